Background: an optimization exercise with open tools, aiming at small area, a short achievable clock period and few clock cycles per item. Do not read the settings as production practice.
Only simulation tests tie the RTL to the original design; equivalence was not proved.
Runs are listed by start time; runs that overlapped did not see each other's results, and the first one shown may already differ from the original design.
Not every run is shown, and edits may drop behaviour that the tests do not exercise.

`design.v`:
```
module maxmin (
  input  [7:0] a,
  input  [7:0] b,
  output [7:0] hi,
  output [7:0] lo
);
  wire s = a[6:0] > b[6:0];
  wire sel = (a[7] ^ b[7]) ? a[7] : s;
  assign hi[7]   = a[7] | b[7];
  assign lo[7]   = a[7] & b[7];
  assign hi[6:0] = sel ? a[6:0] : b[6:0];
  assign lo[6:0] = sel ? b[6:0] : a[6:0];
endmodule
module sorter_top (
  input              clk,
  input              rst,
  input              in_valid,
  input      [79:0]  in_list,
  output reg         out_valid,
  output reg [79:0]  out_list
);
  wire [7:0] s0 [0:9];
  wire [7:0] s1 [0:9];
  wire [7:0] s2 [0:9];
  wire [7:0] s3 [0:9];
  wire [7:0] s4 [0:9];
  reg  [7:0] r4 [0:9];
  wire [7:0] s5 [0:9];
  wire [7:0] s6 [0:9];
  wire [7:0] s7 [0:9];
  wire [7:0] s8 [0:9];
  genvar g;
  generate
    for (g = 0; g < 10; g = g + 1) begin : io
      assign s0[g] = in_list[8*g +: 8];
      always @(posedge clk) r4[g] <= s4[g];
      always @(*) out_list[8*g +: 8] = s8[g];
    end
  endgenerate
  always @(posedge clk) begin
    if (rst) out_valid <= 1'b0;
    else     out_valid <= in_valid;
  end
  maxmin c1a (s0[0], s0[8], s1[0], s1[8]);
  maxmin c1b (s0[1], s0[9], s1[1], s1[9]);
  maxmin c1c (s0[2], s0[7], s1[2], s1[7]);
  maxmin c1d (s0[3], s0[5], s1[3], s1[5]);
  maxmin c1e (s0[4], s0[6], s1[4], s1[6]);
  maxmin c2a (s1[0], s1[2], s2[0], s2[2]);
  maxmin c2b (s1[1], s1[4], s2[1], s2[4]);
  maxmin c2c (s1[5], s1[8], s2[5], s2[8]);
  maxmin c2d (s1[7], s1[9], s2[7], s2[9]);
  assign s2[3] = s1[3];
  assign s2[6] = s1[6];
  maxmin c3a (s2[0], s2[3], s3[0], s3[3]);
  maxmin c3b (s2[2], s2[4], s3[2], s3[4]);
  maxmin c3c (s2[5], s2[7], s3[5], s3[7]);
  maxmin c3d (s2[6], s2[9], s3[6], s3[9]);
  assign s3[1] = s2[1];
  assign s3[8] = s2[8];
  maxmin c4a (s3[0], s3[1], s4[0], s4[1]);
  maxmin c4b (s3[3], s3[6], s4[3], s4[6]);
  maxmin c4c (s3[8], s3[9], s4[8], s4[9]);
  assign s4[2] = s3[2];
  assign s4[4] = s3[4];
  assign s4[5] = s3[5];
  assign s4[7] = s3[7];
  maxmin c5a (r4[1], r4[5], s5[1], s5[5]);
  maxmin c5b (r4[2], r4[3], s5[2], s5[3]);
  maxmin c5c (r4[4], r4[8], s5[4], s5[8]);
  maxmin c5d (r4[6], r4[7], s5[6], s5[7]);
  assign s5[0] = r4[0];
  assign s5[9] = r4[9];
  maxmin c6a (s5[1], s5[2], s6[1], s6[2]);
  maxmin c6b (s5[3], s5[5], s6[3], s6[5]);
  maxmin c6c (s5[4], s5[6], s6[4], s6[6]);
  maxmin c6d (s5[7], s5[8], s6[7], s6[8]);
  assign s6[0] = s5[0];
  assign s6[9] = s5[9];
  maxmin c7a (s6[2], s6[3], s7[2], s7[3]);
  maxmin c7b (s6[4], s6[5], s7[4], s7[5]);
  maxmin c7c (s6[6], s6[7], s7[6], s7[7]);
  assign s7[0] = s6[0];
  assign s7[1] = s6[1];
  assign s7[8] = s6[8];
  assign s7[9] = s6[9];
  maxmin c8a (s7[3], s7[4], s8[3], s8[4]);
  maxmin c8b (s7[5], s7[6], s8[5], s8[6]);
  assign s8[0] = s7[0];
  assign s8[1] = s7[1];
  assign s8[2] = s7[2];
  assign s8[7] = s7[7];
  assign s8[8] = s7[8];
  assign s8[9] = s7[9];
endmodule
```
`run.sh`:
```
#!/bin/bash
# synth_recipe.tcl (not shown) runs the flow's synth.tcl, then flattens the netlist and writes it again
# the make line also repeats each setting of config.mk as NAME=value (left out here)
make -C /OpenROAD-flow-scripts/flow DESIGN_CONFIG=/design/flow/config.mk WORK_HOME=/design/flow/orfs CLKGATE_MAP_FILE= SYNTH_SCRIPT=/design/flow/synth_recipe.tcl finish
```
`config.mk`:
```
export PLATFORM = sky130hd
export DESIGN_NAME = sorter_top
export DESIGN_NICKNAME = sorter_top
export VERILOG_FILES = /design/flow/design.v
export SDC_FILE = /design/flow/constraint.sdc
export NUM_CORES = 4
export LEC_CHECK = 0
export ABC_AREA = 1
export CAP_MARGIN = 20
export CORE_MARGIN = 2
export CORE_UTILIZATION = 40
export SLEW_MARGIN = 20
```
`constraint.sdc`:
```
create_clock -name core_clock -period 700.0 [get_ports {clk}]
set_input_delay 140.0000 -clock core_clock [delete_from_list [all_inputs] [get_ports {clk}]]
set_output_delay 140.0000 -clock core_clock [all_outputs]
set_load 0.01 [all_outputs]
```
==> results of run 1 <==
[flip-flops by register name, indices dropped and copies added (netlist names)]
| signal | count |
|---|---|
| r4 | 80 |
| out_valid | 1 |
[cell usage after synthesis (5+ instances only)]
library cell | n | area [um2]
nand2_4 | 11 | 124
buf_4 | 12 | 90.1
ha_1 | 220 | 2750
nand3b_1 | 9 | 67.6
a211oi_1 | 5 | 37.5
nand4_1 | 6 | 37.5
inv_1 | 318 | 1190
nor2_1 | 100 | 375
nand2_1 | 874 | 3280
clkbuf_1 | 37 | 139
nand2_2 | 48 | 300
dfxtp_1 | 81 | 1620
buf_2 | 5 | 25.0
nand3_1 | 204 | 1020
a31o_2 | 6 | 52.6
o21ai_0 | 295 | 1480
buf_6 | 6 | 67.6
a21oi_1 | 59 | 295
[stage by stage]
stage | hold slack, ps | area [um2] | std cells | utilization (%)
after floorplan | 140070 | 13400 | 2360 | -
after global placement | 140520 | 15300 | 2908 | 45.9
after detailed placement | 140530 | 15300 | 2908 | 45.9
after CTS | 140160 | 15500 | 2924 | 46.7
after global routing | 140190 | 15500 | 2924 | 46.7
final | 140170 | 15500 | 2924 | 46.7
[area by class of cell]
class / count / area share, %
flip-flops and latches: 81 / 10.4
clock inverters: 6 / 0.322
repair buffers: 167 / 10.7
clock buffers: 10 / 1.47
inverters: 325 / 7.85
well taps: 448 / 3.61
multi-input cells: 1887 / 65.6
[metal layers]
metal	GRT usage, %	routed length, um
met2	41.4	19300
met1	28.5	18900
met3	1.24	1180
met5	0	0
met4	9.00	1380
[cells by family after synthesis]
kind of cell	after synthesis	share of synthesized area (%)
flip-flops	81	12.1
AND/OR/NAND/NOR	1260	39.2
XOR/XNOR	1	0.0653
adder cells (fa/ha/maj)	220	20.5
buffers and inverters	392	11.9
AO/OA/AOI/OAI	406	16.2
[tightest hold or removal path, cell delays in order]
cell and delay (ps):
clkdlybuf4s50_1 400, inv_1 50, nor2_1 30
[cells in the final DEF, fill, tap and decap left out, types with 4 or more instances in the layout]
| cell type | instances |
|---|---|
| nand2_1 | 874 |
| inv_1 | 318 |
| o21ai_0 | 295 |
| ha_1 | 220 |
| nand3_1 | 204 |
| clkdlybuf4s50_1 | 163 |
| nor2_1 | 100 |
| dfxtp_1 | 81 |
| a21oi_1 | 59 |
| nand2_2 | 48 |
| nand2_4 | 11 |
| nand3b_1 | 9 |
| clkbuf_16 | 9 |
| a31o_2 | 6 |
| nand4_1 | 6 |
| a211oi_1 | 5 |
| a21boi_0 | 4 |
| a31oi_1 | 4 |
| nor2_2 | 4 |
| o21ai_1 | 4 |
| o21ai_2 | 4 |
| clkinv_1 | 4 |
| o21bai_1 | 4 |
| buf_4 | 4 |
[worst max-delay path by stage]
stage,from,endpoint,slack [ps],cells past startpoint
finish,r4[3][2]$_DFF_P_,out_list[36],552200,38
detailed placement,in_list[66],r4[1][3]$_DFF_P_,552370,37
global placement,in_list[66],r4[1][4]$_DFF_P_,552520,38
global route,r4[3][2]$_DFF_P_,out_list[36],551410,41
floorplan,in_list[58],r4[1][3]$_DFF_P_,554130,40
CTS,r4[3][2]$_DFF_P_,out_list[41],552290,37
==> run_results.csv, run 1 <==
group,metric,value,unit
floorplan,placement_rows,67,
layout,multi_input_area,10200,um2
critical_path,critical_path.startpoint_type,"flip-flop",
synth,yosys_warnings,3,
place,place.port_buffers,163,
detailed_routing,route.detailed.drc,0,
timing,setup_slack,552200,ps
clock_network,cts_setup_buffers,0,
global_route,grt_start_max_net_pins,31,
timing,setup_viol,0,
synth,netlist_area,13400,um2
global_route,number_of_global_route_vias_before_repair,13200,
clock_network,tritoncts.num_buffers,9,
detailed_routing,viasPerCell,4.99,
place,detailed_place_hpwl,35600,um
synth,number_of_enable_flip_flop_cells_after_synthesis,0,
layout,syn2layout_area_growth,15.8,%
synth,synth_seq_area_share,12.1,%
floorplan,core,33300,um2
min_path,worstHoldStart,"in_valid",
clock_network,clk_root_buffer_cell,"clkbuf_16",
floorplan,die_w,187,um
run_status,outcome,"finished clean",
layout,final.fill_count,3590,
layout,final_layout_size_suffix_gt1_share,3.92,%
floorplan,ios,164,
timing,minimum_clock_period_after_layout,147800,ps
timing,tightestPinTransition,964,ps
place,dpl_worst_slack,552370,ps
clock_network,postCtsResizedCells,0,
layout,design.final.nets,2774,
global_route,antenna_found_initial,0,
synth,main_flop_type_after_synthesis,"dfxtp_1",
critical_path,slowest_stage,"o21ai_0",
timing,max_slew_violations,0,
min_path,worstHoldEndpoint,"out_valid$_SDFF_PP0_",
global_route,track_usage,22.9,%
detailed_routing,drt-pass1-iter-count,5,
layout,final-seq-area,1620,um2
clock_network,tritoncts,"done",
clock_network,clockBufferDepth,2,
critical_path,setup.worst_path.end_class,"output pin",
timing,hold_viol,0,
synth,synth_nets,2663,
critical_path,crit_family,"simple AND/OR/NAND/NOR gates",
synth,synthesis.instances,2360,
critical_path,crit_arrival,7800,ps
critical_path,critPathMostFrequentCell,"nand2_1",
global_route,grt_first_pass_wirelength,65400,um
clock_network,number_of_sinks_driven_by_the_clock_tree,81,
floorplan,initial_core_util,40.3,%
place,place_congestion,0.919,
job,drv.max_cap_violation_count,0,
floorplan,height_of_the_chip,187,um
floorplan,dieArea,35000,um2
critical_path,crit_path_max_fanout,24,
synth,synth.lib_cells_used.distinct,46,
timing,setup_repair_after_global_routing_missed_its_margin,"false",
clock_network,postCtsHoldBufs,0,
critical_path,critical_path_class,"flip-flop to output pin",
timing,worst_slew_margin_rel,35.0,%
critical_path,timing.critical_path.slowest_cell_delay,510,ps
timing,accumulated_negative_setup_slack,0,ps
synth,synth-seq-cells,81,
timing,period_share,21.1,%
min_path,worst_hold_path.num_cells,3,
timing,timing.fmax,0.00677,GHz
clock_network,htree_levels,3,
layout,diodes,0,
synth,synth-async-reset-ratio,0,%
critical_path,required,560000,ps
clock_network,clkTransAtPathRegs,60,ps
critical_path,worst-path-buf-inv,5,
detailed_routing,vias,14600,
detailed_routing,drtAntennaViolNets,0,
detailed_routing,drt_iter0_drc,845,
global_route,globalRoute.totalOverflow,0,
detailed_routing,drt-total-wl,40800,um
detailed_routing,wire_per_inst,14.0,um
synth,syn_avg_cell_area,5.68,um2
min_path,timing.hold.worst.class,"primary input to flip-flop",
Testbench counts, summed over its fixed seeds: cycles 16,000, items 16,000.
Power of run 1 is not shown: default switching activity piles up to over one toggle a cycle in this logic, so the estimate is an artifact.
==> run 2, diff against run 1 <==
--- a/design.v
+++ b/design.v
@@ -4,8 +4,15 @@
   output [7:0] hi,
   output [7:0] lo
 );
-  wire s = a[6:0] > b[6:0];
-  wire sel = (a[7] ^ b[7]) ? a[7] : s;
+  wire [7:0] c;
+  assign c[0] = a[0] & ~b[0];
+  genvar i;
+  generate
+    for (i = 1; i < 7; i = i + 1) begin : g
+      assign c[i] = (a[i] & ~b[i]) | (a[i] & c[i-1]) | (~b[i] & c[i-1]);
+    end
+  endgenerate
+  wire sel = (a[7] ^ b[7]) ? a[7] : c[6];
   assign hi[7]   = a[7] | b[7];
   assign lo[7]   = a[7] & b[7];
   assign hi[6:0] = sel ? a[6:0] : b[6:0];
==> flow/run.sh (new file) <==
#!/bin/bash
# Own flow: the standard layout, with two changes.
#  * synthesis: the standard flow's script with a different ABC script (flow/pre_synth.tcl)
#  * port buffers: buffer_ports uses buf_1 instead of the cell it picks itself
# Everything else (floorplan, power grid, placement, CTS, routing) is standard.sh.
set -euo pipefail
W=$(pwd)
cat "$W/flow/pre_synth.tcl" "$W/synth_recipe.tcl" > "$W/own_synth.tcl"
sed "s#synth_recipe\.tcl#own_synth.tcl#g" "$W/standard.sh" > "$W/own_standard.sh"
grep -q own_synth.tcl "$W/own_standard.sh"
export OWN_ABC_SCRIPT="$W/flow/abc.script"
export BUFFER_PORTS_ARGS="-buffer_cell sky130_fd_sc_hd__buf_1"
bash "$W/own_standard.sh" > "$W/make.log" 2>&1
==> flow/abc.script (new file) <==
strash
dc2
dch -f
amap
==> flow/pre_synth.tcl (new file) <==
# Prepended to the standard flow's synthesis script: the same synthesis, except that ABC maps
# with flow/abc.script instead of ORFS's area script, and the adder-extraction
# step (extract_fa) is skipped, so ABC sees the comparators as plain logic.
proc abc {args} {
  set i [lsearch -exact $args -script]
  if { $i >= 0 } {
    lset args [expr {$i + 1}] $::env(OWN_ABC_SCRIPT)
  }
  yosys abc {*}$args
}
unset -nocomplain ::env(ADDER_MAP_FILE)
==> standard.sh (new file) <==
#!/bin/bash
# synth_recipe.tcl (not shown) runs the flow's synth.tcl, then flattens the netlist and writes it again
# the make line also repeats each setting of config.mk as NAME=value (left out here)
make -C /OpenROAD-flow-scripts/flow DESIGN_CONFIG=/design/flow/config.mk WORK_HOME=/design/flow/orfs CLKGATE_MAP_FILE= SYNTH_SCRIPT=/design/flow/synth_recipe.tcl "${@:-finish}"
removed: run.sh
==> run 2 against run 1 <==
Against the previous run:
- cell count shrank 41%
- wire length fell by 34%
- first-iteration DRC count is 20% lower
- critical path type unchanged
==> run_results.csv, run 2 <==
group,metric,value,unit
floorplan,initial_core_util,40.4,%
timing,max_slew_violations,0,
floorplan,core,19300,um2
floorplan,height_of_the_chip,144,um
critical_path,crit_start,"r4[5][2]$_DFF_P_",
floorplan,ios,164,
synth,synth_seq_area_share,20.8,%
timing,minimum_clock_period_after_layout,149590,ps
layout,reg.largest.list,"r4: 80 flops, out_valid: 1 flops",
detailed_routing,route.detailed.drc,0,
global_route,number_of_global_route_vias_before_repair,8255,
synth,number_of_enable_flip_flop_cells_after_synthesis,0,
synth,netlist_area,7800,um2
global_route,track_usage,25.3,%
clock_network,htree_levels,3,
synth,yosys.area_share.simple,11.8,%
clock_network,tritoncts,"done",
detailed_routing,drt-total-wl,26900,um
synth,yosys_warnings,3,
layout,regMostFlops,"r4",
timing,tightestPinTransition,1050,ps
synth,post_synth_mux_area_share,0,%
place,placed_cells_incl_taps,1707,
critical_path,critPathMostFrequentCell,"o21ai_0",
synth,synth_nets,1343,
critical_path,slowest_stage,"o22ai_1",
critical_path,required,560000,ps
min_path,timing.hold.worst.class,"primary input to flip-flop",
layout,post_layout_nonfiller_instances,1723,
layout,layout.cells.most_common,"o22ai_1",
synth,main_flop_type_after_synthesis,"dfxtp_1",
run_status,outcome,"finished clean",
synth,post_synth_xor_area_fraction,0,%
clock_network,clk_root_buffer_cell,"clkbuf_16",
timing,timing.fmax,0.00668,GHz
min_path,worstHoldStart,"rst",
clock_network,postCtsHoldBufs,0,
timing,setup_viol,0,
timing,period_share,21.4,%
layout,syn2layout_area_growth,18.1,%
synth,synth_fa_ha_area_share,0,%
synth,ys_top_cells_by_area,"o22ai_1 32%, dfxtp_1 21%, clkinv_1 15%",
layout,design.final.nets,1537,
layout,finalCoreUtilization,47.7,%
detailed_routing,wire_per_inst,15.6,um
place,place.port_buffers,163,
critical_path,critical_path.startpoint_type,"flip-flop",
synth,synth_compound_area_share,52.4,%
place,place_congestion,1.00,
floorplan,dieArea,20600,um2
synth,synth-seq-cells,81,
synth,synth-async-reset-ratio,0,%
global_route,antenna_found_initial,0,
detailed_routing,drt_iter0_drc,676,
timing,worst_slew_margin_rel,30.2,%
floorplan,placement_rows,51,
layout,largest_register_ff_count,80,
clock_network,tritoncts.num_buffers,9,
layout,diodes,0,
detailed_routing,drtAntennaViolNets,0,
clock_network,clkTransAtPathRegs,60,ps
synth,synthesis.instances,1260,
clock_network,postCtsResizedCells,0,
timing,hold_viol,0,
clock_network,cts_setup_buffers,0,
layout,final_layout_size_suffix_gt1_share,2.40,%
synth,yosys.cell_count.top_type,"o22ai_1",
synth,synthTopCellsByCount,"399 x o22ai_1, 312 x clkinv_1, 145 x nor2_1",
layout,mostFrequentLayoutCells,"399 x o22ai_1, 312 x clkinv_1, 163 x buf_1",
place,detailed_place_hpwl,22400,um
synth,syn_avg_cell_area,6.19,um2
critical_path,timing.critical_path.slowest_cell_delay,820,ps
critical_path,critical_path_class,"flip-flop to output pin",
synth,synth_top_family_by_area,"compound AO/OA/AOI/OAI gates",
detailed_routing,drt-pass1-iter-count,6,
clock_network,number_of_sinks_driven_by_the_clock_tree,81,
critical_path,crit_arrival,9590,ps
detailed_routing,viasPerCell,5.85,
global_route,grt_start_max_net_pins,17,
detailed_routing,vias,10100,
critical_path,crit_path_max_fanout,16,
global_route,grt_first_pass_wirelength,41400,um
critical_path,setup.worst_path.end_class,"output pin",
job,drv.max_cap_violation_count,0,
synth,synth.lib_cells_used.distinct,26,
timing,accumulated_negative_setup_slack,0,ps
global_route,globalRoute.totalOverflow,0,
synth,netlist.area_leader.share,32.0,%
timing,setup_repair_after_global_routing_missed_its_margin,"false",
synth,synth.largest_area_cell,"o22ai_1",
floorplan,die_w,144,um
clock_network,clockBufferDepth,2,
## run 2: cell count changes after synthesis, moves of 12 or more
cell | before | now
a222oi_1 | 0 | 18
buf_4 | 12 | 0
clkbuf_1 | 37 | 0
clkinv_1 | 4 | 312
ha_1 | 220 | 0
inv_1 | 318 | 0
nand2_1 | 874 | 73
nand2_2 | 48 | 0
nand3_1 | 204 | 6
nor2_1 | 100 | 145
o211ai_1 | 2 | 21
o21ai_0 | 295 | 47
o221ai_1 | 2 | 33
o22ai_1 | 0 | 399
## run 2: cells by family after synthesis
group                  count (synthesis)
AOI/OAI and AO/OA                    630
DFF                                   81
buffers and inverters                312
and+or+nand+nor                      237
## run 2: final timing paths
| check | endpoint | slack, ps | cells after the start |
|---|---|---|---|
| max | out_list[32] | 550410 | 46 |
| min | out_valid$_SDFF_PP0_ | 139800 | 2 |
## run 2: cell type report
| class | instances | area [um2] |
|---|---|---|
| repair buffers | 183 | 762 |
| well taps | 265 | 332 |
| flip-flops and latches | 81 | 1620 |
| fillers | 2099 | 10100 |
| multi-input cells | 867 | 5010 |
| clock inverters | 6 | 92.6 |
| clock buffers | 9 | 225 |
| inverters | 312 | 1170 |
## run 2: critical path, delay by kind of cell (launching register included)
family / cells / cell delay [ps]
AND/OR/NAND/NOR: 8 / 1090
buffers and inverters: 9 / 2450
flip-flops: 1 / 360
AO/OA/AOI/OAI: 29 / 5350
## run 2: routing by layer
layer  share of wire [%]  vias up  track usage (%)
li1                    -     5215                -
met1                  46     4499             34.5
met2                  46      326             41.3
met3                 6.4       31             4.23
met4                 1.9        0             6.66
met5                   0        -                0
## run 2: through the flow
step                cell area (um2)  setup slack, ps  hold slack [ps]
global placement               8890           550600           140150
detailed placement             8890           550440           140160
CTS                            9210           550610           139800
global route                   9220           548990           139800
finish                         9220           550410           139800
floorplan                      7800           550780           140070
Testbench counts for the RTL of run 2, summed over its fixed seeds: cycles 16,000, items 16,000.
Power of run 2 is left out for the same reason.
==> run 3, diff against run 2 <==
--- a/flow/run.sh
+++ b/flow/run.sh
@@ -2,6 +2,7 @@
 # Own flow: the standard layout, with two changes.
 #  * synthesis: the standard flow's script with a different ABC script (flow/pre_synth.tcl)
 #  * port buffers: buffer_ports uses buf_1 instead of the cell it picks itself
+#  * CTS: small clock buffers and no dummy loads
 # Everything else (floorplan, power grid, placement, CTS, routing) is standard.sh.
 set -euo pipefail
 W=$(pwd)
@@ -9,5 +10,6 @@
 sed "s#synth_recipe\.tcl#own_synth.tcl#g" "$W/standard.sh" > "$W/own_standard.sh"
 grep -q own_synth.tcl "$W/own_standard.sh"
 export OWN_ABC_SCRIPT="$W/flow/abc.script"
+export CTS_ARGS="-sink_clustering_enable -repair_clock_nets -dont_use_dummy_load -buf_list {sky130_fd_sc_hd__clkbuf_4 sky130_fd_sc_hd__clkbuf_8}"
 export BUFFER_PORTS_ARGS="-buffer_cell sky130_fd_sc_hd__buf_1"
 bash "$W/own_standard.sh" > "$W/make.log" 2>&1
==> flow/abc.script (replaced) <==
strash
dc2
dch -f
amap -F 10 -A 20 -C 5000
--- a/config.mk
+++ b/config.mk
@@ -8,5 +8,6 @@
 export ABC_AREA = 1
 export CAP_MARGIN = 20
 export CORE_MARGIN = 2
-export CORE_UTILIZATION = 40
+export CORE_UTILIZATION = 60
+export GPL_TIMING_DRIVEN = 1
 export SLEW_MARGIN = 20
==> run 3 against run 2 <==
Against the previous run:
- still clean on timing, DRC and antenna
- utilization is 22 points higher
- sequential cell count stayed put
- setup slack worse by 1500 ps
- die area is 33% lower
- sequential share of layout area is 0.99 points higher
- count of clock-buffer cells in the layout stayed put
- worst hold slack worse by 23 ps
- cell count is 8.2% lower
- maximum frequency is 0.98% lower
- cell area is 5.3% lower
==> run_results.csv, run 3 <==
group,metric,value,unit
critical_path,setup.worst_path.end_class,"output pin",
global_route,number_of_global_route_vias_before_repair,7983,
layout,regMostFlops,"r4",
synth,syn_avg_cell_area,6.26,um2
job,drv.max_cap_violation_count,0,
clock_network,postCtsResizedCells,0,
global_route,grt_first_pass_wirelength,38600,um
timing,hold_viol,0,
detailed_routing,route.detailed.drc,0,
synth,yosys.cell_count.top_type,"o22ai_1",
synth,synth-async-reset-ratio,0,%
global_route,globalRoute.totalOverflow,0,
layout,reg.largest.list,"r4: 80 flops, out_valid: 1 flops",
global_route,antenna_found_initial,0,
timing,max_slew_violations,0,
detailed_routing,wire_per_inst,16.1,um
timing,worst_slew_margin_rel,29.2,%
critical_path,critical_path_class,"flip-flop to output pin",
floorplan,die_w,117,um
global_route,grt_start_max_net_pins,19,
critical_path,timing.critical_path.slowest_cell_delay,820,ps
place,dpl_worst_slack,549770,ps
synth,synth-seq-cells,81,
critical_path,crit_path_max_fanout,16,
synth,yosys_warnings,3,
synth,synth_seq_area_share,21.1,%
timing,setup_slack,548930,ps
critical_path,critical_path.startpoint_type,"flip-flop",
timing,accumulated_negative_setup_slack,0,ps
detailed_routing,drt-total-wl,25400,um
detailed_routing,drt-pass1-iter-count,6,
synth,main_flop_type_after_synthesis,"dfxtp_1",
timing,setup_repair_after_global_routing_missed_its_margin,"false",
place,place_congestion,1.04,
detailed_routing,drt_iter0_drc,982,
timing,tightestPinTransition,1060,ps
detailed_routing,viasPerCell,6.52,
layout,layout.cells.most_common,"o22ai_1",
synth,synthTopCellsByCount,"426 x o22ai_1, 305 x clkinv_1, 134 x nor2_1",
clock_network,number_of_sinks_driven_by_the_clock_tree,81,
clock_network,postCtsHoldBufs,0,
floorplan,initial_core_util,61.3,%
clock_network,tritoncts.num_buffers,9,
layout,design.final.nets,1495,
critical_path,critPathMostFrequentCell,"o22ai_1",
synth,synth_nets,1313,
critical_path,required,560000,ps
timing,setup_viol,0,
clock_network,cts_setup_buffers,0,
detailed_routing,drtAntennaViolNets,0,
floorplan,placement_rows,41,
layout,final_layout_size_suffix_gt1_share,1.42,%
timing,minimum_clock_period_after_layout,151070,ps
run_status,outcome,"finished clean",
synth,netlist.area_leader.share,34.6,%
synth,number_of_enable_flip_flop_cells_after_synthesis,0,
layout,mostFrequentLayoutCells,"424 x o22ai_1, 305 x clkinv_1, 163 x buf_1",
timing,timing.fmax,0.00662,GHz
floorplan,height_of_the_chip,117,um
timing,period_share,21.6,%
layout,largest_register_ff_count,80,
floorplan,dieArea,13800,um2
synth,synthesis.instances,1230,
clock_network,clockBufferDepth,2,
synth,netlist_area,7700,um2
synth,synth.largest_area_cell,"o22ai_1",
synth,synth.lib_cells_used.distinct,22,
critical_path,crit_arrival,11070,ps
clock_network,clk_root_buffer_cell,"clkbuf_8",
min_path,timing.hold.worst.class,"primary input to flip-flop",
clock_network,htree_levels,3,
place,place.port_buffers,163,
global_route,track_usage,35.6,%
place,detailed_place_hpwl,20800,um
detailed_routing,vias,10300,
synth,ys_top_cells_by_area,"o22ai_1 35%, dfxtp_1 21%, clkinv_1 15%",
clock_network,tritoncts,"done",
clock_network,clkTransAtPathRegs,90,ps
critical_path,slowest_stage,"o22ai_1",
floorplan,core,12600,um2
layout,diodes,0,
layout,syn2layout_area_growth,13.3,%
floorplan,ios,164,
-- run 3: cell count changes in the layout (fill, tap and decap cells not counted), sizes merged, moves of 6 or more --
cell | before | now
o22a | 5 | 11
nor2 | 145 | 134
o221ai | 33 | 15
o22ai | 399 | 426
a22oi | 9 | 27
nand2 | 73 | 39
o211ai | 21 | 10
a21oi | 62 | 83
clkinv | 313 | 305
a221oi | 10 | 1
buf | 183 | 171
a222oi | 18 | 26
-- run 3: routing by layer --
metal	GRT usage (%)	part of all wire (%)	vias up
li1	-	-	5161
met1	45.6	43	4522
met2	57.8	44	533
met3	4.43	7.2	95
met4	20.4	5.7	0
met5	0	0	-
-- run 3: final timing paths --
check | start | to | slack (ps) | cells past startpoint
worst max-delay path | r4[3][2]$_DFF_P_ | out_list[27] | 548930 | 35
worst min-delay path | rst | out_valid$_SDFF_PP0_ | 139780 | 2
-- run 3: area by class of cell --
class,instances,area [um2]
tap,172,215
timing repair buffer,171,672
inverter,305,1140
fill,1186,3840
clock buffer,9,124
sequential,81,1620
multi-input combinational,844,4950
-- run 3: logic make-up (layout without fill, tap and decap cells) --
family / after synthesis / after routing / synth area share [%]
DFF: 81 / 81 / 21.1
and+or+nand+nor: 179 / 179 / 8.87
buffers and inverters: 305 / 485 / 14.9
AOI/OAI and AO/OA: 665 / 665 / 55.2
-- run 3: through the flow --
stage,hold WS (ps),utilization (%),instance area [um2],instances
after floorplan,140070,-,7700,1230
after global placement,140150,68.3,8590,1573
after detailed placement,140160,68.3,8590,1573
after CTS,139760,69.3,8710,1582
after global routing,139810,69.4,8730,1582
final,139780,69.4,8730,1582
-- run 3: critical path: cells and delay by family (launching register included) --
kind | cells | cell delay, ps
compound gates | 24 | 7200
buf+inv | 8 | 2910
flops | 1 | 360
simple gates | 3 | 240
Power of run 3 is left out for the same reason.
==> run 4, diff against run 3 <==
--- a/config.mk
+++ b/config.mk
@@ -9,5 +9,5 @@
 export CAP_MARGIN = 20
 export CORE_MARGIN = 2
 export CORE_UTILIZATION = 60
-export GPL_TIMING_DRIVEN = 1
+export GPL_TIMING_DRIVEN = 0
 export SLEW_MARGIN = 20
==> run 4 against run 3 <==
Against the previous run:
- first-iteration DRC count grew 7.8%
- via count decreased by 1.1%
- die area is the same
- wire length fell by 0.88%
- cell count is 0.32% lower
- critical path depth fell by 2
- count of clock-buffer cells in the layout unchanged
- global-route usage is 0.66 points lower
- utilization is 0.34 points lower
- maximum frequency hardly changed
- sequential share of layout area is 0.091 points higher
- synthesized area unchanged
==> run_results.csv, run 4 <==
group,metric,value,unit
min_path,timing.hold.worst.class,"primary input to flip-flop",
global_route,grt_first_pass_wirelength,37800,um
timing,tightestPinTransition,1070,ps
synth,synth_seq_area_share,21.1,%
critical_path,crit_arrival,11130,ps
synth,main_flop_type_after_synthesis,"dfxtp_1",
floorplan,ios,164,
clock_network,tritoncts.num_buffers,9,
detailed_routing,wire_per_inst,16.0,um
place,place_congestion,1.01,
detailed_routing,drt-total-wl,25200,um
floorplan,core,12600,um2
clock_network,cts_setup_buffers,0,
clock_network,clk_root_buffer_cell,"clkbuf_8",
synth,synth.lib_cells_used.distinct,22,
synth,netlist_area,7700,um2
synth,synth-async-reset-ratio,0,%
clock_network,clockBufferDepth,2,
clock_network,number_of_sinks_driven_by_the_clock_tree,81,
synth,number_of_enable_flip_flop_cells_after_synthesis,0,
clock_network,htree_levels,3,
synth,syn_avg_cell_area,6.26,um2
layout,final_layout_size_suffix_gt1_share,0.996,%
critical_path,required,560000,ps
layout,mostFrequentLayoutCells,"426 x o22ai_1, 305 x clkinv_1, 163 x buf_1",
floorplan,die_w,117,um
detailed_routing,drt_iter0_drc,1059,
clock_network,postCtsHoldBufs,0,
synth,ys_top_cells_by_area,"o22ai_1 35%, dfxtp_1 21%, clkinv_1 15%",
global_route,globalRoute.totalOverflow,0,
global_route,track_usage,34.9,%
synth,synth_nets,1313,
clock_network,postCtsResizedCells,0,
detailed_routing,drt-pass1-iter-count,8,
synth,synthTopCellsByCount,"426 x o22ai_1, 305 x clkinv_1, 134 x nor2_1",
layout,final-seq-area,1620,um2
floorplan,placement_rows,41,
floorplan,dieArea,13800,um2
timing,accumulated_negative_setup_slack,0,ps
clock_network,clkTransAtPathRegs,90,ps
critical_path,slowest_stage,"o22ai_1",
place,place.port_buffers,163,
timing,worst_slew_margin_rel,28.6,%
timing,setup_viol,0,
synth,synth.largest_area_cell,"o22ai_1",
timing,period_share,21.6,%
run_status,outcome,"finished clean",
floorplan,height_of_the_chip,117,um
detailed_routing,viasPerCell,6.47,
timing,hold_viol,0,
layout,reg.largest.list,"r4: 80 flops, out_valid: 1 flops",
synth,synthesis.instances,1230,
global_route,number_of_global_route_vias_before_repair,7785,
synth,synth-seq-cells,81,
critical_path,critical_path_class,"flip-flop to output pin",
layout,largest_register_ff_count,80,
layout,design.final.nets,1490,
synth,yosys_warnings,3,
job,drv.max_cap_violation_count,0,
layout,syn2layout_area_growth,12.8,%
layout,regMostFlops,"r4",
place,detailed_place_hpwl,20600,um
timing,timing.fmax,0.00662,GHz
layout,diodes,0,
timing,minimum_clock_period_after_layout,151130,ps
layout,multi_input_area,4940,um2
global_route,grt_start_max_net_pins,19,
timing,setup_repair_after_global_routing_missed_its_margin,"false",
critical_path,timing.critical_path.slowest_cell_delay,810,ps
synth,yosys.cell_count.top_type,"o22ai_1",
global_route,antenna_found_initial,0,
critical_path,setup.worst_path.end_class,"output pin",
critical_path,crit_path_max_fanout,16,
timing,max_slew_violations,0,
detailed_routing,vias,10200,
critical_path,critical_path.startpoint_type,"flip-flop",
detailed_routing,drtAntennaViolNets,0,
floorplan,initial_core_util,61.3,%
layout,layout.cells.most_common,"o22ai_1",
clock_network,tritoncts,"done",
synth,netlist.area_leader.share,34.6,%
detailed_routing,route.detailed.drc,0,
layout,final.fill_count,1199,
==> run 4: kinds of logic after synthesis <==
logic type / count (synthesis) / share of synthesized area, %
AND/OR/NAND/NOR: 179 / 8.87
buffers and inverters: 305 / 14.9
flip-flops: 81 / 21.1
AO/OA/AOI/OAI: 665 / 55.2
==> run 4: critical path, delay by kind of cell, from the launching register on <==
family,cells,cell delay (ps)
and+or+nand+nor,3,230
buffers and inverters,8,3000
AOI/OAI and AO/OA,22,7180
DFF,1,390
==> run 4: final timing paths <==
check	depth (start not counted)	to	slack [ps]	start
min	2	out_valid$_SDFF_PP0_	139790	rst
max	33	out_list[25]	548880	r4[3][2]$_DFF_P_
==> run 4: cell type report <==
| type | count | area share (%) |
|---|---|---|
| multi-input cells | 844 | 56.9 |
| clock buffers | 9 | 1.43 |
| flip-flops and latches | 81 | 18.7 |
| repair buffers | 166 | 7.30 |
| well taps | 172 | 2.48 |
| inverters | 305 | 13.2 |
==> run 4: routing by layer <==
metal  part of all wire, %  global-route usage, %
met3                   6.5                   3.55
met4                   4.3                   16.0
met2                    45                   58.0
met1                    44                   45.8
met5                     0                      0
==> run 4: per-stage QoR <==
step	util [%]	std cells	setup WS, ps	hold WS, ps	area [um2]
after floorplan	-	1230	551350	140070	7700
after global placement	67.8	1565	549650	140150	8530
after detailed placement	67.9	1565	549590	140160	8530
after CTS	68.9	1574	549250	139780	8660
after global routing	69.1	1577	547730	139790	8680
final	69.1	1577	548880	139790	8680
Power of run 4 is left out for the same reason.
==> run 5, diff against run 4 <==
==> flow/run.sh (replaced) <==
#!/bin/bash
# Own flow: the standard layout, with these changes.
#  * synthesis: the standard flow's script with a different ABC script (flow/pre_synth.tcl), after
#    which flow/handmap.py replaces the mapped logic with a hand-mapped netlist of the
#    same sorting network (flow/post_synth.tcl); the flip-flops stay as synthesised
#  * port buffers: buffer_ports uses buf_1 instead of the cell it picks itself
#  * CTS: small clock buffers and no dummy loads
# Everything else (floorplan, power grid, placement, CTS, routing) is standard.sh.
set -euo pipefail
W=$(pwd)
cat "$W/flow/pre_synth.tcl" "$W/synth_recipe.tcl" "$W/flow/post_synth.tcl" > "$W/own_synth.tcl"
sed "s#synth_recipe\.tcl#own_synth.tcl#g" "$W/standard.sh" > "$W/own_standard.sh"
grep -q own_synth.tcl "$W/own_standard.sh"
export OWN_FLOW_DIR="$W/flow" OWN_WORK_DIR="$W"
export OWN_ABC_SCRIPT="$W/flow/abc.script"
export CTS_ARGS="-sink_clustering_enable -repair_clock_nets -dont_use_dummy_load -buf_list {sky130_fd_sc_hd__clkbuf_4 sky130_fd_sc_hd__clkbuf_8}"
export BUFFER_PORTS_ARGS="-buffer_cell sky130_fd_sc_hd__buf_1"
bash "$W/own_standard.sh" > "$W/make.log" 2>&1
==> flow/handmap.py (new file) <==
#!/usr/bin/env python3
"""Hand-mapped gate netlist for sorter_top (the 29-comparator network in rtl/).

Usage: handmap.py NETLIST
NETLIST is the standard synthesis's netlist of sorter_top. It is rewritten with the same
ports and the same flip-flops (instance names and cell type), and with the sorting logic
mapped by hand to sky130_fd_sc_hd cells:
  * comparator: a ripple of maj3 cells, from the least significant bit up
  * exchange: two o22ai per bit (bits 0..6); bit 7 is max = a|b, min = a&b
  * signals are kept in whichever polarity is cheaper; inverters where needed.
"""
import sys, re

NET = [[(0, 8), (1, 9), (2, 7), (3, 5), (4, 6)],
       [(0, 2), (1, 4), (5, 8), (7, 9)],
       [(0, 3), (2, 4), (5, 7), (6, 9)],
       [(0, 1), (3, 6), (8, 9)],
       [(1, 5), (2, 3), (4, 8), (6, 7)],
       [(1, 2), (3, 5), (4, 6), (7, 8)],
       [(2, 3), (4, 5), (6, 7)],
       [(3, 4), (5, 6)]]
CUT = 4          # the register sits after this many layers
M, N = 10, 8
P = "sky130_fd_sc_hd__"
AREA = {"inv_2": 3.7536, "nand2_1": 3.7536, "nor2_1": 3.7536, "nand2b_1": 6.256,
        "nor2b_1": 6.256, "and2_0": 6.256, "or2_0": 6.256, "and2b_1": 7.5072,
        "or2b_1": 7.5072, "maj3_1": 10.0096, "o22ai_1": 6.256, "o22a_1": 7.5072 + 1.2512,
        "dfxtp_1": 20.0192}


class Gen:
    def __init__(self):
        self.cells = []
        self.wires = []
        self.n = 0
        self.inv_cache = {}

    def net(self):
        self.n += 1
        w = "hm_%d" % self.n
        self.wires.append(w)
        return w

    def cell(self, typ, pins, name=None):
        if name is None:
            name = "hm_c%d" % len(self.cells)
        self.cells.append((typ, name, pins))

    def g(self, typ, ins, outpin="Y"):
        o = self.net()
        pins = dict(ins)
        pins[outpin] = o
        self.cell(typ, pins)
        return o

    def inv(self, net):
        if net not in self.inv_cache:
            o = self.g("inv_2", {"A": net})
            self.inv_cache[net] = o
            self.inv_cache[o] = net
        return self.inv_cache[net]

    def as_pol(self, sig, pol):
        net, p = sig
        return net if p == pol else self.inv(net)

    def has(self, sig, pol):
        net, p = sig
        return p == pol or net in self.inv_cache

    # ---------------------------------------------------------------- one exchange
    def ce(self, x, y, want_hi, want_lo):
        """x, y: 8 (net, pol) pairs, LSB first. want_*: None or required polarity per bit.
        Returns hi, lo as (net, pol) lists."""
        # Plan: DP over bits on the carry polarity, choosing chain form and mux polarity.
        def inv_cost(needs, avail):
            c = 0
            seen = set()
            for k in needs:
                if k not in avail and k not in seen:
                    seen.add(k)
                    c += AREA["inv_2"]
            return c, seen

        def out_cost(q, want):
            # o22ai gives polarity (not q); o22a gives q
            if want is None or want != q:
                return AREA["o22ai_1"]
            return AREA["o22a_1"]

        INF = 1e9
        best = {}
        # bit 0 options
        px, py = x[0][1], y[0][1]
        for cpol in (True, False):
            for q in (True, False):
                start = {(True, True, True): 6.256, (True, False, True): 6.256,
                         (False, True, True): 3.7536, (False, False, True): 6.256,
                         (True, True, False): 6.256, (True, False, False): 3.7536,
                         (False, True, False): 6.256, (False, False, False): 6.256}[(px, py, cpol)]
                avail = {("x", px), ("y", py)}
                ic, _ = inv_cost([("x", q), ("y", q)], avail)
                c = start + ic + out_cost(q, want_hi[0]) + out_cost(q, want_lo[0])
                if cpol not in best or c < best[cpol][0]:
                    best[cpol] = (c, [(cpol, q)])
        for i in range(1, N):
            px, py = x[i][1], y[i][1]
            nb = {}
            for cin, (c0, plan) in best.items():
                for f in (True, False):
                    cc = c0 + (AREA["inv_2"] if cin != f else 0) + AREA["maj3_1"]
                    avail = {("x", px), ("y", py)}
                    needs = [("x", f), ("y", not f)]
                    if i < N - 1:
                        for q in (True, False):
                            ic, _ = inv_cost(needs + [("x", q), ("y", q)], avail)
                            c = cc + ic + out_cost(q, want_hi[i]) + out_cost(q, want_lo[i])
                            if f not in nb or c < nb[f][0]:
                                nb[f] = (c, plan + [(f, q)])
                    else:
                        ic, made = inv_cost(needs, avail)
                        av = avail | made
                        c = cc + ic + self.msb_cost(av, want_hi[i], want_lo[i])[0]
                        if f not in nb or c < nb[f][0]:
                            nb[f] = (c, plan + [(f, None)])
            best = nb
        spol = min(best, key=lambda k: best[k][0])
        plan = best[spol][1]
        # ---- build it
        # bit 0 carry
        cpol, q = plan[0]
        x0, y0 = x[0], y[0]
        X, Y = x0[0], y0[0]
        k = (x0[1], y0[1], cpol)
        if k == (True, True, True):
            c = self.g(P + "nor2b_1", {"A": Y, "B_N": X})
        elif k == (True, False, True):
            c = self.g(P + "and2_0", {"A": X, "B": Y}, "X")
        elif k == (False, True, True):
            c = self.g(P + "nor2_1", {"A": X, "B": Y})
        elif k == (False, False, True):
            c = self.g(P + "nor2b_1", {"A": X, "B_N": Y})
        elif k == (True, True, False):
            c = self.g(P + "nand2b_1", {"A_N": Y, "B": X})
        elif k == (True, False, False):
            c = self.g(P + "nand2_1", {"A": X, "B": Y})
        elif k == (False, True, False):
            c = self.g(P + "or2_0", {"A": X, "B": Y}, "X")
        else:
            c = self.g(P + "nand2b_1", {"A_N": X, "B": Y})
        carry = (c, cpol)
        for i in range(1, N):
            f, _ = plan[i]
            cn = self.as_pol(carry, f)
            a = self.as_pol(x[i], f)
            b = self.as_pol(y[i], not f)
            o = self.g(P + "maj3_1", {"A": a, "B": b, "C": cn}, "X")
            carry = (o, f)
        # carry: (x > y) in polarity carry[1]
        s = self.as_pol(carry, True)
        ns = self.as_pol(carry, False)
        hi, lo = [], []
        for i in range(N - 1):
            q = plan[i][1]
            a = self.as_pol(x[i], q)
            b = self.as_pol(y[i], q)
            for (u, v, want, out) in ((a, b, want_hi[i], hi), (b, a, want_lo[i], lo)):
                pins = {"A1": ns, "A2": u, "B1": s, "B2": v}
                if want is None or want != q:
                    out.append((self.g(P + "o22ai_1", pins), not q))
                else:
                    out.append((self.g(P + "o22a_1", pins, "X"), q))
        avail = set()
        for nm, sig in (("x", x[N - 1]), ("y", y[N - 1])):
            avail.add((nm, sig[1]))
            if sig[0] in self.inv_cache:
                avail.add((nm, not sig[1]))
        _, hsel, lsel = self.msb_cost(avail, want_hi[N - 1], want_lo[N - 1])
        hi.append(self.msb_build(x[N - 1], y[N - 1], *hsel, True))
        lo.append(self.msb_build(x[N - 1], y[N - 1], *lsel, False))
        return hi, lo

    # bit 7: hi = x|y, lo = x&y. Options: (xpol, ypol, outpol) -> (cell, area)
    MSB = {
        # for hi = x | y
        (True, True, True, True): 6.256, (True, True, False, True): 3.7536,
        (False, False, True, True): 3.7536, (False, False, False, True): 6.256,
        (True, False, False, True): 6.256, (True, False, True, True): 7.5072,
        (False, True, False, True): 6.256, (False, True, True, True): 7.5072,
        # for lo = x & y
        (True, True, True, False): 6.256, (True, True, False, False): 3.7536,
        (False, False, True, False): 3.7536, (False, False, False, False): 6.256,
        (True, False, False, False): 6.256, (True, False, True, False): 7.5072,
        (False, True, False, False): 6.256, (False, True, True, False): 7.5072,
    }

    def msb_cost(self, avail, want_hi, want_lo):
        tot = 0
        sels = []
        for is_hi, want in ((True, want_hi), (False, want_lo)):
            bestc, bsel = 1e9, None
            for xp in (True, False):
                if ("x", xp) not in avail:
                    continue
                for yp in (True, False):
                    if ("y", yp) not in avail:
                        continue
                    for op in (True, False):
                        c = self.MSB[(xp, yp, op, is_hi)]
                        if want is not None and want != op:
                            c += AREA["inv_2"]
                        if c < bestc:
                            bestc, bsel = c, (xp, yp, op)
            tot += bestc
            sels.append(bsel)
        return tot, sels[0], sels[1]

    def msb_build(self, xs, ys, xp, yp, op, is_hi):
        a = self.as_pol(xs, xp)
        b = self.as_pol(ys, yp)
        if not xp and yp:          # make (x, y) = (true, false) or same polarity
            a, b, xp, yp = b, a, yp, xp
        # now (xp, yp) in {(T,T), (F,F), (T,F)}
        if is_hi:
            # x|y
            if xp and yp:
                return (self.g(P + "or2_0", {"A": a, "B": b}, "X"), True) if op else \
                    (self.g(P + "nor2_1", {"A": a, "B": b}), False)
            if not xp and not yp:   # a=~x, b=~y: x|y = nand(a,b)
                return (self.g(P + "nand2_1", {"A": a, "B": b}), True) if op else \
                    (self.g(P + "and2_0", {"A": a, "B": b}, "X"), False)
            # a = x, b = ~y: x|y = a | ~b
            return (self.g(P + "or2b_1", {"A": a, "B_N": b}, "X"), True) if op else \
                (self.g(P + "nor2b_1", {"A": a, "B_N": b}), False)
        else:
            if xp and yp:
                return (self.g(P + "and2_0", {"A": a, "B": b}, "X"), True) if op else \
                    (self.g(P + "nand2_1", {"A": a, "B": b}), False)
            if not xp and not yp:   # x&y = nor(a,b)
                return (self.g(P + "nor2_1", {"A": a, "B": b}), True) if op else \
                    (self.g(P + "or2_0", {"A": a, "B": b}, "X"), False)
            # a = x, b = ~y: x&y = a & ~b
            return (self.g(P + "and2b_1", {"A_N": b, "B": a}, "X"), True) if op else \
                (self.g(P + "nand2b_1", {"A_N": b, "B": a}), False)


def build(flop_names):
    G = Gen()
    vals = [[("in_list[%d]" % (N * k + b), True) for b in range(N)] for k in range(M)]
    # which elements each layer's comparators touch, to know the sinks
    def layers_run(vals, layers, sink_true):
        for li, layer in enumerate(layers):
            last = [True] * M
            # an element's output must be true if no later comparator in these layers uses it
            for e in range(M):
                for later in layers[li + 1:]:
                    if any(e in p for p in later):
                        last[e] = False
                        break
            for (i, j) in layer:
                wh = [True] * N if last[i] else [None] * N
                wl = [True] * N if last[j] else [None] * N
                hi, lo = G.ce(vals[i], vals[j], wh, wl)
                vals[i], vals[j] = hi, lo
        return [[(G.as_pol(s, True), True) for s in v] for v in vals]
    vals = layers_run(vals, NET[:CUT], True)
    q = []
    for k in range(M):
        qq = []
        for b in range(N):
            o = G.net()
            G.cell(P + "dfxtp_1", {"CLK": "clk", "D": vals[k][b][0], "Q": o},
                   name="\\r4[%d][%d]$_DFF_P_ " % (k, b))
            qq.append((o, True))
        q.append(qq)
    vals = layers_run(q, NET[CUT:], True)
    assigns = []
    for k in range(M):
        for b in range(N):
            assigns.append(("out_list[%d]" % (N * k + b), vals[k][b][0]))
    d = G.g(P + "nor2b_1", {"A": "rst", "B_N": "in_valid"})
    G.cell(P + "dfxtp_1", {"CLK": "clk", "D": d, "Q": "out_valid"},
           name="\\out_valid$_SDFF_PP0_ ")
    names = set(c[1].strip() for c in G.cells if c[0].endswith("dfxtp_1"))
    want = set(n.strip() for n in flop_names)
    if names != want:
        raise SystemExit("handmap: flip-flop names differ from the synthesis's: %s" %
                         sorted(names ^ want)[:5])
    return G, assigns


def main():
    path = sys.argv[1]
    text = open(path).read()
    flops = re.findall(r"sky130_fd_sc_hd__(\w+)\s+(\\\S+|\w+)\s*\(", text)
    ff = [n for t, n in flops if t.startswith("df")]
    if any(not t.startswith("dfxtp_1") for t, n in flops if t.startswith("df")):
        raise SystemExit("handmap: unexpected flip-flop cell")
    G, assigns = build(ff)
    out = ["/* sorter_top, hand-mapped by flow/handmap.py */",
           "module sorter_top(clk, rst, in_valid, in_list, out_valid, out_list);",
           "  input clk;", "  input rst;", "  input in_valid;", "  input [79:0] in_list;",
           "  output out_valid;", "  output [79:0] out_list;"]
    for w in G.wires:
        out.append("  wire %s;" % w)
    for typ, name, pins in G.cells:
        if not typ.startswith(P):
            typ = P + typ
        conns = ", ".join(".%s(%s)" % (p, n) for p, n in pins.items())
        out.append("  %s %s (%s);" % (typ, name, conns))
    for o, n in assigns:
        out.append("  assign %s = %s;" % (o, n))
    out.append("endmodule")
    open(path, "w").write("\n".join(out) + "\n")
    area = 0.0
    for typ, name, pins in G.cells:
        t = typ[len(P):] if typ.startswith(P) else typ
        area += AREA[t]
    sys.stderr.write("handmap: %d cells, area %.1f\n" % (len(G.cells), area))


if __name__ == "__main__":
    main()
==> flow/post_synth.tcl (new file) <==
# Appended to the standard flow's synthesis script: replace the mapped logic with the hand-mapped
# netlist from flow/handmap.py (same ports, same flip-flops by name and cell type).
exec python3 $::env(OWN_FLOW_DIR)/handmap.py $::env(RESULTS_DIR)/1_2_yosys.v 2> $::env(OWN_WORK_DIR)/handmap.log
==> run 5 against run 4 <==
Against the previous run:
- via count shrank 17%
- synthesized area fell by 1.3%
- critical endpoint is now out_list[49]
- sequential share of layout area up 0.29 points
- still clean
- count of clock-buffer cells in the layout unchanged
- non-clock buffer count decreased by 3
- synthesized cell count is 17% lower
- largest cell class unchanged
- global-route usage fell by 1.7 points
- highest routed layer unchanged
==> run_results.csv, run 5 <==
group,metric,value,unit
run_status,outcome,"finished clean",
layout,mostFrequentLayoutCells,"388 x o22ai_1, 244 x inv_2, 203 x maj3_1",
critical_path,critical_path.startpoint_type,"flip-flop",
synth,yosys_warnings,3,
synth,netlist_area,7600,um2
global_route,antenna_found_initial,0,
place,place_congestion,0.982,
global_route,grt_first_pass_wirelength,34900,um
floorplan,ios,164,
timing,timing.fmax,0.00649,GHz
global_route,use_met3,4.88,%
global_route,track_usage,33.2,%
clock_network,tritoncts,"done",
timing,setup_viol,0,
layout,layout.cells.most_common,"o22ai_1",
critical_path,critPathMostFrequentCell,"maj3_1",
critical_path,slowest_stage,"maj3_1",
floorplan,placement_rows,41,
layout,regMostFlops,"r4",
critical_path,crit_path_max_fanout,15,
timing,minimum_clock_period_after_layout,154190,ps
clock_network,tritoncts.num_buffers,9,
job,drv.max_cap_violation_count,0,
clock_network,number_of_sinks_driven_by_the_clock_tree,81,
detailed_routing,route.detailed.drc,0,
critical_path,critical_path_class,"flip-flop to output pin",
place,place.port_buffers,163,
clock_network,clockBufferDepth,2,
min_path,timing.hold.worst.class,"primary input to flip-flop",
timing,tightestPinTransition,565,ps
place,placed_cell_area,8430,um2
detailed_routing,drtAntennaViolNets,0,
layout,diodes,0,
critical_path,crit_arrival,14190,ps
global_route,grt_start_max_net_pins,16,
timing,setup_repair_after_global_routing_missed_its_margin,"false",
timing,hold_viol,0,
critical_path,setup.worst_path.end_class,"output pin",
floorplan,core,12500,um2
clock_network,clkTransAtPathRegs,70,ps
floorplan,height_of_the_chip,117,um
clock_network,postCtsHoldBufs,0,
floorplan,die_w,117,um
clock_network,htree_levels,3,
layout,largest_register_ff_count,80,
min_path,worstHoldEndpoint,"out_valid$_SDFF_PP0_",
detailed_routing,viasPerCell,6.23,
critical_path,required,560000,ps
layout,final_layout_size_suffix_gt1_share,21.2,%
global_route,number_of_global_route_vias_before_repair,7011,
detailed_routing,drt_iter0_drc,687,
floorplan,dieArea,13600,um2
clock_network,cts_setup_buffers,0,
min_path,worstHoldStart,"rst",
synth,synth_nets,1105,
global_route,grt-busiest-layer,"met2",
timing,accumulated_negative_setup_slack,0,ps
layout,postLayoutCellArea,8550,um2
place,detailed_place_hpwl,19100,um
global_route,use_met2,53.8,%
clock_network,postCtsResizedCells,0,
timing,worst_slew_margin_rel,62.4,%
layout,reg.largest.list,"r4: 80 flops, out_valid: 1 flops",
global_route,globalRouteMet1Util,42.6,%
layout,finalCoreUtilization,68.3,%
detailed_routing,drt-total-wl,23000,um
timing,period_share,22.0,%
critical_path,timing.critical_path.slowest_cell_delay,570,ps
detailed_routing,drt-pass1-iter-count,5,
synth,synthesis.instances,1022,
clock_network,clk_root_buffer_cell,"clkbuf_8",
synth,syn_avg_cell_area,7.44,um2
min_path,worst_hold_path.num_cells,2,
timing,max_slew_violations,0,
detailed_routing,vias,8504,
floorplan,initial_core_util,60.7,%
layout,final.fill_count,1175,
global_route,globalRoute.totalOverflow,0,
layout,design.final.nets,1279,
layout,syn2layout_area_growth,12.5,%
detailed_routing,wire_per_inst,16.9,um
run 5: per-stage QoR:
stage / hold WS (ps) / instances / setup slack [ps]
2_1_floorplan: 140070 / 1022 / 547150
3_3_place_gp: 140150 / 1357 / 546360
3_5_place_dp: 140160 / 1357 / 546250
4_1_cts: 139780 / 1366 / 545870
5_1_grt: 139820 / 1366 / 545170
6_report: 139800 / 1366 / 545810
run 5: worst max path at each step:
stage | from | endpoint | slack (ps) | depth (start not counted)
after global routing | r4[6][0]$_DFF_P_ | out_list[45] | 545170 | 41
after detailed placement | r4[6][0]$_DFF_P_ | out_list[45] | 546250 | 41
final | r4[6][0]$_DFF_P_ | out_list[49] | 545810 | 41
after floorplan | r4[6][0]$_DFF_P_ | out_list[24] | 547150 | 40
after global placement | r4[6][0]$_DFF_P_ | out_list[45] | 546360 | 41
after CTS | r4[6][0]$_DFF_P_ | out_list[45] | 545870 | 41
run 5: cell type report:
type / instances / area, um2 / area share [%]
timing repair buffer: 163 / 612 / 7.16
sequential: 81 / 1620 / 19.0
inverter: 244 / 916 / 10.7
tap: 172 / 215 / 2.52
clock buffer: 9 / 124 / 1.45
multi-input combinational: 697 / 5060 / 59.2
run 5: layer usage:
metal  routed length (um)  vias to the layer above
li1                     -                     4247
met1                 9940                     3769
met3                 1630                       69
met4                 1270                        0
met2                10200                      419
met5                    0                        -
run 5: worst max-delay path: cells and delay by family, from the launching register on:
kind	cells	cell delay, ps
adder cells (fa/ha/maj)	28	10890
AND/OR/NAND/NOR	4	700
flip-flops	1	310
AO/OA/AOI/OAI	4	660
buffers and inverters	5	1240
Power of run 5 is left out for the same reason.
==> run 6, diff against run 5 <==
--- a/design.v
+++ b/design.v
@@ -5,14 +5,14 @@
   output [7:0] lo
 );
   wire [7:0] c;
-  assign c[0] = a[0] & ~b[0];
+  assign c[0] = a[0];
   genvar i;
   generate
-    for (i = 1; i < 7; i = i + 1) begin : g
+    for (i = 1; i < 8; i = i + 1) begin : g
       assign c[i] = (a[i] & ~b[i]) | (a[i] & c[i-1]) | (~b[i] & c[i-1]);
     end
   endgenerate
-  wire sel = (a[7] ^ b[7]) ? a[7] : c[6];
+  wire sel = c[7];
   assign hi[7]   = a[7] | b[7];
   assign lo[7]   = a[7] & b[7];
   assign hi[6:0] = sel ? a[6:0] : b[6:0];
==> flow/run.sh (replaced) <==
#!/bin/bash
# Own flow: the standard layout, with two changes.
#  * synthesis: the standard flow's script with a different ABC script (flow/pre_synth.tcl)
#  * port buffers: buffer_ports uses buf_1 instead of the cell it picks itself
#  * CTS: small clock buffers and no dummy loads
# Everything else (floorplan, power grid, placement, CTS, routing) is standard.sh.
set -euo pipefail
W=$(pwd)
cat "$W/flow/pre_synth.tcl" "$W/synth_recipe.tcl" > "$W/own_synth.tcl"
sed "s#synth_recipe\.tcl#own_synth.tcl#g" "$W/standard.sh" > "$W/own_standard.sh"
grep -q own_synth.tcl "$W/own_standard.sh"
export OWN_ABC_SCRIPT="$W/flow/abc.script"
export CTS_ARGS="-sink_clustering_enable -repair_clock_nets -dont_use_dummy_load -buf_list {sky130_fd_sc_hd__clkbuf_4 sky130_fd_sc_hd__clkbuf_8}"
export BUFFER_PORTS_ARGS="-buffer_cell sky130_fd_sc_hd__buf_1"
bash "$W/own_standard.sh" > "$W/make.log" 2>&1
removed: flow/handmap.py
removed: flow/post_synth.tcl
==> run 6 against run 5 <==
Against the previous run:
- wire length rose by 12%
- utilization rose by 2.0 points
- synthesized cell count rose by 16%
- cell count rose by 12%
- worst hold slack got worse by 2.0 ps
- sequential cell count unchanged
- setup slack improved by 2900 ps
- critical path depth is 4 lower
- count of clock-buffer cells in the layout did not move
- critical endpoint is now out_list[44]
==> run_results.csv, run 6 <==
group,metric,value,unit
floorplan,height_of_the_chip,116,um
clock_network,clk_root_buffer_cell,"clkbuf_8",
critical_path,critical_path_class,"flip-flop to output pin",
clock_network,clockBufferDepth,2,
min_path,worst_hold_path.num_cells,2,
clock_network,number_of_sinks_driven_by_the_clock_tree,81,
layout,finalCoreUtilization,70.3,%
clock_network,clkTransAtPathRegs,70,ps
synth,number_of_enable_flip_flop_cells_after_synthesis,0,
synth,synthesis.instances,1186,
clock_network,htree_levels,3,
synth,main_flop_type_after_synthesis,"dfxtp_1",
synth,netlist_area,7550,um2
layout,syn2layout_area_growth,13.4,%
global_route,antenna_found_initial,0,
timing,period_share,21.6,%
synth,synth.largest_area_cell,"o22ai_1",
global_route,track_usage,36.4,%
timing,minimum_clock_period_after_layout,151280,ps
floorplan,core,12200,um2
global_route,grt_first_pass_wirelength,39100,um
synth,synth_nets,1269,
global_route,grt_start_max_net_pins,19,
clock_network,postCtsHoldBufs,0,
detailed_routing,drt-total-wl,25700,um
timing,max_slew_violations,0,
floorplan,dieArea,13500,um2
clock_network,tritoncts.num_buffers,9,
layout,final_layout_size_suffix_gt1_share,1.32,%
detailed_routing,wire_per_inst,16.8,um
min_path,timing.hold.worst.class,"primary input to flip-flop",
synth,yosys_warnings,3,
detailed_routing,viasPerCell,6.65,
clock_network,tritoncts,"done",
critical_path,crit_path_max_fanout,17,
timing,timing.fmax,0.00661,GHz
detailed_routing,drt-pass1-iter-count,8,
layout,largest_register_ff_count,80,
detailed_routing,drt_iter0_drc,1321,
critical_path,crit_arrival,11280,ps
layout,reg.largest.list,"r4: 80 flops, out_valid: 1 flops",
clock_network,cts_setup_buffers,0,
floorplan,initial_core_util,62.0,%
place,place_congestion,0.983,
critical_path,critical_path.startpoint_type,"flip-flop",
timing,worst_slew_margin_rel,28.7,%
detailed_routing,route.detailed.drc,0,
critical_path,timing.critical_path.slowest_cell_delay,770,ps
run_status,outcome,"finished clean",
synth,yosys.cell_count.top_type,"o22ai_1",
timing,setup_viol,0,
layout,diodes,0,
timing,hold_viol,0,
critical_path,setup.worst_path.end_class,"output pin",
synth,netlist.area_leader.share,31.3,%
critical_path,slowest_stage,"o22ai_1",
timing,tightestPinTransition,1070,ps
layout,regMostFlops,"r4",
layout,final.fill_count,1148,
critical_path,required,560000,ps
timing,setup_repair_after_global_routing_missed_its_margin,"false",
synth,synth.lib_cells_used.distinct,25,
floorplan,placement_rows,40,
synth,synth-seq-cells,81,
floorplan,ios,164,
synth,synthTopCellsByCount,"378 x o22ai_1, 248 x clkinv_1, 162 x nor2_1",
synth,synth-async-reset-ratio,0,%
synth,ys_top_cells_by_area,"o22ai_1 31%, dfxtp_1 21%, clkinv_1 12%",
detailed_routing,drtAntennaViolNets,0,
synth,syn_avg_cell_area,6.36,um2
timing,accumulated_negative_setup_slack,0,ps
floorplan,die_w,116,um
layout,design.final.nets,1447,
global_route,globalRoute.totalOverflow,0,
detailed_routing,vias,10200,
clock_network,postCtsResizedCells,0,
place,place.port_buffers,163,
layout,layout.cells.most_common,"o22ai_1",
place,detailed_place_hpwl,20600,um
job,drv.max_cap_violation_count,0,
layout,mostFrequentLayoutCells,"376 x o22ai_1, 248 x clkinv_1, 163 x buf_1",
global_route,number_of_global_route_vias_before_repair,8173,
synth,synth_seq_area_share,21.5,%
==> run 6: worst paths after layout <==
kind                        startpoint              endpoint  slack (ps)
worst max-delay path  r4[1][1]$_DFF_P_          out_list[44]      548720
worst min-delay path               rst  out_valid$_SDFF_PP0_      139790
==> run 6: layout make-up <==
class | count | area [um2] | area share (%)
clock buffers | 9 | 124 | 1.45
inverters | 248 | 931 | 10.9
multi-input cells | 857 | 5030 | 58.8
flip-flops and latches | 81 | 1620 | 19.0
well taps | 168 | 210 | 2.46
repair buffers | 167 | 639 | 7.47
==> run 6: metrics by stage <==
stage	hold slack (ps)	area, um2	cells	setup WS, ps
3_3_place_gp	140150	8370	1517	549540
2_1_floorplan	140070	7550	1186	551110
5_1_grt	139810	8550	1530	547810
3_5_place_dp	140160	8410	1519	549230
4_1_cts	139790	8530	1528	548860
6_report	139790	8550	1530	548720
==> run 6: kinds of logic (layout without fill, tap and decap cells) <==
| family | after synthesis | count (layout) | synth area share (%) |
|---|---|---|---|
| AOI/OAI and AO/OA | 643 | 643 | 55.3 |
| buffers and inverters | 248 | 424 | 12.3 |
| and+or+nand+nor | 214 | 214 | 10.9 |
| DFF | 81 | 81 | 21.5 |
==> run 6: per-layer routing <==
layer	up-vias	part of all wire, %	track usage, %
li1	5010	-	-
met5	-	0	0
met2	547	45	61.5
met1	4524	42	46.1
met4	0	5.1	18.2
met3	94	7.8	4.36
==> run 6: worst max-delay path: cells and delay by family (launching register included) <==
family / cells / cell delay [ps]
and+or+nand+nor: 3 / 410
AOI/OAI and AO/OA: 28 / 7550
buffers and inverters: 6 / 2600
DFF: 1 / 340
Testbench counts for the RTL of run 6, summed over its fixed seeds: cycles 16,000, items 16,000.
Power of run 6 is left out for the same reason.
==> run 7, diff against run 6 <==
==> flow/run.sh (replaced) <==
#!/bin/bash
# Own flow: the standard layout, with these changes.
#  * synthesis: the standard flow's script with a different ABC script (flow/pre_synth.tcl), after
#    which flow/handmap.py replaces the mapped logic with a hand-mapped netlist of the
#    same sorting network (flow/post_synth.tcl); the flip-flops stay as synthesised
#  * port buffers: buffer_ports uses buf_1 instead of the cell it picks itself
#  * CTS: small clock buffers and no dummy loads
# Everything else (floorplan, power grid, placement, CTS, routing) is standard.sh.
set -euo pipefail
W=$(pwd)
cat "$W/flow/pre_synth.tcl" "$W/synth_recipe.tcl" "$W/flow/post_synth.tcl" > "$W/own_synth.tcl"
sed "s#synth_recipe\.tcl#own_synth.tcl#g" "$W/standard.sh" > "$W/own_standard.sh"
grep -q own_synth.tcl "$W/own_standard.sh"
export OWN_FLOW_DIR="$W/flow" OWN_WORK_DIR="$W"
export OWN_ABC_SCRIPT="$W/flow/abc.script"
export CTS_ARGS="-sink_clustering_enable -repair_clock_nets -dont_use_dummy_load -buf_list {sky130_fd_sc_hd__clkbuf_4 sky130_fd_sc_hd__clkbuf_8}"
export BUFFER_PORTS_ARGS="-buffer_cell sky130_fd_sc_hd__buf_1"
bash "$W/own_standard.sh" > "$W/make.log" 2>&1
==> flow/handmap.py (new file) <==
#!/usr/bin/env python3
"""Hand-mapped gate netlist for sorter_top (the 29-comparator network in rtl/).

Usage: handmap.py NETLIST
NETLIST is the standard synthesis's netlist of sorter_top. It is rewritten with the same
ports and the same flip-flops (instance names and cell type), and with the sorting logic
mapped by hand to sky130_fd_sc_hd cells:
  * comparator: a ripple of maj3 cells, from the least significant bit up; it starts from
    bit 0 of one operand, which decides only ties of the upper bits
  * exchange: two o22ai per bit (bits 0..6); bit 7 is max = a|b, min = a&b
  * signals are kept in whichever polarity is cheaper; inverters where needed.
"""
import sys, re

NET = [[(0, 8), (1, 9), (2, 7), (3, 5), (4, 6)],
       [(0, 2), (1, 4), (5, 8), (7, 9)],
       [(0, 3), (2, 4), (5, 7), (6, 9)],
       [(0, 1), (3, 6), (8, 9)],
       [(1, 5), (2, 3), (4, 8), (6, 7)],
       [(1, 2), (3, 5), (4, 6), (7, 8)],
       [(2, 3), (4, 5), (6, 7)],
       [(3, 4), (5, 6)]]
CUT = 4          # the register sits after this many layers
M, N = 10, 8
P = "sky130_fd_sc_hd__"
AREA = {"inv_2": 3.7536, "nand2_1": 3.7536, "nor2_1": 3.7536, "nand2b_1": 6.256,
        "nor2b_1": 6.256, "and2_0": 6.256, "or2_0": 6.256, "and2b_1": 7.5072,
        "or2b_1": 7.5072, "maj3_1": 10.0096, "o22ai_1": 6.256, "o22a_1": 7.5072 + 1.2512,
        "dfxtp_1": 20.0192}


class Gen:
    def __init__(self):
        self.cells = []
        self.wires = []
        self.n = 0
        self.inv_cache = {}

    def net(self):
        self.n += 1
        w = "hm_%d" % self.n
        self.wires.append(w)
        return w

    def cell(self, typ, pins, name=None):
        if name is None:
            name = "hm_c%d" % len(self.cells)
        self.cells.append((typ, name, pins))

    def g(self, typ, ins, outpin="Y"):
        o = self.net()
        pins = dict(ins)
        pins[outpin] = o
        self.cell(typ, pins)
        return o

    def inv(self, net):
        if net not in self.inv_cache:
            o = self.g("inv_2", {"A": net})
            self.inv_cache[net] = o
            self.inv_cache[o] = net
        return self.inv_cache[net]

    def as_pol(self, sig, pol):
        net, p = sig
        return net if p == pol else self.inv(net)

    def has(self, sig, pol):
        net, p = sig
        return p == pol or net in self.inv_cache

    # ---------------------------------------------------------------- one exchange
    def ce(self, x, y, want_hi, want_lo):
        """x, y: 8 (net, pol) pairs, LSB first. want_*: None or required polarity per bit.
        Returns hi, lo as (net, pol) lists."""
        # Plan: DP over bits on the carry polarity, choosing chain form and mux polarity.
        def inv_cost(needs, avail):
            c = 0
            seen = set()
            for k in needs:
                if k not in avail and k not in seen:
                    seen.add(k)
                    c += AREA["inv_2"]
            return c, seen

        def out_cost(q, want):
            # o22ai gives polarity (not q); o22a gives q
            if want is None or want != q:
                return AREA["o22ai_1"]
            return AREA["o22a_1"]

        INF = 1e9
        best = {}
        # bit 0: the chain starts from x0 (or ~y0) itself: when the upper bits are equal and
        # x0 != y0, x0 says which is larger; when x == y, either choice gives the same outputs.
        px, py = x[0][1], y[0][1]
        for cpol in (True, False):
            # carry true = x0 or ~y0; carry inverted = ~x0 or y0
            free = (px == cpol) or (py != cpol)
            start = 0.0 if free else AREA["inv_2"]
            for q in (True, False):
                avail = {("x", px), ("y", py)}
                ic, _ = inv_cost([("x", q), ("y", q)], avail)
                c = start + ic + out_cost(q, want_hi[0]) + out_cost(q, want_lo[0])
                if cpol not in best or c < best[cpol][0]:
                    best[cpol] = (c, [(cpol, q)])
        for i in range(1, N):
            px, py = x[i][1], y[i][1]
            nb = {}
            for cin, (c0, plan) in best.items():
                for f in (True, False):
                    cc = c0 + (AREA["inv_2"] if cin != f else 0) + AREA["maj3_1"]
                    avail = {("x", px), ("y", py)}
                    needs = [("x", f), ("y", not f)]
                    if i < N - 1:
                        for q in (True, False):
                            ic, _ = inv_cost(needs + [("x", q), ("y", q)], avail)
                            c = cc + ic + out_cost(q, want_hi[i]) + out_cost(q, want_lo[i])
                            if f not in nb or c < nb[f][0]:
                                nb[f] = (c, plan + [(f, q)])
                    else:
                        ic, made = inv_cost(needs, avail)
                        av = avail | made
                        c = cc + ic + self.msb_cost(av, want_hi[i], want_lo[i])[0]
                        if f not in nb or c < nb[f][0]:
                            nb[f] = (c, plan + [(f, None)])
            best = nb
        spol = min(best, key=lambda k: best[k][0])
        plan = best[spol][1]
        # ---- build it
        # bit 0 carry
        cpol, q = plan[0]
        x0, y0 = x[0], y[0]
        if x0[1] == cpol:
            c = x0[0]
        elif y0[1] != cpol:
            c = y0[0]
        else:
            c = self.inv(x0[0])
        carry = (c, cpol)
        for i in range(1, N):
            f, _ = plan[i]
            cn = self.as_pol(carry, f)
            a = self.as_pol(x[i], f)
            b = self.as_pol(y[i], not f)
            o = self.g(P + "maj3_1", {"A": a, "B": b, "C": cn}, "X")
            carry = (o, f)
        # carry: (x > y) in polarity carry[1]
        s = self.as_pol(carry, True)
        ns = self.as_pol(carry, False)
        hi, lo = [], []
        for i in range(N - 1):
            q = plan[i][1]
            a = self.as_pol(x[i], q)
            b = self.as_pol(y[i], q)
            for (u, v, want, out) in ((a, b, want_hi[i], hi), (b, a, want_lo[i], lo)):
                pins = {"A1": ns, "A2": u, "B1": s, "B2": v}
                if want is None or want != q:
                    out.append((self.g(P + "o22ai_1", pins), not q))
                else:
                    out.append((self.g(P + "o22a_1", pins, "X"), q))
        avail = set()
        for nm, sig in (("x", x[N - 1]), ("y", y[N - 1])):
            avail.add((nm, sig[1]))
            if sig[0] in self.inv_cache:
                avail.add((nm, not sig[1]))
        _, hsel, lsel = self.msb_cost(avail, want_hi[N - 1], want_lo[N - 1])
        hi.append(self.msb_build(x[N - 1], y[N - 1], *hsel, True))
        lo.append(self.msb_build(x[N - 1], y[N - 1], *lsel, False))
        return hi, lo

    # bit 7: hi = x|y, lo = x&y. Options: (xpol, ypol, outpol) -> (cell, area)
    MSB = {
        # for hi = x | y
        (True, True, True, True): 6.256, (True, True, False, True): 3.7536,
        (False, False, True, True): 3.7536, (False, False, False, True): 6.256,
        (True, False, False, True): 6.256, (True, False, True, True): 7.5072,
        (False, True, False, True): 6.256, (False, True, True, True): 7.5072,
        # for lo = x & y
        (True, True, True, False): 6.256, (True, True, False, False): 3.7536,
        (False, False, True, False): 3.7536, (False, False, False, False): 6.256,
        (True, False, False, False): 6.256, (True, False, True, False): 7.5072,
        (False, True, False, False): 6.256, (False, True, True, False): 7.5072,
    }

    def msb_cost(self, avail, want_hi, want_lo):
        tot = 0
        sels = []
        for is_hi, want in ((True, want_hi), (False, want_lo)):
            bestc, bsel = 1e9, None
            for xp in (True, False):
                if ("x", xp) not in avail:
                    continue
                for yp in (True, False):
                    if ("y", yp) not in avail:
                        continue
                    for op in (True, False):
                        c = self.MSB[(xp, yp, op, is_hi)]
                        if want is not None and want != op:
                            c += AREA["inv_2"]
                        if c < bestc:
                            bestc, bsel = c, (xp, yp, op)
            tot += bestc
            sels.append(bsel)
        return tot, sels[0], sels[1]

    def msb_build(self, xs, ys, xp, yp, op, is_hi):
        a = self.as_pol(xs, xp)
        b = self.as_pol(ys, yp)
        if not xp and yp:          # make (x, y) = (true, false) or same polarity
            a, b, xp, yp = b, a, yp, xp
        # now (xp, yp) in {(T,T), (F,F), (T,F)}
        if is_hi:
            # x|y
            if xp and yp:
                return (self.g(P + "or2_0", {"A": a, "B": b}, "X"), True) if op else \
                    (self.g(P + "nor2_1", {"A": a, "B": b}), False)
            if not xp and not yp:   # a=~x, b=~y: x|y = nand(a,b)
                return (self.g(P + "nand2_1", {"A": a, "B": b}), True) if op else \
                    (self.g(P + "and2_0", {"A": a, "B": b}, "X"), False)
            # a = x, b = ~y: x|y = a | ~b
            return (self.g(P + "or2b_1", {"A": a, "B_N": b}, "X"), True) if op else \
                (self.g(P + "nor2b_1", {"A": a, "B_N": b}), False)
        else:
            if xp and yp:
                return (self.g(P + "and2_0", {"A": a, "B": b}, "X"), True) if op else \
                    (self.g(P + "nand2_1", {"A": a, "B": b}), False)
            if not xp and not yp:   # x&y = nor(a,b)
                return (self.g(P + "nor2_1", {"A": a, "B": b}), True) if op else \
                    (self.g(P + "or2_0", {"A": a, "B": b}, "X"), False)
            # a = x, b = ~y: x&y = a & ~b
            return (self.g(P + "and2b_1", {"A_N": b, "B": a}, "X"), True) if op else \
                (self.g(P + "nand2b_1", {"A_N": b, "B": a}), False)


def build(flop_names):
    G = Gen()
    vals = [[("in_list[%d]" % (N * k + b), True) for b in range(N)] for k in range(M)]
    # which elements each layer's comparators touch, to know the sinks
    def layers_run(vals, layers, sink_true):
        for li, layer in enumerate(layers):
            last = [True] * M
            # an element's output must be true if no later comparator in these layers uses it
            for e in range(M):
                for later in layers[li + 1:]:
                    if any(e in p for p in later):
                        last[e] = False
                        break
            for (i, j) in layer:
                wh = [True] * N if last[i] else [None] * N
                wl = [True] * N if last[j] else [None] * N
                hi, lo = G.ce(vals[i], vals[j], wh, wl)
                vals[i], vals[j] = hi, lo
        return [[(G.as_pol(s, True), True) for s in v] for v in vals]
    vals = layers_run(vals, NET[:CUT], True)
    q = []
    for k in range(M):
        qq = []
        for b in range(N):
            o = G.net()
            G.cell(P + "dfxtp_1", {"CLK": "clk", "D": vals[k][b][0], "Q": o},
                   name="\\r4[%d][%d]$_DFF_P_ " % (k, b))
            qq.append((o, True))
        q.append(qq)
    vals = layers_run(q, NET[CUT:], True)
    assigns = []
    for k in range(M):
        for b in range(N):
            assigns.append(("out_list[%d]" % (N * k + b), vals[k][b][0]))
    d = G.g(P + "nor2b_1", {"A": "rst", "B_N": "in_valid"})
    G.cell(P + "dfxtp_1", {"CLK": "clk", "D": d, "Q": "out_valid"},
           name="\\out_valid$_SDFF_PP0_ ")
    names = set(c[1].strip() for c in G.cells if c[0].endswith("dfxtp_1"))
    want = set(n.strip() for n in flop_names)
    if names != want:
        raise SystemExit("handmap: flip-flop names differ from the synthesis's: %s" %
                         sorted(names ^ want)[:5])
    return G, assigns


def main():
    path = sys.argv[1]
    text = open(path).read()
    flops = re.findall(r"sky130_fd_sc_hd__(\w+)\s+(\\\S+|\w+)\s*\(", text)
    ff = [n for t, n in flops if t.startswith("df")]
    if any(not t.startswith("dfxtp_1") for t, n in flops if t.startswith("df")):
        raise SystemExit("handmap: unexpected flip-flop cell")
    G, assigns = build(ff)
    out = ["/* sorter_top, hand-mapped by flow/handmap.py */",
           "module sorter_top(clk, rst, in_valid, in_list, out_valid, out_list);",
           "  input clk;", "  input rst;", "  input in_valid;", "  input [79:0] in_list;",
           "  output out_valid;", "  output [79:0] out_list;"]
    for w in G.wires:
        out.append("  wire %s;" % w)
    for typ, name, pins in G.cells:
        if not typ.startswith(P):
            typ = P + typ
        conns = ", ".join(".%s(%s)" % (p, n) for p, n in pins.items())
        out.append("  %s %s (%s);" % (typ, name, conns))
    for o, n in assigns:
        out.append("  assign %s = %s;" % (o, n))
    out.append("endmodule")
    open(path, "w").write("\n".join(out) + "\n")
    area = 0.0
    for typ, name, pins in G.cells:
        t = typ[len(P):] if typ.startswith(P) else typ
        area += AREA[t]
    sys.stderr.write("handmap: %d cells, area %.1f\n" % (len(G.cells), area))


if __name__ == "__main__":
    main()
==> flow/post_synth.tcl (new file) <==
# Appended to the standard flow's synthesis script: replace the mapped logic with the hand-mapped
# netlist from flow/handmap.py (same ports, same flip-flops by name and cell type).
exec python3 $::env(OWN_FLOW_DIR)/handmap.py $::env(RESULTS_DIR)/1_2_yosys.v 2> $::env(OWN_WORK_DIR)/handmap.log
==> run 7 against run 6 <==
Against the previous run:
- global-route usage decreased by 3.6 points
- cell count decreased by 13%
- first-iteration DRC count decreased by 43%
- synthesized cell count decreased by 16%
- utilization decreased by 0.99 points
- critical path depth increased by 1
- maximum frequency decreased by 1.6%
- worst hold slack got worse by 3.0 ps
- via count decreased by 17%
==> run_results.csv, run 7 <==
group,metric,value,unit
critical_path,critical_path.startpoint_type,"flip-flop",
floorplan,core,12100,um2
clock_network,postCtsResizedCells,0,
critical_path,critPathMostFrequentCell,"maj3_1",
floorplan,die_w,115,um
timing,period_share,22.0,%
layout,syn2layout_area_growth,12.8,%
layout,final-seq-area,1620,um2
clock_network,clkTransAtPathRegs,70,ps
floorplan,dieArea,13300,um2
layout,mostFrequentLayoutCells,"388 x o22ai_1, 244 x inv_2, 203 x maj3_1",
detailed_routing,vias,8493,
min_path,timing.hold.worst.class,"primary input to flip-flop",
layout,reg.largest.list,"r4: 80 flops, out_valid: 1 flops",
critical_path,crit_arrival,13800,ps
synth,yosys_warnings,3,
global_route,track_usage,32.8,%
timing,accumulated_negative_setup_slack,0,ps
timing,max_slew_violations,0,
critical_path,required,560000,ps
place,place.port_buffers,163,
layout,design.final.nets,1250,
global_route,globalRoute.totalOverflow,0,
global_route,number_of_global_route_vias_before_repair,7013,
detailed_routing,drt-total-wl,22800,um
synth,synth_nets,1076,
detailed_routing,route.detailed.drc,0,
detailed_routing,viasPerCell,6.37,
critical_path,crit_path_max_fanout,15,
clock_network,tritoncts,"done",
global_route,grt_first_pass_wirelength,34200,um
clock_network,tritoncts.num_buffers,9,
synth,synthesis.instances,993,
layout,regMostFlops,"r4",
critical_path,slowest_stage,"maj3_1",
critical_path,timing.critical_path.slowest_cell_delay,570,ps
timing,timing.fmax,0.00650,GHz
synth,netlist_area,7420,um2
detailed_routing,drt_iter0_drc,750,
job,drv.max_cap_violation_count,0,
layout,multi_input_area,4880,um2
synth,syn_avg_cell_area,7.47,um2
critical_path,setup.worst_path.end_class,"output pin",
timing,hold_slack,139790,ps
floorplan,placement_rows,40,
detailed_routing,wire_per_inst,17.1,um
place,detailed_place_hpwl,18900,um
global_route,grt_start_max_net_pins,16,
layout,largest_register_ff_count,80,
floorplan,height_of_the_chip,115,um
clock_network,postCtsHoldBufs,0,
clock_network,clk_root_buffer_cell,"clkbuf_8",
clock_network,cts_setup_buffers,0,
critical_path,critical_path_class,"flip-flop to output pin",
layout,diodes,0,
timing,minimum_clock_period_after_layout,153800,ps
timing,hold_viol,0,
timing,worst_slew_margin_rel,64.5,%
timing,setup_repair_after_global_routing_missed_its_margin,"false",
run_status,outcome,"finished clean",
clock_network,clockBufferDepth,2,
timing,setup_viol,0,
detailed_routing,drtAntennaViolNets,0,
floorplan,initial_core_util,61.5,%
layout,final.fill_count,1129,
global_route,antenna_found_initial,0,
layout,final_layout_size_suffix_gt1_share,21.7,%
detailed_routing,drt-pass1-iter-count,6,
place,place_congestion,1.01,
timing,tightestPinTransition,533,ps
clock_network,htree_levels,3,
floorplan,ios,164,
layout,layout.cells.most_common,"o22ai_1",
clock_network,number_of_sinks_driven_by_the_clock_tree,81,
==> run 7: layout make-up <==
class,instances,area share (%)
multi-input combinational,668,58.4
sequential,81,19.4
inverter,244,10.9
timing repair buffer,163,7.31
tap,168,2.51
clock buffer,9,1.48
==> run 7: worst max-delay path: cells and delay by family, from the launching register on <==
kind / cells / cell delay [ps]
fa+ha+maj: 28 / 11080
compound gates: 4 / 740
buf+inv: 6 / 1250
flops: 1 / 390
==> run 7: metrics by stage <==
| step | util (%) | std cells | setup slack, ps | instance area (um2) |
|---|---|---|---|---|
| after floorplan | - | 993 | 547610 | 7420 |
| after global placement | 68.3 | 1324 | 546860 | 8240 |
| after detailed placement | 68.3 | 1324 | 546710 | 8240 |
| after CTS | 69.3 | 1333 | 546310 | 8360 |
| after global routing | 69.3 | 1333 | 545690 | 8360 |
| final | 69.3 | 1333 | 546200 | 8360 |
==> run 7: worst paths after layout <==
kind / from / endpoint / slack, ps / cells past startpoint
setup / recovery: r4[7][1]$_DFF_P_ / out_list[26] / 546200 / 38
hold / removal: rst / out_valid$_SDFF_PP0_ / 139790 / 2
==> run 7: metal layers <==
metal | GRT usage [%] | routed length (um) | vias up
li1 | - | - | 4155
met1 | 41.7 | 9840 | 3819
met2 | 53.8 | 10100 | 444
met3 | 4.48 | 1740 | 75
met4 | 18.2 | 1170 | 0
met5 | 0 | 0 | -
Power of run 7 is left out for the same reason.
==> run 8, diff against run 7 <==
==> flow/run.sh (replaced) <==
#!/bin/bash
# Own flow: the standard layout, with these changes.
#  * synthesis: the standard synthesis, after which flow/handmap.py replaces the
#    mapped logic with a hand-mapped netlist of the same sorting network
#    (flow/post_synth.tcl); the flip-flops stay as synthesised
#  * port buffers: buffer_ports uses buf_1 instead of the cell it picks itself
#  * CTS: small clock buffers and no dummy loads
# Everything else (floorplan, power grid, placement, routing) is standard.sh.
set -euo pipefail
W=$(pwd)
cat "$W/synth_recipe.tcl" "$W/flow/post_synth.tcl" > "$W/own_synth.tcl"
sed "s#synth_recipe\.tcl#own_synth.tcl#g" "$W/standard.sh" > "$W/own_standard.sh"
grep -q own_synth.tcl "$W/own_standard.sh"
export OWN_FLOW_DIR="$W/flow" OWN_WORK_DIR="$W"
export CTS_ARGS="-sink_clustering_enable -repair_clock_nets -dont_use_dummy_load -buf_list {sky130_fd_sc_hd__clkbuf_4 sky130_fd_sc_hd__clkbuf_8}"
export BUFFER_PORTS_ARGS="-buffer_cell sky130_fd_sc_hd__buf_1"
bash "$W/own_standard.sh" > "$W/make.log" 2>&1
--- a/flow/handmap.py
+++ b/flow/handmap.py
@@ -5,7 +5,7 @@
 NETLIST is the standard synthesis's netlist of sorter_top. It is rewritten with the same
 ports and the same flip-flops (instance names and cell type), and with the sorting logic
 mapped by hand to sky130_fd_sc_hd cells:
-  * comparator: a ripple of maj3 cells, from the least significant bit up; it starts from
+  * comparator: a ripple of majority cells (a222oi, inverting, and maj3 for the last bit), from the least significant bit up; it starts from
     bit 0 of one operand, which decides only ties of the upper bits
   * exchange: two o22ai per bit (bits 0..6); bit 7 is max = a|b, min = a&b
   * signals are kept in whichever polarity is cheaper; inverters where needed.
@@ -25,7 +25,7 @@
 P = "sky130_fd_sc_hd__"
 AREA = {"inv_2": 3.7536, "nand2_1": 3.7536, "nor2_1": 3.7536, "nand2b_1": 6.256,
         "nor2b_1": 6.256, "and2_0": 6.256, "or2_0": 6.256, "and2b_1": 7.5072,
-        "or2b_1": 7.5072, "maj3_1": 10.0096, "o22ai_1": 6.256, "o22a_1": 7.5072 + 1.2512,
+        "or2b_1": 7.5072, "maj3_1": 10.0096, "a222oi_1": 10.0096, "o22ai_1": 6.256, "o22a_1": 7.5072 + 1.2512,
         "dfxtp_1": 20.0192}
 
 
@@ -108,22 +108,29 @@
             px, py = x[i][1], y[i][1]
             nb = {}
             for cin, (c0, plan) in best.items():
-                for f in (True, False):
-                    cc = c0 + (AREA["inv_2"] if cin != f else 0) + AREA["maj3_1"]
+                # chain cell options: (kind, x pol, y pol, carry out pol, area)
+                # maj3: c' = maj(x, ~y, c), or its dual on inverted signals
+                # a222oi: inverting majority, faster; the carry changes polarity
+                opts = []
+                if i < N - 1:
+                    opts.append(("a222oi", cin, not cin, not cin, AREA["a222oi_1"]))
+                opts.append(("maj3", cin, not cin, cin, AREA["maj3_1"] + (1e-3 if i < N - 1 else 0)))
+                for kind, fx, fy, cout, ca in opts:
+                    cc = c0 + ca
                     avail = {("x", px), ("y", py)}
-                    needs = [("x", f), ("y", not f)]
+                    needs = [("x", fx), ("y", fy)]
                     if i < N - 1:
                         for q in (True, False):
                             ic, _ = inv_cost(needs + [("x", q), ("y", q)], avail)
                             c = cc + ic + out_cost(q, want_hi[i]) + out_cost(q, want_lo[i])
-                            if f not in nb or c < nb[f][0]:
-                                nb[f] = (c, plan + [(f, q)])
+                            if cout not in nb or c < nb[cout][0]:
+                                nb[cout] = (c, plan + [(kind, q)])
                     else:
                         ic, made = inv_cost(needs, avail)
                         av = avail | made
                         c = cc + ic + self.msb_cost(av, want_hi[i], want_lo[i])[0]
-                        if f not in nb or c < nb[f][0]:
-                            nb[f] = (c, plan + [(f, None)])
+                        if cout not in nb or c < nb[cout][0]:
+                            nb[cout] = (c, plan + [(kind, None)])
             best = nb
         spol = min(best, key=lambda k: best[k][0])
         plan = best[spol][1]
@@ -139,12 +146,17 @@
             c = self.inv(x0[0])
         carry = (c, cpol)
         for i in range(1, N):
-            f, _ = plan[i]
-            cn = self.as_pol(carry, f)
-            a = self.as_pol(x[i], f)
-            b = self.as_pol(y[i], not f)
-            o = self.g(P + "maj3_1", {"A": a, "B": b, "C": cn}, "X")
-            carry = (o, f)
+            kind, _ = plan[i]
+            cp = carry[1]
+            a = self.as_pol(x[i], cp)
+            b = self.as_pol(y[i], not cp)
+            if kind == "maj3":
+                o = self.g(P + "maj3_1", {"A": a, "B": b, "C": carry[0]}, "X")
+                carry = (o, cp)
+            else:
+                o = self.g(P + "a222oi_1", {"A1": a, "A2": b, "B1": a, "B2": carry[0],
+                                              "C1": b, "C2": carry[0]})
+                carry = (o, not cp)
         # carry: (x > y) in polarity carry[1]
         s = self.as_pol(carry, True)
         ns = self.as_pol(carry, False)
--- a/config.mk
+++ b/config.mk
@@ -8,6 +8,6 @@
 export ABC_AREA = 1
 export CAP_MARGIN = 20
 export CORE_MARGIN = 2
-export CORE_UTILIZATION = 60
+export CORE_UTILIZATION = 75
 export GPL_TIMING_DRIVEN = 0
 export SLEW_MARGIN = 20
removed: flow/abc.script
removed: flow/pre_synth.tcl
==> run 8 against run 7 <==
Against the previous run:
- largest cell class unchanged
- highest routed layer unchanged
- synthesized cell count increased by 0.40%
- utilization grew 17 points
- non-clock buffer count is the same
- maximum frequency is 0.96% higher
==> run_results.csv, run 8 <==
group,metric,value,unit
min_path,timing.hold.worst.class,"primary input to flip-flop",
critical_path,crit_arrival,12340,ps
layout,layout.cells.most_common,"o22ai_1",
place,dpl_worst_slack,547830,ps
critical_path,critPathMostFrequentCell,"a222oi_1",
critical_path,crit_path_max_fanout,15,
timing,minimum_clock_period_after_layout,152340,ps
floorplan,height_of_the_chip,103,um
clock_network,postCtsResizedCells,0,
timing,tightestPinTransition,543,ps
detailed_routing,drt_iter0_drc,1094,
place,placed_cell_area,8200,um2
clock_network,clkTransAtPathRegs,80,ps
clock_network,htree_levels,3,
timing,worst_slew_margin_rel,63.8,%
clock_network,tritoncts.num_buffers,9,
detailed_routing,route.detailed.drc,0,
global_route,track_usage,42.0,%
layout,final.fill_count,622,
critical_path,critical_path.startpoint_type,"flip-flop",
layout,reg.largest.list,"r4: 80 flops, out_valid: 1 flops",
layout,final_layout_size_suffix_gt1_share,22.0,%
detailed_routing,viasPerCell,7.17,
floorplan,initial_core_util,76.6,%
global_route,antenna_found_initial,0,
critical_path,slowest_stage,"maj3_1",
layout,diodes,0,
job,drv.max_cap_violation_count,0,
timing,setup_repair_after_global_routing_missed_its_margin,"false",
detailed_routing,vias,9339,
clock_network,number_of_sinks_driven_by_the_clock_tree,81,
place,detailed_place_hpwl,18500,um
floorplan,die_w,103,um
detailed_routing,drt-total-wl,23700,um
place,place_congestion,1.08,
timing,setup_slack,547660,ps
layout,design.final.nets,1254,
floorplan,placement_rows,36,
clock_network,clockBufferDepth,2,
timing,accumulated_negative_setup_slack,0,ps
timing,max_slew_violations,0,
critical_path,crit_family,"compound AO/OA/AOI/OAI gates",
clock_network,clk_root_buffer_cell,"clkbuf_8",
synth,netlist_area,7420,um2
detailed_routing,wire_per_inst,18.2,um
clock_network,tritoncts,"done",
critical_path,setup.worst_path.end_class,"output pin",
critical_path,timing.critical_path.slowest_cell_delay,570,ps
synth,yosys_warnings,3,
place,place.port_buffers,163,
global_route,grt_first_pass_wirelength,35000,um
timing,setup_viol,0,
layout,syn2layout_area_growth,12.2,%
run_status,outcome,"finished clean",
layout,postLayoutCellArea,8320,um2
global_route,grt_start_max_net_pins,17,
synth,syn_avg_cell_area,7.44,um2
synth,synthesis.instances,997,
floorplan,core,9680,um2
clock_network,cts_setup_buffers,0,
critical_path,worst-path-buf-inv,8,
global_route,number_of_global_route_vias_before_repair,7161,
floorplan,ios,164,
layout,mostFrequentLayoutCells,"388 x o22ai_1, 248 x inv_2, 163 x buf_1",
global_route,globalRoute.totalOverflow,0,
floorplan,dieArea,10700,um2
layout,regMostFlops,"r4",
critical_path,required,560000,ps
layout,largest_register_ff_count,80,
synth,synth_nets,1080,
timing,timing.fmax,0.00656,GHz
detailed_routing,drtAntennaViolNets,0,
timing,period_share,21.8,%
detailed_routing,drt-pass1-iter-count,11,
clock_network,postCtsHoldBufs,0,
critical_path,critical_path_class,"flip-flop to output pin",
timing,hold_viol,0,
run 8: layout make-up:
class	instances	area [um2]	area share [%]
inverters	248	931	11.2
repair buffers	163	612	7.35
multi-input cells	668	4870	58.5
clock buffers	9	124	1.49
well taps	133	166	2.00
flip-flops and latches	81	1620	19.5
run 8: stage by stage:
step           utilization [%]  std cells  hold slack [ps]
2_1_floorplan                -        997           140070
3_3_place_gp              84.6       1293           140160
3_5_place_dp              84.6       1293           140160
4_1_cts                   85.9       1302           139790
5_1_grt                   85.9       1302           139810
6_report                  85.9       1302           139800
run 8: per-layer routing:
layer | wire length, um | up-vias | track usage (%)
met3 | 2680 | 102 | 7.66
met4 | 1240 | 0 | 21.1
met5 | 0 | - | 0
met1 | 9160 | 3904 | 51.7
met2 | 10600 | 714 | 70.3
li1 | - | 4619 | -
run 8: path summary, 6_finish.rpt:
kind	cells after the start	end	slack, ps	from
worst min-delay path	2	out_valid$_SDFF_PP0_	139800	rst
worst max-delay path	40	out_list[43]	547660	r4[8][1]$_DFF_P_
Power of run 8 is left out for the same reason.
==> run 9, diff against run 8 <==
==> flow/run.sh (replaced) <==
#!/bin/bash
# Own flow: the standard layout, with these changes.
#  * synthesis: the standard flow's script with a different ABC script (flow/pre_synth.tcl), after
#    which flow/handmap.py replaces the mapped logic with a hand-mapped netlist of the
#    same sorting network (flow/post_synth.tcl); the flip-flops stay as synthesised
#  * port buffers: buffer_ports uses buf_1 instead of the cell it picks itself
#  * CTS: small clock buffers and no dummy loads
# Everything else (floorplan, power grid, placement, CTS, routing) is standard.sh.
set -euo pipefail
W=$(pwd)
cat "$W/flow/pre_synth.tcl" "$W/synth_recipe.tcl" "$W/flow/post_synth.tcl" > "$W/own_synth.tcl"
sed "s#synth_recipe\.tcl#own_synth.tcl#g" "$W/standard.sh" > "$W/own_standard.sh"
grep -q own_synth.tcl "$W/own_standard.sh"
export OWN_FLOW_DIR="$W/flow" OWN_WORK_DIR="$W"
export OWN_ABC_SCRIPT="$W/flow/abc.script"
export CTS_ARGS="-sink_clustering_enable -repair_clock_nets -dont_use_dummy_load -buf_list {sky130_fd_sc_hd__clkbuf_4 sky130_fd_sc_hd__clkbuf_8}"
export BUFFER_PORTS_ARGS="-buffer_cell sky130_fd_sc_hd__buf_1"
bash "$W/own_standard.sh" > "$W/make.log" 2>&1
==> flow/abc.script (new file) <==
strash
dc2
dch -f
amap -F 10 -A 20 -C 5000
==> flow/pre_synth.tcl (new file) <==
# Prepended to the standard flow's synthesis script: the same synthesis, except that ABC maps
# with flow/abc.script instead of ORFS's area script, and the adder-extraction
# step (extract_fa) is skipped, so ABC sees the comparators as plain logic.
proc abc {args} {
  set i [lsearch -exact $args -script]
  if { $i >= 0 } {
    lset args [expr {$i + 1}] $::env(OWN_ABC_SCRIPT)
  }
  yosys abc {*}$args
}
unset -nocomplain ::env(ADDER_MAP_FILE)
--- a/config.mk
+++ b/config.mk
@@ -8,6 +8,6 @@
 export ABC_AREA = 1
 export CAP_MARGIN = 20
 export CORE_MARGIN = 2
-export CORE_UTILIZATION = 75
+export CORE_UTILIZATION = 60
 export GPL_TIMING_DRIVEN = 0
 export SLEW_MARGIN = 20
==> run 9 against run 8 <==
Against the previous run:
- critical endpoint unchanged
- global-route usage fell by 8.3 points
- sequential share of layout area down 0.10 points
- synthesized area unchanged
==> run_results.csv, run 9 <==
group,metric,value,unit
floorplan,initial_core_util,61.5,%
synth,netlist_area,7420,um2
min_path,timing.hold.worst.class,"primary input to flip-flop",
global_route,globalRoute.totalOverflow,0,
place,place.port_buffers,163,
layout,mostFrequentLayoutCells,"388 x o22ai_1, 248 x inv_2, 163 x buf_1",
timing,minimum_clock_period_after_layout,152000,ps
clock_network,htree_levels,3,
layout,layout.cells.most_common,"o22ai_1",
layout,design.final.nets,1254,
synth,synth_nets,1080,
detailed_routing,drt_iter0_drc,1032,
layout,reg.largest.list,"r4: 80 flops, out_valid: 1 flops",
timing,tightestPinTransition,535,ps
layout,largest_register_ff_count,80,
timing,period_share,21.7,%
clock_network,tritoncts,"done",
timing,setup_repair_after_global_routing_missed_its_margin,"false",
job,drv.max_cap_violation_count,0,
critical_path,crit_path_max_fanout,15,
layout,final_layout_size_suffix_gt1_share,22.0,%
clock_network,cts_setup_buffers,0,
detailed_routing,drt-total-wl,23300,um
layout,diodes,0,
layout,post_layout_nonfiller_instances,1337,
critical_path,critPathMostFrequentCell,"a222oi_1",
timing,timing.fmax,0.00658,GHz
detailed_routing,vias,8910,
floorplan,ios,164,
global_route,antenna_found_initial,0,
clock_network,postCtsResizedCells,0,
global_route,grt_start_max_net_pins,18,
timing,accumulated_negative_setup_slack,0,ps
synth,synthesis.instances,997,
floorplan,placement_rows,40,
floorplan,core,12100,um2
critical_path,crit_arrival,12000,ps
clock_network,clockBufferDepth,2,
place,placed_cells_incl_taps,1328,
global_route,grt_first_pass_wirelength,35200,um
critical_path,critical_path_class,"flip-flop to output pin",
timing,hold_slack,139810,ps
layout,postLayoutCellArea,8360,um2
run_status,outcome,"finished clean",
layout,syn2layout_area_growth,12.8,%
detailed_routing,routed-wl-met3,1650,um
floorplan,dieArea,13300,um2
clock_network,postCtsHoldBufs,0,
timing,setup_viol,0,
place,place_congestion,1.04,
critical_path,timing.critical_path.slowest_cell_delay,590,ps
timing,worst_slew_margin_rel,64.3,%
detailed_routing,route.detailed.drc,0,
detailed_routing,drt-pass1-iter-count,9,
detailed_routing,dr_top_layer,"met4",
timing,hold_viol,0,
critical_path,setup.worst_path.end_class,"output pin",
clock_network,number_of_sinks_driven_by_the_clock_tree,81,
clock_network,tritoncts.num_buffers,9,
detailed_routing,m1WireLength,10400,um
detailed_routing,wl_met2,10800,um
detailed_routing,viasPerCell,6.66,
layout,regMostFlops,"r4",
floorplan,die_w,115,um
detailed_routing,wire_per_inst,17.4,um
critical_path,slowest_stage,"maj3_1",
clock_network,clk_root_buffer_cell,"clkbuf_8",
critical_path,required,560000,ps
place,placed_cell_area,8240,um2
floorplan,height_of_the_chip,115,um
synth,yosys_warnings,3,
detailed_routing,drtAntennaViolNets,0,
synth,syn_avg_cell_area,7.44,um2
clock_network,clkTransAtPathRegs,60,ps
timing,max_slew_violations,0,
global_route,number_of_global_route_vias_before_repair,6984,
critical_path,critical_path.startpoint_type,"flip-flop",
global_route,track_usage,33.7,%
place,detailed_place_hpwl,19100,um
-- run 9: cell counts in the layout (fill, tap and decap cells not counted) --
No cell type changed its count.
-- run 9: layout make-up --
class	instances	area, um2
Inverter	248	931
Clock buffer	9	124
Timing Repair Buffer	163	612
Multi-Input combinational cell	668	4870
Tap cell	168	210
Fill cell	1113	3700
Sequential cell	81	1620
-- run 9: per-stage QoR --
stage                     worst slack [ps]  utilization (%)
after floorplan                     549080                -
after global placement              548020             68.3
after detailed placement            547860             68.3
after CTS                           548080             69.3
after global routing                546850             69.3
final                               548000             69.3
-- run 9: worst max-delay path, delay by kind of cell (launching register included) --
family          cells  cell delay [ps]
compound gates     28             7780
fa+ha+maj           4             2240
buf+inv             7             1240
flops               1              390
-- run 9: final timing paths --
path	endpoint	cells after the start	slack (ps)	start
setup / recovery	out_list[43]	39	548000	r4[1][1]$_DFF_P_
hold / removal	out_valid$_SDFF_PP0_	2	139810	rst
-- run 9: layer usage --
metal	GRT usage (%)	vias up
met5	0	-
met4	8.03	0
met3	3.16	33
met2	57.8	387
met1	45.8	3850
li1	-	4640
Power of run 9 is left out for the same reason.
==> run 10, diff against run 9 <==
==> flow/run.sh (replaced) <==
#!/bin/bash
# Own flow: the standard layout, with these changes.
#  * synthesis: the standard synthesis, after which flow/handmap.py replaces the
#    mapped logic with a hand-mapped netlist of the same sorting network
#    (flow/post_synth.tcl); the flip-flops stay as synthesised
#  * port buffers: buffer_ports uses buf_1 instead of the cell it picks itself
#  * CTS: small clock buffers and no dummy loads
# Everything else (floorplan, power grid, placement, routing) is standard.sh.
set -euo pipefail
W=$(pwd)
cat "$W/synth_recipe.tcl" "$W/flow/post_synth.tcl" > "$W/own_synth.tcl"
sed "s#synth_recipe\.tcl#own_synth.tcl#g" "$W/standard.sh" > "$W/own_standard.sh"
grep -q own_synth.tcl "$W/own_standard.sh"
export OWN_FLOW_DIR="$W/flow" OWN_WORK_DIR="$W"
export CTS_ARGS="-sink_clustering_enable -repair_clock_nets -dont_use_dummy_load -buf_list {sky130_fd_sc_hd__clkbuf_4 sky130_fd_sc_hd__clkbuf_8}"
export BUFFER_PORTS_ARGS="-buffer_cell sky130_fd_sc_hd__buf_1"
bash "$W/own_standard.sh" > "$W/make.log" 2>&1
--- a/config.mk
+++ b/config.mk
@@ -9,5 +9,5 @@
 export CAP_MARGIN = 20
 export CORE_MARGIN = 2
 export CORE_UTILIZATION = 60
-export GPL_TIMING_DRIVEN = 0
+export GPL_TIMING_DRIVEN = 1
 export SLEW_MARGIN = 20
removed: flow/abc.script
removed: flow/pre_synth.tcl
==> run 10 against run 9 <==
Against the previous run:
- still clean
- count of clock-buffer cells in the layout unchanged
- worst hold slack worse by 20 ps
- cell count is the same
- synthesized cell count stayed put
==> run_results.csv, run 10 <==
group,metric,value,unit
run_status,outcome,"finished clean",
min_path,timing.hold.worst.class,"primary input to flip-flop",
layout,finalCoreUtilization,69.3,%
clock_network,number_of_sinks_driven_by_the_clock_tree,81,
timing,timing.fmax,0.00658,GHz
layout,mostFrequentLayoutCells,"388 x o22ai_1, 248 x inv_2, 163 x buf_1",
floorplan,ios,164,
global_route,grt_first_pass_wirelength,35600,um
clock_network,cts_setup_buffers,0,
layout,layout.cells.most_common,"o22ai_1",
job,drv.max_cap_violation_count,0,
detailed_routing,drtAntennaViolNets,0,
timing,tightestPinTransition,527,ps
clock_network,postCtsResizedCells,0,
detailed_routing,wire_per_inst,17.6,um
clock_network,tritoncts,"done",
synth,syn_avg_cell_area,7.44,um2
layout,diodes,0,
clock_network,clk_root_buffer_cell,"clkbuf_8",
synth,yosys_warnings,3,
timing,setup_slack,547980,ps
critical_path,critical_path_class,"flip-flop to output pin",
layout,largest_register_ff_count,80,
detailed_routing,drt_iter0_drc,1115,
synth,synth_nets,1080,
layout,final_layout_size_suffix_gt1_share,22.0,%
detailed_routing,drt-pass1-iter-count,9,
synth,synthesis.instances,997,
floorplan,initial_core_util,61.5,%
timing,minimum_clock_period_after_layout,152020,ps
floorplan,height_of_the_chip,115,um
timing,setup_viol,0,
critical_path,crit_arrival,12020,ps
global_route,track_usage,34.0,%
synth,netlist_area,7420,um2
detailed_routing,drt-total-wl,23500,um
floorplan,placement_rows,40,
critical_path,setup.worst_path.end_class,"output pin",
timing,hold_slack,139790,ps
layout,syn2layout_area_growth,12.8,%
place,place_congestion,1.03,
detailed_routing,viasPerCell,6.67,
critical_path,crit_family,"compound AO/OA/AOI/OAI gates",
clock_network,tritoncts.num_buffers,9,
timing,hold_viol,0,
detailed_routing,route.detailed.drc,0,
clock_network,clockBufferDepth,2,
critical_path,required,560000,ps
timing,worst_slew_margin_rel,64.8,%
global_route,grt_start_max_net_pins,16,
critical_path,critPathMostFrequentCell,"a222oi_1",
global_route,globalRoute.totalOverflow,0,
clock_network,clkTransAtPathRegs,80,ps
critical_path,crit_path_max_fanout,15,
floorplan,core,12100,um2
timing,setup_repair_after_global_routing_missed_its_margin,"false",
timing,max_slew_violations,0,
place,detailed_place_hpwl,19200,um
clock_network,postCtsHoldBufs,0,
clock_network,htree_levels,3,
floorplan,die_w,115,um
layout,design.final.nets,1254,
critical_path,timing.critical_path.slowest_cell_delay,580,ps
place,place.port_buffers,163,
detailed_routing,vias,8920,
critical_path,critical_path.startpoint_type,"flip-flop",
global_route,number_of_global_route_vias_before_repair,7045,
floorplan,dieArea,13300,um2
timing,accumulated_negative_setup_slack,0,ps
layout,regMostFlops,"r4",
critical_path,slowest_stage,"maj3_1",
place,dpl_worst_slack,547900,ps
global_route,antenna_found_initial,0,
critical_path,worst-path-buf-inv,7,
timing,period_share,21.7,%
layout,reg.largest.list,"r4: 80 flops, out_valid: 1 flops",
run 10: worst paths after layout:
check	end	slack, ps	cells after the start	start
setup / recovery	out_list[37]	547980	39	r4[8][1]$_DFF_P_
hold / removal	out_valid$_SDFF_PP0_	139790	2	rst
run 10: through the flow:
| step | std cells | instance area [um2] |
|---|---|---|
| final | 1337 | 8360 |
| after floorplan | 997 | 7420 |
| after detailed placement | 1328 | 8240 |
| after global placement | 1328 | 8240 |
| after CTS | 1337 | 8360 |
| after global routing | 1337 | 8360 |
run 10: final cells by class:
type                    instances  area [um2]
multi-input cells             668        4870
fillers                      1112        3700
repair buffers                163         612
clock buffers                   9         124
flip-flops and latches         81        1620
well taps                     168         210
inverters                     248         931
run 10: metal layers:
layer | vias up | wire length [um] | global-route usage (%)
li1 | 4628 | - | -
met1 | 3794 | 10300 | 44.3
met2 | 439 | 10500 | 57.0
met3 | 59 | 1900 | 5.11
met4 | 0 | 821 | 12.6
met5 | - | 0 | 0
Power of run 10 is left out for the same reason.
==> run 11, diff against run 10 <==
--- a/config.mk
+++ b/config.mk
@@ -9,5 +9,5 @@
 export CAP_MARGIN = 20
 export CORE_MARGIN = 2
 export CORE_UTILIZATION = 60
-export GPL_TIMING_DRIVEN = 1
+export GPL_TIMING_DRIVEN = 0
 export SLEW_MARGIN = 20
==> run 11 against run 10 <==
Against the previous run:
- synthesized area is the same
- highest routed layer unchanged
- setup slack gained 13 ps
- synthesized cell count is the same
- cell count is the same
- sequential share of layout area is the same
- utilization is the same
- cell area is the same
- critical path depth is the same
==> run_results.csv, run 11 <==
group,metric,value,unit
global_route,antenna_found_initial,0,
detailed_routing,viasPerCell,6.66,
min_path,timing.hold.worst.class,"primary input to flip-flop",
clock_network,tritoncts,"done",
clock_network,number_of_sinks_driven_by_the_clock_tree,81,
timing,worst_slew_margin_rel,64.3,%
synth,synthesis.instances,997,
synth,netlist_area,7420,um2
run_status,outcome,"finished clean",
global_route,track_usage,33.7,%
critical_path,critical_path.startpoint_type,"flip-flop",
synth,syn_avg_cell_area,7.44,um2
floorplan,ios,164,
critical_path,timing.critical_path.slowest_cell_delay,590,ps
layout,final.fill_count,1113,
detailed_routing,vias,8910,
place,dpl_worst_slack,547860,ps
clock_network,postCtsResizedCells,0,
critical_path,worst-path-buf-inv,7,
timing,tightestPinTransition,535,ps
detailed_routing,route.detailed.drc,0,
min_path,worstHoldStart,"rst",
timing,minimum_clock_period_after_layout,152000,ps
timing,setup_viol,0,
detailed_routing,drt-total-wl,23300,um
synth,synth_nets,1080,
critical_path,slowest_stage,"maj3_1",
synth,yosys_warnings,3,
timing,accumulated_negative_setup_slack,0,ps
clock_network,htree_levels,3,
timing,hold_viol,0,
critical_path,crit_arrival,12000,ps
floorplan,placement_rows,40,
place,place_congestion,1.04,
layout,diodes,0,
layout,mostFrequentLayoutCells,"388 x o22ai_1, 248 x inv_2, 163 x buf_1",
critical_path,setup.worst_path.end_class,"output pin",
layout,finalCoreUtilization,69.3,%
layout,final-seq-area,1620,um2
floorplan,dieArea,13300,um2
floorplan,initial_core_util,61.5,%
clock_network,postCtsHoldBufs,0,
detailed_routing,drtAntennaViolNets,0,
clock_network,tritoncts.num_buffers,9,
layout,reg.largest.list,"r4: 80 flops, out_valid: 1 flops",
clock_network,clockBufferDepth,2,
global_route,grt_first_pass_wirelength,35200,um
min_path,worst_hold_path.num_cells,2,
global_route,globalRoute.totalOverflow,0,
clock_network,cts_setup_buffers,0,
layout,syn2layout_area_growth,12.8,%
floorplan,height_of_the_chip,115,um
place,placed_cell_area,8240,um2
critical_path,critPathMostFrequentCell,"a222oi_1",
critical_path,crit_path_max_fanout,15,
layout,design.final.nets,1254,
detailed_routing,drt_iter0_drc,1032,
layout,multi_input_area,4870,um2
floorplan,core,12100,um2
timing,max_slew_violations,0,
critical_path,required,560000,ps
detailed_routing,wire_per_inst,17.4,um
layout,regMostFlops,"r4",
floorplan,die_w,115,um
clock_network,clk_root_buffer_cell,"clkbuf_8",
place,place.port_buffers,163,
critical_path,crit_family,"compound AO/OA/AOI/OAI gates",
place,detailed_place_hpwl,19100,um
detailed_routing,drt-pass1-iter-count,9,
global_route,grt_start_max_net_pins,18,
layout,layout.cells.most_common,"o22ai_1",
critical_path,critical_path_class,"flip-flop to output pin",
layout,final_layout_size_suffix_gt1_share,22.0,%
min_path,worstHoldEndpoint,"out_valid$_SDFF_PP0_",
timing,timing.fmax,0.00658,GHz
clock_network,clkTransAtPathRegs,60,ps
timing,setup_slack,548000,ps
global_route,number_of_global_route_vias_before_repair,6984,
timing,setup_repair_after_global_routing_missed_its_margin,"false",
layout,postLayoutCellArea,8360,um2
layout,largest_register_ff_count,80,
job,drv.max_cap_violation_count,0,
timing,period_share,21.7,%
run 11: cell counts in the layout (fill, tap and decap cells not counted):
No cell type changed its count.
run 11: area by class of cell:
class	instances	area share (%)
flip-flops and latches	81	19.4
well taps	168	2.51
multi-input cells	668	58.2
clock buffers	9	1.48
inverters	248	11.1
repair buffers	163	7.31
run 11: how the worst max path moves through the flow:
stage                     startpoint  cells after the start               end  slack (ps)
CTS                 r4[1][1]$_DFF_P_                     38      out_list[29]      548080
global route        r4[3][1]$_DFF_P_                     41      out_list[43]      546850
global placement          in_list[1]                     38  r4[1][6]$_DFF_P_      548020
finish              r4[1][1]$_DFF_P_                     39      out_list[43]      548000
detailed placement       in_list[65]                     39  r4[1][6]$_DFF_P_      547860
floorplan                in_list[57]                     37  r4[0][0]$_DFF_P_      549080
run 11: stage by stage:
step	std cells	hold slack, ps
after floorplan	997	140070
after detailed placement	1328	140160
after global routing	1337	139800
final	1337	139810
after CTS	1337	139790
after global placement	1328	140150
run 11: layer usage:
metal | up-vias | global-route usage (%) | routed length (um)
li1 | 4640 | - | -
met1 | 3850 | 45.8 | 10400
met2 | 387 | 57.8 | 10800
met3 | 33 | 3.16 | 1650
met4 | 0 | 8.03 | 490
met5 | - | 0 | 0
Power of run 11 is left out for the same reason.
==> run 12, diff against run 11 <==
--- a/flow/handmap.py
+++ b/flow/handmap.py
@@ -9,6 +9,7 @@
     bit 0 of one operand, which decides only ties of the upper bits
   * exchange: two o22ai per bit (bits 0..6); bit 7 is max = a|b, min = a&b
   * signals are kept in whichever polarity is cheaper; inverters where needed.
+  * the late signals (carry, select) go to each cell's faster input pins.
 """
 import sys, re
 
@@ -151,11 +152,11 @@
             a = self.as_pol(x[i], cp)
             b = self.as_pol(y[i], not cp)
             if kind == "maj3":
-                o = self.g(P + "maj3_1", {"A": a, "B": b, "C": carry[0]}, "X")
+                o = self.g(P + "maj3_1", {"A": a, "B": carry[0], "C": b}, "X")
                 carry = (o, cp)
             else:
-                o = self.g(P + "a222oi_1", {"A1": a, "A2": b, "B1": a, "B2": carry[0],
-                                              "C1": b, "C2": carry[0]})
+                o = self.g(P + "a222oi_1", {"A1": a, "A2": b, "B1": carry[0], "B2": a,
+                                              "C1": carry[0], "C2": b})
                 carry = (o, not cp)
         # carry: (x > y) in polarity carry[1]
         s = self.as_pol(carry, True)
@@ -166,7 +167,7 @@
             a = self.as_pol(x[i], q)
             b = self.as_pol(y[i], q)
             for (u, v, want, out) in ((a, b, want_hi[i], hi), (b, a, want_lo[i], lo)):
-                pins = {"A1": ns, "A2": u, "B1": s, "B2": v}
+                pins = {"A1": u, "A2": ns, "B1": v, "B2": s}
                 if want is None or want != q:
                     out.append((self.g(P + "o22ai_1", pins), not q))
                 else:
==> run 12 against run 11 <==
Against the previous run:
- still clean on timing, DRC and antenna
- non-clock buffer count is the same
- via count rose by 2.1%
- worst hold slack worse by 12 ps
- synthesized cell count unchanged
- sequential share of layout area unchanged
- utilization is the same
- count of clock-buffer cells in the layout unchanged
- cell count unchanged
- wire length grew 0.94%
- global-route usage is 0.24 points lower
- highest routed layer unchanged
==> run_results.csv, run 12 <==
group,metric,value,unit
critical_path,crit_path_max_fanout,15,
timing,tightestPinTransition,541,ps
global_route,globalRoute.totalOverflow,0,
layout,post_layout_nonfiller_instances,1337,
detailed_routing,viasPerCell,6.80,
detailed_routing,drt-total-wl,23500,um
detailed_routing,drt_iter0_drc,1878,
layout,syn2layout_area_growth,12.8,%
clock_network,tritoncts.num_buffers,9,
place,detailed_place_hpwl,19100,um
clock_network,htree_levels,3,
critical_path,timing.critical_path.slowest_cell_delay,560,ps
timing,setup_viol,0,
job,drv.max_cap_violation_count,0,
detailed_routing,route.detailed.drc,0,
synth,netlist_area,7420,um2
critical_path,slowest_stage,"maj3_1",
critical_path,critical_path.startpoint_type,"flip-flop",
floorplan,initial_core_util,61.5,%
clock_network,postCtsResizedCells,0,
global_route,number_of_global_route_vias_before_repair,7034,
layout,reg.largest.list,"r4: 80 flops, out_valid: 1 flops",
detailed_routing,drtAntennaViolNets,0,
layout,design.final.nets,1254,
clock_network,cts_setup_buffers,0,
place,place.port_buffers,163,
critical_path,required,560000,ps
critical_path,crit_arrival,11660,ps
detailed_routing,wire_per_inst,17.6,um
min_path,worstHoldEndpoint,"out_valid$_SDFF_PP0_",
critical_path,critPathMostFrequentCell,"a222oi_1",
layout,diodes,0,
min_path,worstHoldStart,"rst",
critical_path,setup.worst_path.end_class,"output pin",
synth,synth_nets,1080,
clock_network,clkTransAtPathRegs,80,ps
floorplan,placement_rows,40,
layout,largest_register_ff_count,80,
global_route,grt_start_max_net_pins,16,
layout,finalCoreUtilization,69.3,%
floorplan,ios,164,
timing,setup_repair_after_global_routing_missed_its_margin,"false",
min_path,timing.hold.worst.class,"primary input to flip-flop",
clock_network,postCtsHoldBufs,0,
clock_network,clk_root_buffer_cell,"clkbuf_8",
clock_network,number_of_sinks_driven_by_the_clock_tree,81,
synth,syn_avg_cell_area,7.44,um2
layout,mostFrequentLayoutCells,"388 x o22ai_1, 248 x inv_2, 163 x buf_1",
global_route,track_usage,33.5,%
critical_path,critical_path_class,"flip-flop to output pin",
floorplan,dieArea,13300,um2
global_route,grt_first_pass_wirelength,35300,um
synth,synthesis.instances,997,
layout,regMostFlops,"r4",
timing,minimum_clock_period_after_layout,151660,ps
layout,final_layout_size_suffix_gt1_share,22.0,%
min_path,worst_hold_path.num_cells,2,
detailed_routing,drt-pass1-iter-count,17,
timing,hold_viol,0,
floorplan,height_of_the_chip,115,um
timing,timing.fmax,0.00659,GHz
timing,accumulated_negative_setup_slack,0,ps
run_status,outcome,"finished clean",
clock_network,tritoncts,"done",
global_route,antenna_found_initial,0,
detailed_routing,vias,9098,
layout,layout.cells.most_common,"o22ai_1",
timing,period_share,21.7,%
timing,worst_slew_margin_rel,63.9,%
floorplan,core,12100,um2
synth,yosys_warnings,3,
place,place_congestion,0.988,
timing,max_slew_violations,0,
place,placed_cells_incl_taps,1328,
clock_network,clockBufferDepth,2,
floorplan,die_w,115,um
run 12: cell type report:
class | count | area, um2
Sequential cell | 81 | 1620
Fill cell | 1082 | 3700
Clock buffer | 9 | 124
Inverter | 248 | 931
Tap cell | 168 | 210
Multi-Input combinational cell | 668 | 4870
Timing Repair Buffer | 163 | 612
run 12: worst max-delay path by stage:
stage                                   to  depth (start not counted)        startpoint  slack, ps
after detailed placement  r4[1][2]$_DFF_P_                         38       in_list[57]     548480
after global placement    r4[1][1]$_DFF_P_                         38       in_list[57]     548580
after floorplan           r4[0][0]$_DFF_P_                         37       in_list[57]     549650
final                         out_list[30]                         40  r4[3][1]$_DFF_P_     548340
after global routing          out_list[25]                         39  r4[5][1]$_DFF_P_     547230
after CTS                     out_list[30]                         40  r4[3][1]$_DFF_P_     548500
run 12: worst max-delay path: cells and delay by family (launching register included):
| family | cells | cell delay (ps) |
|---|---|---|
| fa+ha+maj | 4 | 2210 |
| flops | 1 | 370 |
| buf+inv | 8 | 1380 |
| compound gates | 28 | 7350 |
run 12: per-stage QoR:
step / hold slack, ps / setup WS, ps / cell area, um2
after global routing: 139790 / 547230 / 8360
final: 139790 / 548340 / 8360
after global placement: 140160 / 548580 / 8240
after detailed placement: 140170 / 548480 / 8240
after CTS: 139790 / 548500 / 8360
after floorplan: 140070 / 549650 / 7420
run 12: metal layers:
layer	routed length (um)	GRT usage [%]
met5	0	0
met4	802	12.7
met3	2070	3.85
met2	10200	53.3
met1	10500	46.6
Power of run 12 is left out for the same reason.

port drivers added, routing unchanged:
The flow's constraints put no driver on any port. The routed layouts listed below were extracted and timed again, unchanged, in two steps.
Step 1 (the two cells are an assumption about what drives the block):
set clk [get_ports {clk}]
set_driving_cell -lib_cell sky130_fd_sc_hd__clkbuf_16 $clk
set_driving_cell -lib_cell sky130_fd_sc_hd__buf_2 [delete_from_list [all_inputs] $clk]
Step 2 adds t to the input delays and takes it off the output delays; t is the mean of the earliest and latest rising clock arrival at the registers after step 1. Input paths then give back, and output paths get back, about the clock's delay inside the block.
Three values: no drivers, after step 1, after step 2; two values: the first two.
run | t, ns | slack for setup (ns) | worst setup path at the end | slew at the worst register clock pin (ns)
run 1 | 0.382 | 552.197 / 552.151 / 552.236 | input to register | 0.06 / 0.06
run 2 | 0.380 | 550.410 / 550.366 / 550.530 | input to register | 0.06 / 0.06
run 3 | 0.380 | 548.933 / 548.899 / 549.279 | register to output | 0.09 / 0.09
run 4 | 0.368 | 548.875 / 548.840 / 549.208 | register to output | 0.09 / 0.09
run 5 | 0.381 | 545.808 / 545.772 / 546.153 | register to output | 0.08 / 0.08
run 6 | 0.373 | 548.721 / 548.686 / 549.059 | register to output | 0.07 / 0.07
run 7 | 0.376 | 546.197 / 546.161 / 546.536 | register to output | 0.07 / 0.07
run 8 | 0.385 | 547.659 / 547.626 / 547.693 | input to register | 0.08 / 0.08
run 9 | 0.369 | 547.997 / 547.970 / 547.691 | input to register | 0.10 / 0.10
run 10 | 0.373 | 547.984 / 547.956 / 547.695 | input to register | 0.08 / 0.08
run 11 | 0.369 | 547.997 / 547.970 / 547.691 | input to register | 0.10 / 0.10
run 12 | 0.367 | 548.341 / 548.315 / 548.263 | input to register | 0.08 / 0.08
After both steps every run listed still meets setup and hold.
